What follows belongs to an exercise in optimizing a design on an open flow for small area; a production flow would make more cautious choices.
Only simulation tests tie the RTL to the original design; equivalence was not proved.
Runs are listed by start time; runs that overlapped did not see each other's results, and the first one shown may already differ from the original design.
Not every run is shown, and edits may drop behaviour that the tests do not exercise.

==> flow/config.mk <==
export PLATFORM = sky130hd
export DESIGN_NAME = vga_char_86x32
export DESIGN_NICKNAME = vga_char_86x32
export VERILOG_FILES = /design/flow/design.v
export SDC_FILE = /design/flow/constraint.sdc
export NUM_CORES = 4
export LEC_CHECK = 0
export CAP_MARGIN = 20
export CORE_MARGIN = 2
export CORE_UTILIZATION = 40
export SLEW_MARGIN = 20
export SYNTH_MEMORY_MAX_BITS = 32768
==> flow/constraint.sdc <==
create_clock -name core_clock -period 20.0 [get_ports {clk}]
set_input_delay 4.0000 -clock core_clock [delete_from_list [all_inputs] [get_ports {clk}]]
set_output_delay 4.0000 -clock core_clock [all_outputs]
set_load 0.01 [all_outputs]
==> flow/design.v <==
module vga_char_86x32 #(
    parameter VGA_CLK_DIV = 1
)(
	input  logic         clk, rst_n,
	output logic         hsync, vsync,
	output logic         red, green, blue,
    output logic         req,
    output logic [ 6:0]  reqx,
    output logic [ 4:0]  reqy,
    input  logic [ 6:0]  ascii
);
localparam  H_END           =                 10'd688,
            H_BRSTART       = H_END         + 10'd4  ,
            H_BREND         = H_BRSTART     + 10'd30 ,
            H_SYNCSTART     = H_BREND       + 10'd25 ,
            H_SYNCEND       = H_SYNCSTART   + 10'd128,
            H_BLSTART       = H_SYNCEND     + 10'd89 ,
            H_BLEND         = H_BLSTART     + 10'd30 ,
            H_PERIOD        = H_BLEND       + 10'd4  ,
            V_END           =                 10'd512,
            V_BRSTART       = V_END         + 10'd4  ,
            V_BREND         = V_BRSTART     + 10'd30 ,
            V_SYNCSTART     = V_BREND       + 10'd38 ,
            V_SYNCEND       = V_SYNCSTART   + 10'd4  ,
            V_BLSTART       = V_SYNCEND     + 10'd66 ,
            V_BLEND         = V_BLSTART     + 10'd30 ,
            V_PERIOD        = V_BLEND       + 10'd4  ;
logic [3:0] rlp, clp, hsp, vsp;
logic vlbr, vgbl, vlbl, vgbr, hlbr, hgbl, hlbl, hgbr;
logic vir, hir, vbr, hbr, vbl, hbl, hb, vb, border;
logic [9:0] cnt, hcnt, vcnt;
logic req1, req2;
logic [6:0] ascii_bufferout, ascii_latch, ascii_to_rom;
logic [7:0] rom_data;
logic [6:0] x_h, x_h1, x_h2;
logic [5:0] y_h;
logic [2:0] x_l, x_l1, x_l2, x_l3, x_l4;
logic [3:0] y_l, y_l1, y_l2, y_l3;
assign {x_h, x_l} = hcnt;
assign {y_h, y_l} = vcnt;
always @ (posedge clk)
    if(~rst_n) begin
        vlbr<= 1'b0;
        vgbl<= 1'b0;
        vlbl<= 1'b0;
        vgbr<= 1'b0;
        hlbr<= 1'b0;
        hgbl<= 1'b0;
        hlbl<= 1'b0;
        hgbr<= 1'b0;
        vir <= 1'b0;
        hir <= 1'b0;
        vbr <= 1'b0;
        hbr <= 1'b0;
        vbl <= 1'b0;
        hbl <= 1'b0;
        hb  <= 1'b0;
        vb  <= 1'b0;
        border <= 1'b0;
    end else begin
        vlbr<= vcnt <  V_BREND  ;
        vgbl<= vcnt >= V_BLSTART;
        vlbl<= vcnt <  V_BLEND  ;
        vgbr<= vcnt >= V_BRSTART;
        hlbr<= hcnt <  H_BREND  ;
        hgbl<= hcnt >= H_BLSTART;
        hlbl<= hcnt <  H_BLEND;
        hgbr<= hcnt >= H_BRSTART;
        vir <= vlbr | vgbl;
        hir <= hlbr | hgbl;
        vbr <= vgbr & vlbr;
        hbr <= hgbr & hlbr;
        vbl <= vgbl & vlbl;
        hbl <= hgbl & hlbl;
        hb  <= (hbr | hbl) & vir;
        vb  <= (vbr | vbl) & hir;
        border <= hb | vb;
    end
always @ (posedge clk or negedge rst_n)
    if(~rst_n) begin
        cnt  <= 10'h0;
        hcnt <= 10'h0;
        vcnt <= 10'h0;
    end else begin
        cnt <= (cnt<(VGA_CLK_DIV-1)) ? cnt + 10'h1 : 10'h0;
        if(cnt==10'h0) begin
            if(hcnt < H_PERIOD) begin
                hcnt <= hcnt + 10'h1;
            end else begin
                hcnt <= 10'h0;
                vcnt <= (vcnt<V_PERIOD) ? vcnt + 10'h1 : 10'h0;
            end
        end
    end
always @ (posedge clk or negedge rst_n)
    if(~rst_n) begin
        req <= 1'b0;
        req1<= 1'b0;
        req2<= 1'b0;
    end else begin
        req <= cnt==10'h0 && hcnt<H_END && vcnt<V_END && x_l==3'h0 && y_l==4'h0;
        req1<= req;
        req2<= req1;
    end
always @ (posedge clk or negedge rst_n)
    if(~rst_n) begin
        clp <= 4'h0;
        rlp <= 4'h0;
        hsp <= 4'h0;
        vsp <= 4'h0;
    end else begin
        clp <= {clp[2:0], ( cnt==10'h0 ) };
        rlp <= {rlp[2:0], ( hcnt<H_END && vcnt<V_END ) };
        hsp <= {hsp[2:0], ( hcnt>=H_SYNCSTART && hcnt<H_SYNCEND ) };
        vsp <= {vsp[2:0], ( vcnt>=V_SYNCSTART && vcnt<V_SYNCEND ) };
    end
always @ (posedge clk or negedge rst_n)
    if(~rst_n) begin
        {reqy, reqx} <= '0;
    end else begin
        if( cnt==10'h0 && hcnt<H_END && vcnt<V_END ) begin
            {reqy, reqx} <= {y_h[4:0],x_h};
        end else begin
            {reqy, reqx} <= '0;
        end
    end
always @ (posedge clk or negedge rst_n)
    if(~rst_n)
        {x_l1, y_l1, x_l2, y_l2, x_l3, y_l3, x_l4, x_h1, x_h2} <= 38'h0;
    else
        {x_l1, y_l1, x_l2, y_l2, x_l3, y_l3, x_l4, x_h1, x_h2} <= {x_l, y_l, x_l1, y_l1, x_l2, y_l2, x_l3, x_h, x_h1};
always @ (posedge clk or negedge rst_n)
    if(~rst_n) begin
        hsync <= 1'b0;
        vsync <= 1'b0;
        {red,green,blue} <= 3'h0;
    end else begin
        if(clp[3]) begin
            hsync <= ~hsp[3];
            vsync <= ~vsp[3];
            if(rlp[3])
                {red,green,blue} <= {3{rom_data[x_l4]}};
            else if(border)
                {red,green,blue} <= 3'b100;
            else
                {red,green,blue} <= 3'b000;
        end
    end
always @ (posedge clk or negedge rst_n)
    if(~rst_n)
        ascii_latch <= 6'h0;
    else begin
        ascii_latch <= req1 ? ascii : 6'h0;
    end
assign ascii_to_rom = req2 ? ascii_latch : ascii_bufferout;
ram128B vga_line_buffer_i(             
    .clk        (  clk                 ),
    .i_we       (  req1                ),
    .i_addr     (  x_h2                ),
    .i_wdata    (  ascii               ),
    .o_rdata    (  ascii_bufferout     )
);
char8x16_rom char_8x16_rom_i(
    .clk        ( clk                  ),
    .addr       ( {ascii_to_rom, y_l3} ),
    .data       ( rom_data             )
);
endmodule
module ram128B(             
    input  logic        clk,
    input  logic        i_we,
    input  logic [ 6:0] i_addr,
    input  logic [ 6:0] i_wdata,
    output logic [ 6:0] o_rdata
);
logic [6:0] data_ram_cell [0:127];
always @ (posedge clk)
    o_rdata <= data_ram_cell[i_addr];
always @ (posedge clk)
    if(i_we) 
        data_ram_cell[i_addr] <= i_wdata;
endmodule
module char8x16_rom(
    input  logic        clk,
    input  logic [10:0] addr,
    output logic [ 7:0] data
);
logic [7:0] rom_cell [0:2047];
initial $readmemh("font8x16.hex", rom_cell);
always @ (posedge clk)
    data <= rom_cell[addr];
endmodule
==> flow/font8x16.hex <==
00
00
00
00
00
00
00
00
00
00
00
00
00
00
00
00
00
00
00
00
00
00
00
00
00
00
00
00
00
00
00
00
00
00
00
00
00
00
00
00
00
00
00
00
00
00
00
00
00
00
00
00
00
00
00
00
00
00
00
00
00
00
00
00
00
00
00
00
00
00
00
00
00
00
00
00
00
00
00
00
00
00
00
00
00
00
00
00
00
00
00
00
00
00
00
00
00
00
00
00
00
00
00
00
00
00
00
00
00
00
00
00
00
00
00
00
00
00
00
00
00
00
00
00
00
00
00
00
00
00
00
00
00
00
00
00
00
00
00
00
00
00
00
00
00
00
00
00
00
00
00
00
00
00
00
00
00
00
00
00
00
00
00
00
00
00
00
00
00
00
00
00
00
00
00
00
00
00
00
00
00
00
00
00
00
00
00
00
00
00
00
00
00
00
00
00
00
00
00
00
00
00
00
00
00
00
00
00
00
00
00
00
00
00
00
00
00
00
00
00
00
00
00
00
00
00
00
00
00
00
00
00
00
00
00
00
00
00
00
00
00
00
00
00
00
00
00
00
00
00
00
00
00
00
00
00
00
00
00
00
00
00
00
00
00
00
00
00
00
00
00
00
00
00
00
00
00
00
00
00
00
00
00
00
00
00
00
00
00
00
00
00
00
00
00
00
00
00
00
00
00
00
00
00
00
00
00
00
00
00
00
00
00
00
00
00
00
00
00
00
00
00
00
00
00
00
00
00
00
00
00
00
00
00
00
00
00
00
00
00
00
00
00
00
00
00
00
00
00
00
00
00
00
00
00
00
00
00
00
00
00
00
00
00
00
00
00
00
00
00
00
00
00
00
00
00
00
00
00
00
00
00
00
00
00
00
00
00
00
00
00
00
00
00
00
00
00
00
00
00
00
00
00
00
00
00
00
00
00
00
00
00
00
00
00
00
00
00
00
00
00
00
00
00
00
00
00
00
00
00
00
00
00
00
00
00
00
00
00
00
00
00
00
00
00
00
00
00
00
00
00
00
00
00
00
00
00
00
00
00
00
00
00
00
00
00
00
00
00
00
00
00
00
00
00
00
00
00
00
00
00
00
00
00
00
00
00
00
00
00
00
00
00
00
00
00
00
00
00
00
00
00
00
00
00
00
00
00
00
00
00
00
00
00
00
00
00
00
00
00
00
00
00
00
00
00
00
00
00
00
00
18
18
18
18
18
18
10
00
10
18
00
00
00
00
00
00
2c
24
24
24
00
00
00
00
00
00
00
00
00
00
00
00
00
68
24
fe
24
24
24
7e
24
24
00
00
00
00
00
00
10
7c
16
12
16
38
68
48
48
3e
08
08
00
00
00
00
86
4b
69
2e
10
08
68
94
92
63
00
00
00
00
00
00
00
3c
26
26
1c
4e
52
73
62
fe
00
00
00
00
00
00
18
18
18
18
00
00
00
00
00
00
00
00
00
00
00
00
20
10
18
08
0c
0c
0c
0c
08
08
18
30
20
00
00
00
04
08
10
10
30
20
20
20
30
10
18
08
04
00
00
00
10
50
2c
38
56
10
00
00
00
00
00
00
00
00
00
00
00
00
00
18
18
18
fe
18
18
18
00
00
00
00
00
00
00
00
00
00
00
00
00
00
18
18
10
0c
00
00
00
00
00
00
00
00
00
00
3c
00
00
00
00
00
00
00
00
00
00
00
00
00
00
00
00
00
18
18
00
00
00
00
00
00
40
60
20
30
10
10
08
08
04
04
02
00
00
00
00
00
00
3c
66
42
e2
da
ce
42
66
3c
00
00
00
00
00
00
00
18
1e
12
10
10
10
10
10
7e
00
00
00
00
00
00
00
3c
62
60
60
20
10
08
04
7e
00
00
00
00
00
00
00
3e
60
60
20
3c
40
40
60
3e
00
00
00
00
00
00
00
30
38
28
24
26
22
ff
20
20
00
00
00
00
00
00
00
7e
06
06
06
7e
40
40
60
3e
00
00
00
00
00
00
00
78
0c
06
12
6e
42
42
46
3c
00
00
00
00
00
00
00
7e
40
60
20
30
10
18
08
0c
00
00
00
00
00
00
00
3c
46
42
6c
38
66
42
42
3c
00
00
00
00
00
00
00
3c
66
42
42
66
58
40
20
1e
00
00
00
00
00
00
00
00
00
18
18
00
00
00
18
18
00
00
00
00
00
00
00
00
00
18
18
00
00
00
18
18
10
0c
00
00
00
00
00
00
00
20
18
0c
06
08
30
60
00
00
00
00
00
00
00
00
00
00
00
7e
00
7e
00
00
00
00
00
00
00
00
00
00
00
0c
18
20
60
30
08
04
00
00
00
00
00
00
0c
38
60
60
60
18
08
00
08
08
00
00
00
00
00
00
38
44
82
82
bb
ad
a5
a5
f5
29
03
02
3c
00
00
00
00
18
38
2c
24
64
46
7e
c2
83
00
00
00
00
00
00
00
3e
62
42
62
3e
42
42
42
3e
00
00
00
00
00
00
00
78
04
02
02
02
02
02
06
7c
00
00
00
00
00
00
00
3e
62
42
c2
c2
c2
42
62
1e
00
00
00
00
00
00
00
7e
06
06
06
7e
06
06
06
7e
00
00
00
00
00
00
00
7e
06
06
06
7e
06
06
06
06
00
00
00
00
00
00
00
78
06
02
02
73
42
42
46
7c
00
00
00
00
00
00
00
42
42
42
42
7e
42
42
42
42
00
00
00
00
00
00
00
7e
18
18
18
18
18
18
18
7e
00
00
00
00
00
00
00
3e
20
20
20
20
20
20
22
1e
00
00
00
00
00
00
00
42
22
12
0a
0e
1a
32
22
42
00
00
00
00
00
00
00
04
04
04
04
04
04
04
04
7c
00
00
00
00
00
00
00
46
66
e6
fa
da
da
83
83
83
00
00
00
00
00
00
00
46
46
4e
4a
5a
52
72
62
62
00
00
00
00
00
00
00
3c
46
c2
c3
c3
c3
c2
46
3c
00
00
00
00
00
00
00
3e
62
42
42
62
1e
02
02
02
00
00
00
00
00
00
00
3c
46
c2
c3
c3
c3
c2
46
3c
18
f0
00
00
00
00
00
3e
66
46
66
3e
36
26
66
46
00
00
00
00
00
00
00
7c
06
02
06
38
60
40
40
3e
00
00
00
00
00
00
00
fe
18
18
18
18
18
18
18
18
00
00
00
00
00
00
00
42
42
42
42
42
42
42
46
3c
00
00
00
00
00
00
00
83
c2
42
46
64
24
2c
38
18
00
00
00
00
00
00
00
83
83
82
92
da
da
6e
66
66
00
00
00
00
00
00
00
c2
66
2c
18
18
38
24
66
c3
00
00
00
00
00
00
00
83
42
66
2c
38
18
18
18
18
00
00
00
00
00
00
00
7e
40
20
30
18
08
04
06
7e
00
00
00
00
00
00
38
08
08
08
08
08
08
08
08
08
08
08
38
00
00
00
02
04
04
08
08
10
10
30
20
60
40
00
00
00
00
00
3c
30
30
30
30
30
30
30
30
30
30
30
3c
00
00
00
00
18
38
24
46
00
00
00
00
00
00
00
00
00
00
00
00
00
00
00
00
00
00
00
00
00
00
00
ff
00
00
00
04
08
00
00
00
00
00
00
00
00
00
00
00
00
00
00
00
00
00
3c
60
40
7c
42
62
5e
00
00
00
00
00
00
02
02
02
3a
46
42
42
42
42
3e
00
00
00
00
00
00
00
00
00
78
04
06
02
06
04
7c
00
00
00
00
00
00
40
40
40
7c
46
42
42
42
66
5c
00
00
00
00
00
00
00
00
00
3c
46
42
7e
02
06
7c
00
00
00
00
00
00
f0
18
08
08
7e
08
08
08
08
08
00
00
00
00
00
00
00
00
00
fc
66
42
66
1a
02
7c
c2
42
3c
00
00
00
02
02
02
3a
46
42
42
42
42
42
00
00
00
00
00
00
18
18
00
1e
10
10
10
10
10
7e
00
00
00
00
00
00
20
30
00
3e
20
20
20
20
20
20
20
30
1e
00
00
00
06
06
06
46
36
1e
0e
16
26
46
00
00
00
00
00
00
1e
10
10
10
10
10
10
10
10
7e
00
00
00
00
00
00
00
00
00
6e
d2
d2
d2
d2
d2
d2
00
00
00
00
00
00
00
00
00
3a
46
42
42
42
42
42
00
00
00
00
00
00
00
00
00
3c
46
42
c2
42
46
3c
00
00
00
00
00
00
00
00
00
3a
46
42
42
42
42
3e
02
02
02
00
00
00
00
00
00
7c
46
42
42
42
66
5c
40
40
40
00
00
00
00
00
00
76
4e
c6
06
06
06
06
00
00
00
00
00
00
00
00
00
7c
04
04
3c
60
40
3e
00
00
00
00
00
00
00
08
08
7f
08
08
08
08
08
78
00
00
00
00
00
00
00
00
00
42
42
42
42
42
66
5c
00
00
00
00
00
00
00
00
00
c2
42
66
24
2c
18
18
00
00
00
00
00
00
00
00
00
83
83
da
5a
7a
66
66
00
00
00
00
00
00
00
00
00
46
64
38
18
38
64
46
00
00
00
00
00
00
00
00
00
c2
42
66
24
2c
38
18
18
0c
07
00
00
00
00
00
00
7e
60
30
18
08
04
7e
00
00
00
00
00
00
70
18
08
08
08
0c
0e
08
08
08
08
18
70
00
00
10
10
10
10
10
10
10
10
10
10
10
10
10
10
00
00
00
0c
18
10
10
10
30
70
10
10
10
10
18
0c
00
00
00
00
00
00
00
00
8e
d2
60
00
00
00
00
00
00
00
00
00
00
00
00
00
00
00
00
00
00
00
00
00
==> flow/run.sh <==
#!/bin/bash
# synth_recipe.tcl (not shown) runs the flow's synth.tcl, then flattens the netlist and writes it again
# the make line also repeats each setting of config.mk as NAME=value (left out here)
make -C /OpenROAD-flow-scripts/flow DESIGN_CONFIG=/design/flow/config.mk WORK_HOME=/design/flow/orfs CLKGATE_MAP_FILE= SYNTH_SCRIPT=/design/flow/synth_recipe.tcl finish
==> results.ini, run 1 <==
[layout]
drive_gt1_frac = 0.0989
final_area_um2 = 48700
nets = 3223
area_growth_pct = 10.6
n_fill_cell = 9734

[drt]
drc = 0
detail-route-antenna-nets = 0
wl_per_cell_um = 32.9
drtIter0Drc = 5394
dr_total_vias = 31487
drt-vias-per-instance = 6.71
wl_um = 155000
first_pass_iters = 6

[floorplan]
die_h_um = 336
die_area_um2 = 113000
pin_count = 27
coreArea_um2 = 109000
die_w_um = 336
rows = 121
start_util = 0.404

[critical_path]
end_kind = output pin
crit_family = buffers and inverters
rrSetupSlack_ns = 15.28
path_max_fanout = 3
path_class = reg2out
rr_endpoint = vga_line_buffer_i.o_rdata[3]
slowest_stage = clkdlybuf4s50_1
critPathLaunchType = flop
reg2reg_depth = 10
worstPathRequired_ns = 16.00
r2r-start = x_h2[1]
path_cells = clkdlybuf4s50_1
cp_slowest_stage_delay_ns = 0.55
arrival_ns = 1.58
path_buf_inv = 1

[hold_path]
hold_end = x_l3[2]
min-delay-start = x_l2[2]
min_path_cells = 0
hold_path_class = reg2reg

[synth]
synth_mux_area_frac = 0.0224
synth.ff_latch_count = 1028
synth_top_family_by_area = compound AO/OA/AOI/OAI gates
synth_edf_count = 896
synth_compound_area_frac = 0.175
synth_area_um2 = 44100
synth_flop_cell = edfxtp_1
synth_cells = 3271
async_reset_ff_frac = 0.0973
synth_xor_area_frac = 0.00258
ys_top_cells_by_area = edfxtp_1 (61%), dfrtp_1 (5.7%), a22oi_1 (3.9%), nor2_1 (2.2%), a221oi_1 (2.0%)
yosysSeqAreaShare = 0.682
synth-adder-area-share = 0.00397
synth_fp_nets = 3294
yosys.area.top_type = edfxtp_1
synthDominantCellAreaShare = 0.611
ys_warn_count = 3
synthSimpleGateAreaFrac = 0.0806
yosysUniqueCellTypes = 87
avgSynthCellArea_um2 = 13.5

[timing]
tightest_slew_ns = 1.18
period_minus_slack_ns = 5.58
rsz0062_at_grt = false
relSlewSlack = 0.196
tns_ns = 0
slew_viol_final = 0
whs_ns = 0.343
fin_skew_ns = 0.0427
setup_viol = 0
finalCritPeriodShare = 0.279
max_freq_mhz = 179
hold_viol = 0

[flow_run]
maxCapViolations = 0

[clock_tree]
numClockSinks = 1028
clkLatencyLatePin_ns = 0.68
ctsResizeCount = 0
root_buffer = clkbuf_16
holdBufCountCts = 0
clockBufferDepth = 3
cts_tree = done
clk_pin_slew_ns = 0.06
h-tree-depth = 3
cts_setup_buffers = 0
numCtsBuffers = 100

[grt]
grt_max_degree = 130
grt_pass1_wl_um = 222000
grtUsageTotal = 0.270
overflow = 0
antenna_found_initial = 6
grt_pass1_vias = 29562

[place]
placed_area_um2 = 45600
io_buffers = 26
hpwl_um = 93900
gp_congestion = 1.06

[outcome]
status = timing/DRC/antenna clean

## kinds of logic after synthesis
kind of cell             after synthesis
multiplexers                          78
other                                  1
AND/OR/NAND/NOR                      736
adder cells (fa/ha/maj)               14
AO/OA/AOI/OAI                       1081
buffers and inverters                320
flip-flops                          1028
XOR/XNOR                              13
## worst reg2reg max path, stage by stage (launching register included)
cell	delay [ns]
dfrtp_4	0.73
buf_4	0.66
and3_4	0.59
buf_4	0.58
buf_4	0.62
a22o_1	0.33
a221oi_1	0.04
and3_1	0.23
mux4_2	0.47
a211o_1	0.31
nand4_1	0.09
## cells in the mapped netlist (11+ instances only)
library cell / n
nor3_1: 42
o31ai_1: 14
o211ai_1: 51
nand2_1: 155
dfrtp_1: 100
inv_1: 22
nand2b_1: 19
nand4_1: 42
ha_1: 14
a22oi_1: 231
a311oi_1: 14
a22o_1: 90
nor4_1: 24
a31oi_1: 90
a21oi_1: 139
edfxtp_1: 896
clkbuf_1: 125
a211oi_1: 32
mux2_2: 33
a221oi_1: 103
o311ai_0: 11
nor2b_1: 22
mux2i_1: 31
and2_1: 25
nor2_1: 254
dfxtp_1: 32
o21ai_0: 143
o2111ai_1: 18
nand3_1: 75
mux4_2: 13
o221ai_1: 12
buf_4: 11
a2111oi_0: 14
buf_2: 124
buf_1: 28
o22ai_1: 26
and3_1: 16
## through the flow
step                      utilization  cells  setup slack [ns]
after global routing            0.447   4691             14.38
after detailed placement        0.418   4512             14.41
final                           0.447   4693             14.42
after CTS                       0.447   4691             14.38
after global placement          0.418   4512             14.42
after floorplan                     -   3271             15.45
## layout by cell type, fill, tap and decap left out, types with 20 or more instances in the layout
cell type,instances
a22oi_1,231
clkinv_1,20
o21ai_0,143
nor3_1,42
a211oi_1,32
a21oi_1,139
nor2_1,252
nand3_1,75
a22o_1,90
inv_1,22
clkbuf_1,23
mux2_2,32
dfrtp_1,95
nand4_1,42
buf_4,101
a31oi_1,90
nor4_1,24
clkbuf_16,104
edfxtp_1,896
o22ai_1,26
o211ai_1,51
dfxtp_1,32
and2_1,25
mux2i_1,27
a221oi_1,103
nand2_1,155
## layer usage
layer  GRT usage  share of wire  up-vias
met5           0        0.00015        -
met3      0.0616           0.11      504
li1            -              -    12973
met1       0.372           0.39    15760
met2       0.405           0.44     2246
met4       0.128          0.057        4
## registers in the layout, summed over array words and instances (netlist names), 4 cells and up
register / flops
vga_line_buffer_i.data_ram_cell: 896
hcnt: 10
vcnt: 10
char_8x16_rom_i.data: 8
ascii_latch: 7
reqx: 7
vga_line_buffer_i.o_rdata: 7
x_h1: 7
x_h2: 7
reqy: 5
clp: 4
hsp: 4
rlp: 4
vsp: 4
y_l1: 4
y_l2: 4
y_l3: 4
## worst max-delay path by stage
stage | startpoint | endpoint | slack, ns | cells past startpoint
floorplan | green | green | 15.45 | 1
global placement | rst_n | border | 14.42 | 3
detailed placement | ascii[2] | vga_line_buffer_i.data_ram_cell[12][2] | 14.41 | 2
CTS | green | blue | 14.38 | 1
global route | green | green | 14.38 | 1
finish | green | blue | 14.42 | 1
## final cells by class
class,instances,area (µm²),area share
clock inverters,51,423,0.00868
inverters,24,90.1,0.00185
well taps,1414,1770,0.0363
multi-input cells,1923,12700,0.260
flip-flops and latches,1028,30100,0.617
repair buffers,123,1020,0.0209
diodes,2,5.00,0.000103
clock buffers,128,2700,0.0555
Power of run 1 is not shown: the default activity estimate is doubtful for this run.
==> run 2: changes to the inputs <==
==> flow/design.v (replaced) <==
module vga_char_86x32 #(
    parameter VGA_CLK_DIV = 1
)(
    input  logic         clk, rst_n,
    output logic         hsync, vsync,
    output logic         red, green, blue,
    output logic         req,
    output logic [ 6:0]  reqx,
    output logic [ 4:0]  reqy,
    input  logic [ 6:0]  ascii
);
logic [9:0] h, v;
logic       hold;
always @ (posedge clk or negedge rst_n)
    if (~rst_n) begin
        h    <= 10'd998;
        v    <= 10'd688;
        hold <= 1'b1;
    end else begin
        if (h == 10'd998) begin
            h <= 10'd0;
            v <= (v == 10'd688) ? 10'd0 : v + 10'd1;
        end else
            h <= h + 10'd1;
        if (h == 10'd3) hold <= 1'b0;
    end
wire [6:0] x  = h[9:3];
wire       act = (h < 10'd688) && (v < 10'd512);
assign req  = act && h[2:0] == 3'd0 && v[3:0] == 4'd0;
assign reqx = act ? x      : 7'd0;
assign reqy = act ? v[8:4] : 5'd0;
wire wr = act && h[2:0] == 3'd1 && v[3:0] == 4'd0;
wire ga = x < 7'd37;
wire gb = ~ga && x < 7'd74;
wire gc = ~ga && ~gb && x < 7'd83;
wire gd = ~ga && ~gb && ~gc;
logic [37*7-1:0] ra, rb;
logic [ 9*7-1:0] rc;
logic [ 3*7-1:0] rd;
always @ (posedge clk) begin
    ra <= {ra[36*7-1:0], (wr && ga) ? ascii : ra[37*7-1 -: 7]};
    rb <= {rb[36*7-1:0], (wr && gb) ? ascii : rb[37*7-1 -: 7]};
    rc <= {rc[ 8*7-1:0], (wr && gc) ? ascii : rc[ 9*7-1 -: 7]};
    rd <= {rd[ 2*7-1:0], (wr && gd) ? ascii : rd[ 3*7-1 -: 7]};
end
logic [6:0] ch;
always @ (posedge clk)
    if (h[2:0] == 3'd3)
        ch <= ga ? ra[13:7] : gb ? rb[13:7] : gc ? rc[13:7] : rd[13:7];
logic [7:0] font [0:2047];
initial $readmemh("font8x16.hex", font);
wire [7:0] row = font[{ch, v[3:0]}];
wire pix = row[h[2:0] ^ 3'd4];
wire txt = (h >= 10'd4) && (h < 10'd692) && (v < 10'd512);
wire hs = (h >= 10'd751) && (h < 10'd879);
wire vs = (h >= 10'd4) ? (v >= 10'd584 && v < 10'd588) : (v >= 10'd585 && v < 10'd589);
wire hr = (h >= 10'd696 && h < 10'd726) || (h >= 10'd968 && h < 10'd998);
wire hi = (h < 10'd726) || (h >= 10'd968);
wire vr = (v >= 10'd516 && v < 10'd546) || (v >= 10'd654 && v < 10'd684);
wire vi = (v < 10'd546) || (v >= 10'd654);
wire vr1 = (v >= 10'd517 && v < 10'd547) || (v >= 10'd655 && v < 10'd685);
wire border = (h < 10'd4) ? vr1 : ((hr && vi) || (vr && hi));
assign hsync = ~hold & ~hs;
assign vsync = ~hold & ~vs;
assign green = txt & pix;
assign blue  = txt & pix;
assign red   = (txt & pix) | border;
endmodule
==> run 2 against run 1 <==
- flip-flop and latch count fell by 398
- critical path type unchanged
- worst setup slack got worse by 4.7 ns
- final cell count fell by 42%
- via count fell by 46%
- maximum frequency fell by 46%
- critical path depth rose by 11
- die area fell by 51%
- area after synthesis fell by 51%
- count of clock-buffer cells in the layout fell by 57
- non-clock buffer count fell by 38
- design area fell by 50%
==> results.ini, run 2 <==
[outcome]
status = timing/DRC/antenna clean

[synth]
synth_top_family_by_area = compound AO/OA/AOI/OAI gates
async_reset_ff_frac = 0.0333  ; -0.0639
synth_common_cells = dfxtp_1 (602), nand2_1 (118), o21ai_0 (103)
ys_top_cells_by_area = dfxtp_1 (56%), o21ai_0 (2.4%), a21oi_1 (2.4%), nand2_1 (2.1%), mux2_2 (1.8%)
synth.ff_latch_count = 630  ; -39%
synth_cells = 2005  ; -39%
synth_fp_nets = 2035  ; -38%
yosys.area.top_type = dfxtp_1
synth_area_um2 = 21500  ; -51%
synth_edf_count = 7  ; -99%
avgSynthCellArea_um2 = 10.7  ; -21%
yosysUniqueCellTypes = 95  ; +9.2%
synthSimpleGateAreaFrac = 0.135  ; +0.0540
synth_xor_area_frac = 0.00489  ; +0.00231
synth_mux_area_frac = 0.0232  ; +0.000760
synth_compound_area_frac = 0.183  ; +0.00778
synth-adder-area-share = 0.0122  ; +0.00826
yosys.cell_count.top_type = dfxtp_1
ys_warn_count = 1  ; -2
synthDominantCellAreaShare = 0.561  ; -0.0493
yosysSeqAreaShare = 0.596  ; -0.0857
synth_flop_cell = dfxtp_1

[floorplan]
coreArea_um2 = 52900  ; -52%
die_area_um2 = 55600  ; -51%
die_w_um = 236  ; -30%
rows = 84  ; -31%
pin_count = 27  ; unchanged
die_h_um = 236  ; -30%
start_util = 0.406  ; +0.00191

[drt]
wl_per_cell_um = 33.3  ; +1.0%
wl_um = 90000  ; -42%
drc = 0  ; unchanged
drtIter0Drc = 2222  ; -59%
first_pass_iters = 8  ; +2
dr_total_vias = 17029  ; -46%
detail-route-antenna-nets = 0  ; unchanged
drt-vias-per-instance = 6.30  ; -6.2%

[layout]
final_common_cell = dfxtp_1
n_fill_cell = 4940  ; -49%
nets = 1999  ; -38%
layout_common_cells = dfxtp_1 (602), nand2_1 (118), a21oi_1 (102), o21ai_0 (102), nor2_1 (91)
final_area_um2 = 24200  ; -50%
multi_input_area_um2 = 7730  ; -39%
seq_area_um2 = 12800  ; -57%
biggestRegsByFlops = ra x259, rb x259, rc x63
area_growth_pct = 12.5
drive_gt1_frac = 0.126  ; +0.0273

[timing]
setup_viol = 0  ; unchanged
hold_viol = 0  ; unchanged
tightest_slew_ns = 1.23  ; +0.0585 ns
max_freq_mhz = 97.1  ; -46%
period_minus_slack_ns = 10.30  ; +4.72 ns
tns_ns = 0  ; unchanged
relSlewSlack = 0.175  ; -0.0212
rsz0062_at_grt = false
fin_skew_ns = 0.0260  ; -0.0167 ns
slew_viol_final = 0  ; unchanged
finalCritPeriodShare = 0.515  ; +0.236

[clock_tree]
clockBufferDepth = 3  ; unchanged
cts_setup_buffers = 0  ; unchanged
numClockSinks = 630  ; -39%
h-tree-depth = 2  ; -1
clkLatencyLatePin_ns = 0.60  ; -0.08 ns
root_buffer = clkbuf_16
cts_tree = done
clk_pin_slew_ns = 0.07  ; about the same
numCtsBuffers = 54  ; -46%
ctsResizeCount = 0  ; unchanged
holdBufCountCts = 0  ; unchanged

[grt]
antenna_found_initial = 2  ; -4
grt_max_degree = 102  ; -22%
grtUsageTotal = 0.317  ; +0.0473
overflow = 0  ; unchanged
grt_pass1_vias = 16401  ; -45%
grt_pass1_wl_um = 126000  ; -43%

[place]
gp_congestion = 1.05  ; -0.85%
hpwl_um = 60600  ; -35%
placed_area_um2 = 22200  ; -51%
io_buffers = 26  ; unchanged

[critical_path]
end_kind = output pin
arrival_ns = 6.30  ; +4.72 ns
worstPathRequired_ns = 16.00  ; about the same
path_class = reg2out
critPathLaunchType = flop
path_max_fanout = 64  ; +61

[hold_path]
hold_path_class = reg2reg

[flow_run]
maxCapViolations = 0  ; unchanged

[run 2: cell type report]
cell class / count / area share
Timing Repair Buffer: 85 / 0.0299
Sequential cell: 630 / 0.530
Clock inverter: 29 / 0.0181
Antenna cell: 4 / 0.000414
Inverter: 23 / 0.00357
Tap cell: 688 / 0.0356
Clock buffer: 71 / 0.0619
Multi-Input combinational cell: 1175 / 0.320
[run 2: final timing paths]
check                       from      to  slack, ns  depth (start not counted)
setup / recovery            v[3]     red       9.70                         12
hold / removal             rb[3]  rb[10]       0.31                          0
setup reg to reg            v[3]   ra[3]      15.98                          8
hold reg to reg            rb[3]  rb[10]       0.31                          0
max in group asynchronous  rst_n    v[2]      16.18                          1
min in group asynchronous  rst_n    v[1]       3.39                          1
[run 2: logic make-up (layout without fill, tap and decap cells)]
| group | count (synthesis) | count (layout) |
|---|---|---|
| AND/OR/NAND/NOR | 539 | 539 |
| buffers and inverters | 200 | 208 |
| AO/OA/AOI/OAI | 560 | 560 |
| multiplexers | 43 | 43 |
| adder cells (fa/ha/maj) | 21 | 21 |
| XOR/XNOR | 12 | 12 |
| other | 0 | 4 |
| flip-flops | 630 | 630 |
[run 2: worst max-delay path: stages, from the launching register on]
cell and delay [ns]:
dfrtp_4 0.80, buf_4 0.54, buf_4 0.74, and2_0 0.68, a2111oi_0 0.37, buf_4 0.24
a211oi_1 0.30, o311ai_0 0.17, nor4bb_1 0.48, a31oi_1 0.08, o21a_1 0.27, a32oi_1 0.31
clkdlybuf4s50_1 0.61
[run 2: per-stage QoR]
step / hold WS (ns) / setup WS [ns] / util / instances
6_report: 0.315 / 9.70 / 0.457 / 2705
5_1_grt: 0.325 / 9.69 / 0.457 / 2701
4_1_cts: 0.318 / 9.95 / 0.457 / 2701
3_5_place_dp: 0.312 / 10.62 / 0.420 / 2601
3_3_place_gp: 0.310 / 10.52 / 0.420 / 2601
2_1_floorplan: 0.310 / 12.51 / - / 2005
[run 2: per-layer routing]
metal  wire (µm)  vias to the layer above  part of all wire  global-route usage
met2       35700                     1143              0.40               0.440
met5          13                        -           0.00014                   0
met4        5810                        2             0.065               0.177
li1            -                     7229                 -                   -
met3       10400                      347              0.12               0.107
met1       38000                     8308              0.42               0.430
Power of run 2 is not shown: the default activity estimate is doubtful for this run.
==> run 3: changes to the inputs <==
--- a/flow/design.v
+++ b/flow/design.v
@@ -47,10 +47,8 @@
 always @ (posedge clk)
     if (h[2:0] == 3'd3)
         ch <= ga ? ra[13:7] : gb ? rb[13:7] : gc ? rc[13:7] : rd[13:7];
-logic [7:0] font [0:2047];
-initial $readmemh("font8x16.hex", font);
-wire [7:0] row = font[{ch, v[3:0]}];
-wire pix = row[h[2:0] ^ 3'd4];
+wire pix;
+glyph_rom u_rom(.c(ch), .y(v[3:0]), .xc(h[2:0]), .p(pix));
 wire txt = (h >= 10'd4) && (h < 10'd692) && (v < 10'd512);
 wire hs = (h >= 10'd751) && (h < 10'd879);
 wire vs = (h >= 10'd4) ? (v >= 10'd584 && v < 10'd588) : (v >= 10'd585 && v < 10'd589);
@@ -66,3 +64,683 @@
 assign blue  = txt & pix;
 assign red   = (txt & pix) | border;
 endmodule
+module glyph_rom(input logic [6:0] c, input logic [3:0] y, input logic [2:0] xc, output logic p);
+wire [2:0] xx = xc ^ 3'd4;
+wire r_new_n16, r_new_n17, r_new_n18, r_new_n19, r_new_n20, r_new_n21, r_new_n22, r_new_n23, r_new_n24, r_new_n25, r_new_n26, r_new_n27, r_new_n28, r_new_n29, r_new_n30, r_new_n31, r_new_n32, r_new_n33, r_new_n34, r_new_n35, r_new_n36, r_new_n37, r_new_n38, r_new_n39, r_new_n40, r_new_n41, r_new_n42, r_new_n43, r_new_n44, r_new_n45, r_new_n46, r_new_n47, r_new_n48, r_new_n49, r_new_n50, r_new_n51, r_new_n52, r_new_n53, r_new_n54, r_new_n55, r_new_n56, r_new_n57, r_new_n58, r_new_n59, r_new_n60, r_new_n61, r_new_n62, r_new_n63, r_new_n64, r_new_n65, r_new_n66, r_new_n67, r_new_n68, r_new_n69, r_new_n70, r_new_n71, r_new_n72, r_new_n73, r_new_n74, r_new_n75, r_new_n76, r_new_n77, r_new_n78, r_new_n79, r_new_n80, r_new_n81, r_new_n82, r_new_n83, r_new_n84, r_new_n85, r_new_n86, r_new_n87, r_new_n88, r_new_n89, r_new_n90, r_new_n91, r_new_n92, r_new_n93, r_new_n94, r_new_n95, r_new_n96, r_new_n97, r_new_n98, r_new_n99, r_new_n100, r_new_n101, r_new_n102, r_new_n103, r_new_n104, r_new_n105, r_new_n106, r_new_n107, r_new_n108, r_new_n109, r_new_n110, r_new_n111, r_new_n112, r_new_n113, r_new_n114, r_new_n115, r_new_n116, r_new_n117, r_new_n118, r_new_n119, r_new_n120, r_new_n121, r_new_n122, r_new_n123, r_new_n124, r_new_n125, r_new_n126, r_new_n127, r_new_n128, r_new_n129, r_new_n130, r_new_n131, r_new_n132, r_new_n133, r_new_n134, r_new_n135, r_new_n136, r_new_n137, r_new_n138, r_new_n139, r_new_n140, r_new_n141, r_new_n142, r_new_n143, r_new_n144, r_new_n145, r_new_n146, r_new_n147, r_new_n148, r_new_n149, r_new_n150, r_new_n151, r_new_n152, r_new_n153, r_new_n154, r_new_n155, r_new_n156, r_new_n157, r_new_n158, r_new_n159, r_new_n160, r_new_n161, r_new_n162, r_new_n163, r_new_n164, r_new_n165, r_new_n166, r_new_n167, r_new_n168, r_new_n169, r_new_n170, r_new_n171, r_new_n172, r_new_n173, r_new_n174, r_new_n175, r_new_n176, r_new_n177, r_new_n178, r_new_n179, r_new_n180, r_new_n181, r_new_n182, r_new_n183, r_new_n184, r_new_n185, r_new_n186, r_new_n187, r_new_n188, r_new_n189, r_new_n190, r_new_n191, r_new_n192, r_new_n193, r_new_n194, r_new_n195, r_new_n196, r_new_n197, r_new_n198, r_new_n199, r_new_n200, r_new_n201, r_new_n202, r_new_n203, r_new_n204, r_new_n205, r_new_n206, r_new_n207, r_new_n208, r_new_n209, r_new_n210, r_new_n211, r_new_n212, r_new_n213, r_new_n214, r_new_n215, r_new_n216, r_new_n217, r_new_n218, r_new_n219, r_new_n220, r_new_n221, r_new_n222, r_new_n223, r_new_n224, r_new_n225, r_new_n226, r_new_n227, r_new_n228, r_new_n229, r_new_n230, r_new_n231, r_new_n232, r_new_n233, r_new_n234, r_new_n235, r_new_n236, r_new_n237, r_new_n238, r_new_n239, r_new_n240, r_new_n241, r_new_n242, r_new_n243, r_new_n244, r_new_n245, r_new_n246, r_new_n247, r_new_n248, r_new_n249, r_new_n250, r_new_n251, r_new_n252, r_new_n253, r_new_n254, r_new_n255, r_new_n256, r_new_n257, r_new_n258, r_new_n259, r_new_n260, r_new_n261, r_new_n262, r_new_n263, r_new_n264, r_new_n265, r_new_n266, r_new_n267, r_new_n268, r_new_n269, r_new_n270, r_new_n271, r_new_n272, r_new_n273, r_new_n274, r_new_n275, r_new_n276, r_new_n277, r_new_n278, r_new_n279, r_new_n280, r_new_n281, r_new_n282, r_new_n283, r_new_n284, r_new_n285, r_new_n286, r_new_n287, r_new_n288, r_new_n289, r_new_n290, r_new_n291, r_new_n292, r_new_n293, r_new_n294, r_new_n295, r_new_n296, r_new_n297, r_new_n298, r_new_n299, r_new_n300, r_new_n301, r_new_n302, r_new_n303, r_new_n304, r_new_n305, r_new_n306, r_new_n307, r_new_n308, r_new_n309, r_new_n310, r_new_n311, r_new_n312, r_new_n313, r_new_n314, r_new_n315, r_new_n316, r_new_n317, r_new_n318, r_new_n319, r_new_n320, r_new_n321, r_new_n322, r_new_n323, r_new_n324, r_new_n325, r_new_n326, r_new_n327, r_new_n328, r_new_n329, r_new_n330, r_new_n331, r_new_n332, r_new_n333, r_new_n334, r_new_n335, r_new_n336, r_new_n337, r_new_n338, r_new_n339, r_new_n340, r_new_n341, r_new_n342, r_new_n343, r_new_n344, r_new_n345, r_new_n346, r_new_n347, r_new_n348, r_new_n349, r_new_n350, r_new_n351, r_new_n352, r_new_n353, r_new_n354, r_new_n355, r_new_n356, r_new_n357, r_new_n358, r_new_n359, r_new_n360, r_new_n361, r_new_n362, r_new_n363, r_new_n364, r_new_n365, r_new_n366, r_new_n367, r_new_n368, r_new_n369, r_new_n370, r_new_n371, r_new_n372, r_new_n373, r_new_n374, r_new_n375, r_new_n376, r_new_n377, r_new_n378, r_new_n379, r_new_n380, r_new_n381, r_new_n382, r_new_n383, r_new_n384, r_new_n385, r_new_n386, r_new_n387, r_new_n388, r_new_n389, r_new_n390, r_new_n391, r_new_n392, r_new_n393, r_new_n394, r_new_n395, r_new_n396, r_new_n397, r_new_n398, r_new_n399, r_new_n400, r_new_n401, r_new_n402, r_new_n403, r_new_n404, r_new_n405, r_new_n406, r_new_n407, r_new_n408, r_new_n409, r_new_n410, r_new_n411, r_new_n412, r_new_n413, r_new_n414, r_new_n415, r_new_n416, r_new_n417, r_new_n418, r_new_n419, r_new_n420, r_new_n421, r_new_n422, r_new_n423, r_new_n424, r_new_n425, r_new_n426, r_new_n427, r_new_n428, r_new_n429, r_new_n430, r_new_n431, r_new_n432, r_new_n433, r_new_n434, r_new_n435, r_new_n436, r_new_n437, r_new_n438, r_new_n439, r_new_n440, r_new_n441, r_new_n442, r_new_n443, r_new_n444, r_new_n445, r_new_n446, r_new_n447, r_new_n448, r_new_n449, r_new_n450, r_new_n451, r_new_n452, r_new_n453, r_new_n454, r_new_n455, r_new_n456, r_new_n457, r_new_n458, r_new_n459, r_new_n460, r_new_n461, r_new_n462, r_new_n463, r_new_n464, r_new_n465, r_new_n466, r_new_n467, r_new_n468, r_new_n469, r_new_n470, r_new_n471, r_new_n472, r_new_n473, r_new_n474, r_new_n475, r_new_n476, r_new_n477, r_new_n478, r_new_n479, r_new_n480, r_new_n481, r_new_n482, r_new_n483, r_new_n484, r_new_n485, r_new_n486, r_new_n487, r_new_n488, r_new_n489, r_new_n490, r_new_n491, r_new_n492, r_new_n493, r_new_n494, r_new_n495, r_new_n496, r_new_n497, r_new_n498, r_new_n499, r_new_n500, r_new_n501, r_new_n502, r_new_n503, r_new_n504, r_new_n505, r_new_n506, r_new_n507, r_new_n508, r_new_n509, r_new_n510, r_new_n511, r_new_n512, r_new_n513, r_new_n514, r_new_n515, r_new_n516, r_new_n517, r_new_n518, r_new_n519, r_new_n520, r_new_n521, r_new_n522, r_new_n523, r_new_n524, r_new_n525, r_new_n526, r_new_n527, r_new_n528, r_new_n529, r_new_n530, r_new_n531, r_new_n532, r_new_n533, r_new_n534, r_new_n535, r_new_n536, r_new_n537, r_new_n538, r_new_n539, r_new_n540, r_new_n541, r_new_n542, r_new_n543, r_new_n544, r_new_n545, r_new_n546, r_new_n547, r_new_n548, r_new_n549, r_new_n550, r_new_n551, r_new_n552, r_new_n553, r_new_n554, r_new_n555, r_new_n556, r_new_n557, r_new_n558, r_new_n559, r_new_n560, r_new_n561, r_new_n562, r_new_n563, r_new_n564, r_new_n565, r_new_n566, r_new_n567, r_new_n568, r_new_n569, r_new_n570, r_new_n571, r_new_n572, r_new_n573, r_new_n574, r_new_n575, r_new_n576, r_new_n577, r_new_n578, r_new_n579, r_new_n580, r_new_n581, r_new_n582, r_new_n583, r_new_n584, r_new_n585, r_new_n586, r_new_n587, r_new_n588, r_new_n589, r_new_n590, r_new_n591, r_new_n592, r_new_n593, r_new_n594, r_new_n595, r_new_n596, r_new_n597, r_new_n598, r_new_n599, r_new_n600, r_new_n601, r_new_n602, r_new_n603, r_new_n604, r_new_n605, r_new_n606, r_new_n607, r_new_n608, r_new_n609, r_new_n610, r_new_n611, r_new_n612, r_new_n613, r_new_n614, r_new_n615, r_new_n616, r_new_n617, r_new_n618, r_new_n619, r_new_n620, r_new_n621, r_new_n622, r_new_n623, r_new_n624, r_new_n625, r_new_n626, r_new_n627, r_new_n628, r_new_n629, r_new_n630, r_new_n631, r_new_n632, r_new_n633, r_new_n634, r_new_n635, r_new_n636, r_new_n637, r_new_n638, r_new_n639, r_new_n640, r_new_n641, r_new_n642, r_new_n643, r_new_n644, r_new_n645, r_new_n646, r_new_n647, r_new_n648, r_new_n649, r_new_n650, r_new_n651, r_new_n652, r_new_n653, r_new_n654, r_new_n655, r_new_n656, r_new_n657, r_new_n658, r_new_n659, r_new_n660, r_new_n661, r_new_n662, r_new_n663, r_new_n664, r_new_n665, r_new_n666, r_new_n667, r_new_n668, r_new_n669, r_new_n670, r_new_n671, r_new_n672, r_new_n673, r_new_n674, r_new_n675, r_new_n676, r_new_n677, r_new_n678, r_new_n679, r_new_n680, r_new_n681, r_new_n682, r_new_n683, r_new_n684, r_new_n685, r_new_n686, r_new_n687, r_new_n688, r_new_n689, r_p;
+assign r_new_n16 = (~y[2]);
+assign r_new_n17 = (~y[3]&~r_new_n16);
+assign r_new_n18 = (~y[3]);
+assign r_new_n19 = (~y[2]&~r_new_n18);
+assign r_new_n20 = (~r_new_n17&~r_new_n19);
+assign r_new_n21 = (~r_new_n20);
+assign r_new_n22 = (~y[0]&~y[1]);
+assign r_new_n23 = (~r_new_n22);
+assign r_new_n24 = (~r_new_n16&~r_new_n23);
+assign r_new_n25 = (~r_new_n24&~r_new_n21);
+assign r_new_n26 = (~c[0]&~r_new_n25);
+assign r_new_n27 = (~r_new_n26);
+assign r_new_n28 = (~xx[0]&~xx[1]);
+assign r_new_n29 = (~r_new_n28);
+assign r_new_n30 = (~y[3]&~r_new_n29);
+assign r_new_n31 = (~y[1]);
+assign r_new_n32 = (~y[0]&~r_new_n31);
+assign r_new_n33 = (~r_new_n32);
+assign r_new_n34 = (~xx[1]&~r_new_n30&~r_new_n33&~r_new_n27);
+assign r_new_n35 = (~y[0]);
+assign r_new_n36 = (~r_new_n35&~r_new_n31);
+assign r_new_n37 = (~r_new_n36);
+assign r_new_n38 = (~c[0]&~y[3]);
+assign r_new_n39 = (~r_new_n38);
+assign r_new_n40 = (~r_new_n16&~r_new_n39);
+assign r_new_n41 = (~r_new_n40);
+assign r_new_n42 = (~r_new_n31&~r_new_n41);
+assign r_new_n43 = (~c[0]);
+assign r_new_n44 = (~y[3]&~r_new_n43);
+assign r_new_n45 = (~y[1]&~y[2]);
+assign r_new_n46 = (~r_new_n44&~r_new_n45) | (~r_new_n20);
+assign r_new_n47 = (~r_new_n43&~r_new_n18);
+assign r_new_n48 = (~r_new_n47);
+assign r_new_n49 = (~r_new_n16&~r_new_n48);
+assign r_new_n50 = (~r_new_n49) | (~r_new_n36);
+assign r_new_n51 = (~r_new_n50) | (~r_new_n46);
+assign r_new_n52 = (~r_new_n51&~r_new_n42) | (~r_new_n36&~r_new_n42);
+assign r_new_n53 = (~y[3]&~r_new_n37);
+assign r_new_n54 = (~r_new_n53);
+assign r_new_n55 = (~r_new_n54&~r_new_n52);
+assign r_new_n56 = (~r_new_n17);
+assign r_new_n57 = (~r_new_n43&~r_new_n56);
+assign r_new_n58 = (~r_new_n37&~r_new_n55) | (~r_new_n57&~r_new_n55);
+assign r_new_n59 = (~xx[2]);
+assign r_new_n60 = (~xx[1]&~r_new_n59);
+assign r_new_n61 = (~r_new_n60);
+assign r_new_n62 = (~xx[0]&~r_new_n61);
+assign r_new_n63 = (~xx[0]);
+assign r_new_n64 = (~xx[1]);
+assign r_new_n65 = (~xx[2]&~r_new_n64);
+assign r_new_n66 = (~r_new_n65);
+assign r_new_n67 = (~r_new_n63&~r_new_n66);
+assign r_new_n68 = (~r_new_n62&~r_new_n67);
+assign r_new_n69 = (~r_new_n68&~r_new_n58);
+assign r_new_n70 = (~c[1]);
+assign r_new_n71 = (~c[3]&~r_new_n70);
+assign r_new_n72 = (~r_new_n71);
+assign r_new_n73 = (~xx[1]&~r_new_n63);
+assign r_new_n74 = (~r_new_n35&~r_new_n16);
+assign r_new_n75 = (~r_new_n74);
+assign r_new_n76 = (~r_new_n39&~r_new_n75);
+assign r_new_n77 = (~r_new_n76) | (~r_new_n73);
+assign r_new_n78 = (~r_new_n77);
+assign r_new_n79 = (~r_new_n58&~r_new_n72) | (~r_new_n78&~r_new_n72);
+assign r_new_n80 = (~y[0]&~r_new_n61);
+assign r_new_n81 = (~xx[0]&~xx[2]);
+assign r_new_n82 = (~r_new_n81);
+assign r_new_n83 = (~c[0]&~r_new_n18);
+assign r_new_n84 = (~r_new_n24);
+assign r_new_n85 = (~r_new_n62);
+assign r_new_n86 = (~y[0]&~r_new_n85);
+assign r_new_n87 = (~r_new_n63&~r_new_n59);
+assign r_new_n88 = (~r_new_n87);
+assign r_new_n89 = (~r_new_n64&~r_new_n88) | (~y[3]&~r_new_n88);
+assign r_new_n90 = (~r_new_n84&~r_new_n89&~r_new_n65&~r_new_n86);
+assign r_new_n91 = (~r_new_n90) | (~r_new_n83);
+assign r_new_n92 = (~xx[0]&~r_new_n59);
+assign r_new_n93 = (~xx[2]&~r_new_n63);
+assign r_new_n94 = (~r_new_n92&~r_new_n93);
+assign r_new_n95 = (~r_new_n94);
+assign r_new_n96 = (~r_new_n83);
+assign r_new_n97 = (~y[1]&~r_new_n96);
+assign r_new_n98 = (~r_new_n97);
+assign r_new_n99 = (~r_new_n95&~r_new_n98);
+assign r_new_n100 = (~r_new_n63&~r_new_n64);
+assign r_new_n101 = (~r_new_n28&~r_new_n100);
+assign r_new_n102 = (~r_new_n29&~r_new_n36);
+assign r_new_n103 = (~r_new_n19);
+assign r_new_n104 = (~c[0]&~r_new_n103);
+assign r_new_n105 = (~r_new_n22&~r_new_n101&~r_new_n102) | (~r_new_n104);
+assign r_new_n106 = (~r_new_n99&~r_new_n105) | (~r_new_n91);
+assign r_new_n107 = (~r_new_n106) | (~r_new_n82);
+assign r_new_n108 = (~xx[0]&~r_new_n66);
+assign r_new_n109 = (~r_new_n108);
+assign r_new_n110 = (~r_new_n60&~r_new_n65);
+assign r_new_n111 = (~r_new_n23&~r_new_n110);
+assign r_new_n112 = (~r_new_n111);
+assign r_new_n113 = (~r_new_n112&~r_new_n41) | (~r_new_n109&~r_new_n41);
+assign r_new_n114 = (~r_new_n23&~r_new_n96);
+assign r_new_n115 = (~xx[1]&~xx[2]);
+assign r_new_n116 = (~r_new_n104&~r_new_n115) | (~xx[2]&~r_new_n115);
+assign r_new_n117 = (~r_new_n114&~r_new_n113) | (~r_new_n116&~r_new_n113);
+assign r_new_n118 = (~r_new_n80&~r_new_n107) | (~r_new_n79) | (~r_new_n117);
+assign r_new_n119 = (~c[1]&~c[3]);
+assign r_new_n120 = (~xx[0]&~r_new_n64);
+assign r_new_n121 = (~r_new_n110);
+assign r_new_n122 = (~r_new_n95&~r_new_n121);
+assign r_new_n123 = (~y[0]&~r_new_n120);
+assign r_new_n124 = (~r_new_n123);
+assign r_new_n125 = (~r_new_n124&~r_new_n122);
+assign r_new_n126 = (~y[0]&~r_new_n125) | (~r_new_n120&~r_new_n125);
+assign r_new_n127 = (~r_new_n59&~r_new_n33);
+assign r_new_n128 = (~r_new_n31&~r_new_n127);
+assign r_new_n129 = (~r_new_n101);
+assign r_new_n130 = (~r_new_n60&~r_new_n129);
+assign r_new_n131 = (~r_new_n126) | (~r_new_n128) | (~r_new_n130);
+assign r_new_n132 = (~y[1]&~r_new_n61);
+assign r_new_n133 = (~r_new_n132);
+assign r_new_n134 = (~r_new_n35&~r_new_n63);
+assign r_new_n135 = (~r_new_n134);
+assign r_new_n136 = (~r_new_n135&~r_new_n133);
+assign r_new_n137 = (~r_new_n31&~r_new_n136) | (~r_new_n67&~r_new_n136);
+assign r_new_n138 = (~r_new_n31&~r_new_n59);
+assign r_new_n139 = (~y[1]&~r_new_n35);
+assign r_new_n140 = (~r_new_n92) | (~r_new_n139);
+assign r_new_n141 = (~r_new_n64&~r_new_n140);
+assign r_new_n142 = (~r_new_n129&~r_new_n141) | (~r_new_n138&~r_new_n141);
+assign r_new_n143 = (~r_new_n131&~r_new_n103) | (~r_new_n137&~r_new_n103) | (~r_new_n142&~r_new_n103);
+assign r_new_n144 = (~r_new_n138);
+assign r_new_n145 = (~r_new_n28) | (~y[0]);
+assign r_new_n146 = (~r_new_n145&~r_new_n144);
+assign r_new_n147 = (~y[1]&~xx[0]);
+assign r_new_n148 = (~r_new_n147);
+assign r_new_n149 = (~r_new_n121&~r_new_n148) | (~r_new_n137);
+assign r_new_n150 = (~r_new_n146&~r_new_n149) | (~r_new_n17);
+assign r_new_n151 = (~r_new_n73);
+assign r_new_n152 = (~r_new_n56&~r_new_n33);
+assign r_new_n153 = (~r_new_n152);
+assign r_new_n154 = (~r_new_n151&~r_new_n153) | (~r_new_n66&~r_new_n153);
+assign r_new_n155 = (~r_new_n43&~r_new_n154);
+assign r_new_n156 = (~r_new_n110) | (~xx[0]);
+assign r_new_n157 = (~r_new_n109) | (~r_new_n156);
+assign r_new_n158 = (~r_new_n157) | (~r_new_n16) | (~r_new_n53);
+assign r_new_n159 = (~r_new_n150) | (~r_new_n155) | (~r_new_n158);
+assign r_new_n160 = (~r_new_n90&~r_new_n143&~r_new_n159);
+assign r_new_n161 = (~r_new_n115);
+assign r_new_n162 = (~r_new_n63&~r_new_n161);
+assign r_new_n163 = (~r_new_n108&~r_new_n22&~r_new_n162) | (~y[0]&~r_new_n22&~r_new_n162);
+assign r_new_n164 = (~r_new_n120);
+assign r_new_n165 = (~r_new_n164) | (~r_new_n22);
+assign r_new_n166 = (~r_new_n165&~r_new_n121);
+assign r_new_n167 = (~r_new_n16&~r_new_n166&~r_new_n163);
+assign r_new_n168 = (~r_new_n167);
+assign r_new_n169 = (~y[2]&~r_new_n36);
+assign r_new_n170 = (~r_new_n39&~r_new_n169);
+assign r_new_n171 = (~r_new_n170);
+assign r_new_n172 = (~r_new_n85&~r_new_n171);
+assign r_new_n173 = (~r_new_n39&~r_new_n172);
+assign r_new_n174 = (~r_new_n168) | (~r_new_n173);
+assign r_new_n175 = (~r_new_n16&~r_new_n37);
+assign r_new_n176 = (~r_new_n67);
+assign r_new_n177 = (~r_new_n175&~r_new_n176);
+assign r_new_n178 = (~r_new_n96&~r_new_n177);
+assign r_new_n179 = (~r_new_n29) | (~r_new_n59);
+assign r_new_n180 = (~r_new_n179);
+assign r_new_n181 = (~y[1]&~r_new_n63);
+assign r_new_n182 = (~r_new_n181);
+assign r_new_n183 = (~r_new_n61&~r_new_n182);
+assign r_new_n184 = (~r_new_n183);
+assign r_new_n185 = (~r_new_n59&~r_new_n22);
+assign r_new_n186 = (~r_new_n185);
+assign r_new_n187 = (~r_new_n164&~r_new_n186);
+assign r_new_n188 = (~r_new_n187);
+assign r_new_n189 = (~r_new_n188) | (~r_new_n184);
+assign r_new_n190 = (~r_new_n110&~r_new_n165);
+assign r_new_n191 = (~r_new_n24&~r_new_n189&~r_new_n190) | (~r_new_n24&~r_new_n16&~r_new_n190) | (~r_new_n180&~r_new_n189&~r_new_n190) | (~r_new_n180&~r_new_n16&~r_new_n190);
+assign r_new_n192 = (~r_new_n191) | (~r_new_n178);
+assign r_new_n193 = (~r_new_n192) | (~r_new_n174);
+assign r_new_n194 = (~r_new_n193&~r_new_n160) | (~r_new_n119);
+assign r_new_n195 = (~r_new_n16&~r_new_n22);
+assign r_new_n196 = (~r_new_n102);
+assign r_new_n197 = (~r_new_n148&~r_new_n61);
+assign r_new_n198 = (~r_new_n197);
+assign r_new_n199 = (~r_new_n66&~r_new_n33);
+assign r_new_n200 = (~r_new_n199);
+assign r_new_n201 = (~r_new_n200&~r_new_n16) | (~r_new_n198&~r_new_n16);
+assign r_new_n202 = (~r_new_n74&~r_new_n169&~r_new_n68);
+assign r_new_n203 = (~r_new_n202&~r_new_n201) | (~r_new_n196&~r_new_n201);
+assign r_new_n204 = (~r_new_n96&~r_new_n195&~r_new_n203);
+assign r_new_n205 = (~r_new_n43&~r_new_n103);
+assign r_new_n206 = (~r_new_n205);
+assign r_new_n207 = (~c[3]);
+assign r_new_n208 = (~r_new_n70&~r_new_n207);
+assign r_new_n209 = (~r_new_n208);
+assign r_new_n210 = (~r_new_n197&~r_new_n209) | (~r_new_n205&~r_new_n209) | (~r_new_n35&~r_new_n209);
+assign r_new_n211 = (~r_new_n22&~r_new_n36);
+assign r_new_n212 = (~r_new_n67) | (~r_new_n211);
+assign r_new_n213 = (~r_new_n206&~r_new_n212) | (~r_new_n210);
+assign r_new_n214 = (~r_new_n161&~r_new_n135);
+assign r_new_n215 = (~r_new_n214);
+assign r_new_n216 = (~r_new_n215) | (~r_new_n66);
+assign r_new_n217 = (~xx[2]&~r_new_n216) | (~xx[2]&~r_new_n47) | (~r_new_n44&~r_new_n216) | (~r_new_n44&~r_new_n47);
+assign r_new_n218 = (~r_new_n36) | (~r_new_n120);
+assign r_new_n219 = (~r_new_n31&~r_new_n29);
+assign r_new_n220 = (~r_new_n219);
+assign r_new_n221 = (~r_new_n164&~r_new_n195) | (~r_new_n220);
+assign r_new_n222 = (~r_new_n73&~r_new_n221) | (~r_new_n37&~r_new_n221);
+assign r_new_n223 = (~r_new_n16&~r_new_n222&~r_new_n217) | (~r_new_n218&~r_new_n222&~r_new_n217);
+assign r_new_n224 = (~r_new_n213&~r_new_n223&~r_new_n204);
+assign r_new_n225 = (~c[4]);
+assign r_new_n226 = (~r_new_n225) | (~c[2]);
+assign r_new_n227 = (~c[1]&~r_new_n207);
+assign r_new_n228 = (~r_new_n227);
+assign r_new_n229 = (~r_new_n139);
+assign r_new_n230 = (~r_new_n229&~r_new_n110);
+assign r_new_n231 = (~r_new_n230);
+assign r_new_n232 = (~r_new_n206&~r_new_n231);
+assign r_new_n233 = (~r_new_n232);
+assign r_new_n234 = (~r_new_n96&~r_new_n203) | (~r_new_n233);
+assign r_new_n235 = (~r_new_n228&~r_new_n234);
+assign r_new_n236 = (~r_new_n226&~r_new_n235&~r_new_n224);
+assign r_new_n237 = (~r_new_n34&~r_new_n69&~r_new_n118) | (~r_new_n194) | (~r_new_n236);
+assign r_new_n238 = (~r_new_n119);
+assign r_new_n239 = (~r_new_n110&~r_new_n153);
+assign r_new_n240 = (~r_new_n37&~r_new_n129);
+assign r_new_n241 = (~r_new_n240);
+assign r_new_n242 = (~r_new_n56&~r_new_n241);
+assign r_new_n243 = (~r_new_n242&~r_new_n239) | (~r_new_n61&~r_new_n239);
+assign r_new_n244 = (~r_new_n64&~r_new_n59);
+assign r_new_n245 = (~r_new_n244);
+assign r_new_n246 = (~r_new_n39&~r_new_n245);
+assign r_new_n247 = (~r_new_n47&~r_new_n53&~r_new_n246) | (~r_new_n174);
+assign r_new_n248 = (~r_new_n230) | (~r_new_n17) | (~r_new_n29);
+assign r_new_n249 = (~r_new_n21&~r_new_n209) | (~r_new_n197&~r_new_n209) | (~r_new_n35&~r_new_n209);
+assign r_new_n250 = (~r_new_n81&~r_new_n243) | (~r_new_n248) | (~r_new_n249) | (~r_new_n247);
+assign r_new_n251 = (~r_new_n31&~r_new_n56);
+assign r_new_n252 = (~r_new_n68);
+assign r_new_n253 = (~r_new_n252&~r_new_n209) | (~r_new_n251&~r_new_n209);
+assign r_new_n254 = (~r_new_n195&~r_new_n48);
+assign r_new_n255 = (~r_new_n252&~r_new_n43) | (~r_new_n254&~r_new_n43);
+assign r_new_n256 = (~y[2]&~r_new_n28&~r_new_n229) | (~r_new_n253) | (~r_new_n255);
+assign r_new_n257 = (~c[2]&~c[4]);
+assign r_new_n258 = (~r_new_n169);
+assign r_new_n259 = (~y[3]&~r_new_n258) | (~c[0]);
+assign r_new_n260 = (~y[2]&~xx[0]&~r_new_n35);
+assign r_new_n261 = (~r_new_n18&~r_new_n22&~r_new_n260);
+assign r_new_n262 = (~r_new_n261&~r_new_n68&~r_new_n259);
+assign r_new_n263 = (~r_new_n238&~r_new_n262) | (~r_new_n256) | (~r_new_n257) | (~r_new_n250);
+assign r_new_n264 = (~y[2]&~r_new_n61);
+assign r_new_n265 = (~y[3]) | (~xx[0]);
+assign r_new_n266 = (~r_new_n37) | (~r_new_n265);
+assign r_new_n267 = (~r_new_n264&~r_new_n55) | (~r_new_n264&~r_new_n65) | (~r_new_n266&~r_new_n55) | (~r_new_n266&~r_new_n65);
+assign r_new_n268 = (~r_new_n172&~r_new_n267);
+assign r_new_n269 = (~r_new_n57);
+assign r_new_n270 = (~r_new_n198) | (~r_new_n212);
+assign r_new_n271 = (~r_new_n36&~r_new_n270) | (~r_new_n108&~r_new_n270);
+assign r_new_n272 = (~r_new_n16&~r_new_n271) | (~r_new_n269);
+assign r_new_n273 = (~r_new_n36&~r_new_n102) | (~r_new_n81&~r_new_n102);
+assign r_new_n274 = (~r_new_n273) | (~r_new_n65);
+assign r_new_n275 = (~r_new_n274) | (~r_new_n104);
+assign r_new_n276 = (~r_new_n62) | (~r_new_n211);
+assign r_new_n277 = (~r_new_n36) | (~r_new_n60);
+assign r_new_n278 = (~r_new_n277&~r_new_n269);
+assign r_new_n279 = (~r_new_n100);
+assign r_new_n280 = (~r_new_n22&~r_new_n279);
+assign r_new_n281 = (~r_new_n280);
+assign r_new_n282 = (~r_new_n63) | (~y[2]);
+assign r_new_n283 = (~r_new_n281) | (~r_new_n65) | (~r_new_n282);
+assign r_new_n284 = (~r_new_n283) | (~r_new_n44);
+assign r_new_n285 = (~r_new_n278&~r_new_n284);
+assign r_new_n286 = (~r_new_n151&~r_new_n144);
+assign r_new_n287 = (~r_new_n65&~r_new_n286) | (~r_new_n181&~r_new_n286);
+assign r_new_n288 = (~r_new_n287);
+assign r_new_n289 = (~r_new_n16&~r_new_n96&~r_new_n288);
+assign r_new_n290 = (~r_new_n289&~r_new_n285) | (~r_new_n276);
+assign r_new_n291 = (~r_new_n83&~r_new_n272&~r_new_n268) | (~r_new_n275) | (~r_new_n290);
+assign r_new_n292 = (~r_new_n59&~r_new_n151);
+assign r_new_n293 = (~r_new_n292);
+assign r_new_n294 = (~r_new_n37&~r_new_n293);
+assign r_new_n295 = (~r_new_n294);
+assign r_new_n296 = (~r_new_n295&~r_new_n41) | (~r_new_n295&~r_new_n206) | (~r_new_n112&~r_new_n41) | (~r_new_n188&~r_new_n41) | (~r_new_n112&~r_new_n206) | (~r_new_n188&~r_new_n206);
+assign r_new_n297 = (~r_new_n162&~r_new_n187&~r_new_n111&~r_new_n78);
+assign r_new_n298 = (~r_new_n43&~r_new_n84&~r_new_n297);
+assign r_new_n299 = (~r_new_n296&~r_new_n298);
+assign r_new_n300 = (~r_new_n18&~r_new_n299) | (~r_new_n175&~r_new_n171);
+assign r_new_n301 = (~r_new_n66&~r_new_n37);
+assign r_new_n302 = (~r_new_n108&~r_new_n292&~r_new_n301) | (~r_new_n300);
+assign r_new_n303 = (~r_new_n120&~r_new_n301) | (~r_new_n32&~r_new_n301);
+assign r_new_n304 = (~r_new_n64&~r_new_n140) | (~r_new_n303);
+assign r_new_n305 = (~r_new_n37&~r_new_n166&~r_new_n286&~r_new_n304) | (~r_new_n162&~r_new_n166&~r_new_n286&~r_new_n304);
+assign r_new_n306 = (~r_new_n255);
+assign r_new_n307 = (~r_new_n244) | (~xx[0]);
+assign r_new_n308 = (~r_new_n307) | (~r_new_n161);
+assign r_new_n309 = (~c[0]&~r_new_n23&~r_new_n20&~r_new_n308) | (~xx[1]&~r_new_n23&~r_new_n20&~r_new_n308);
+assign r_new_n310 = (~r_new_n309&~r_new_n306) | (~r_new_n56&~r_new_n306);
+assign r_new_n311 = (~r_new_n56&~r_new_n305) | (~r_new_n310);
+assign r_new_n312 = (~y[0]&~r_new_n82);
+assign r_new_n313 = (~r_new_n60&~r_new_n92);
+assign r_new_n314 = (~r_new_n281&~r_new_n43) | (~r_new_n180&~r_new_n43);
+assign r_new_n315 = (~r_new_n23&~r_new_n313) | (~r_new_n314);
+assign r_new_n316 = (~r_new_n315) | (~r_new_n17);
+assign r_new_n317 = (~r_new_n312&~r_new_n316&~r_new_n311);
+assign r_new_n318 = (~r_new_n317) | (~xx[1]);
+assign r_new_n319 = (~y[2]) | (~xx[1]);
+assign r_new_n320 = (~r_new_n122) | (~r_new_n319);
+assign r_new_n321 = (~r_new_n35&~r_new_n82) | (~r_new_n33) | (~r_new_n293);
+assign r_new_n322 = (~r_new_n43&~r_new_n20);
+assign r_new_n323 = (~r_new_n320&~r_new_n72) | (~r_new_n321&~r_new_n72) | (~r_new_n322&~r_new_n72);
+assign r_new_n324 = (r_new_n318&r_new_n302&r_new_n323) | (r_new_n291&r_new_n227);
+assign r_new_n325 = (~r_new_n114);
+assign r_new_n326 = (~r_new_n325&~r_new_n168);
+assign r_new_n327 = (~r_new_n195&~r_new_n96);
+assign r_new_n328 = (~r_new_n327&~r_new_n42);
+assign r_new_n329 = (~r_new_n328);
+assign r_new_n330 = (~y[3]&~r_new_n126);
+assign r_new_n331 = (~r_new_n162);
+assign r_new_n332 = (~r_new_n59&~r_new_n164);
+assign r_new_n333 = (~r_new_n162&~r_new_n332);
+assign r_new_n334 = (~r_new_n18&~r_new_n333) | (~r_new_n331&~r_new_n333);
+assign r_new_n335 = (~r_new_n334&~r_new_n330) | (~r_new_n329);
+assign r_new_n336 = (~r_new_n326&~r_new_n335) | (r_new_n326&r_new_n335);
+assign r_new_n337 = (~r_new_n17&~r_new_n336);
+assign r_new_n338 = (~r_new_n23&~r_new_n313&~r_new_n337);
+assign r_new_n339 = (~y[0]&~r_new_n16);
+assign r_new_n340 = (~r_new_n339);
+assign r_new_n341 = (~r_new_n340&~r_new_n328);
+assign r_new_n342 = (~c[0]&~r_new_n341) | (~c[0]&~r_new_n63) | (~r_new_n24&~r_new_n341) | (~r_new_n24&~r_new_n63);
+assign r_new_n343 = (~r_new_n342&~r_new_n66) | (~r_new_n325&~r_new_n66);
+assign r_new_n344 = (~r_new_n23&~r_new_n129);
+assign r_new_n345 = (~r_new_n344);
+assign r_new_n346 = (~r_new_n186&~r_new_n306) | (~r_new_n345&~r_new_n306);
+assign r_new_n347 = (~y[1]&~r_new_n66);
+assign r_new_n348 = (~r_new_n347);
+assign r_new_n349 = (~r_new_n348) | (~r_new_n277);
+assign r_new_n350 = (~y[0]&~r_new_n82) | (~r_new_n19);
+assign r_new_n351 = (~r_new_n63&~r_new_n186) | (~c[0]&~r_new_n101);
+assign r_new_n352 = (~r_new_n350&~r_new_n351&~r_new_n349);
+assign r_new_n353 = (~r_new_n346&~r_new_n352) | (~r_new_n311);
+assign r_new_n354 = (~r_new_n42) | (~r_new_n162);
+assign r_new_n355 = (~r_new_n64&~r_new_n312) | (~r_new_n29);
+assign r_new_n356 = (~r_new_n349) | (~r_new_n40) | (~r_new_n355);
+assign r_new_n357 = (~r_new_n353) | (~r_new_n71) | (~r_new_n354) | (~r_new_n356);
+assign r_new_n358 = (~c[2]) | (~c[4]);
+assign r_new_n359 = (~c[0]&~r_new_n169&~r_new_n292);
+assign r_new_n360 = (~r_new_n83&~r_new_n271) | (~r_new_n83&~r_new_n359) | (~r_new_n33&~r_new_n271) | (~r_new_n355&~r_new_n271) | (~r_new_n33&~r_new_n359) | (~r_new_n355&~r_new_n359);
+assign r_new_n361 = (~r_new_n206&~r_new_n345);
+assign r_new_n362 = (~r_new_n299) | (~r_new_n316);
+assign r_new_n363 = (~r_new_n327&~r_new_n361&~r_new_n362) | (~r_new_n360);
+assign r_new_n364 = (~r_new_n363&~r_new_n358) | (~r_new_n119&~r_new_n358);
+assign r_new_n365 = (~r_new_n104);
+assign r_new_n366 = (~r_new_n187&~r_new_n292&~r_new_n190) | (~r_new_n57);
+assign r_new_n367 = (~r_new_n60&~r_new_n141) | (~r_new_n32&~r_new_n141);
+assign r_new_n368 = (~r_new_n97&~r_new_n32&~r_new_n265) | (~r_new_n52);
+assign r_new_n369 = (~y[2]&~r_new_n331);
+assign r_new_n370 = (~r_new_n369);
+assign r_new_n371 = (~r_new_n370&~r_new_n20) | (~r_new_n293&~r_new_n20);
+assign r_new_n372 = (~xx[2]&~r_new_n129);
+assign r_new_n373 = (~r_new_n347&~r_new_n372&~r_new_n86);
+assign r_new_n374 = (~r_new_n373);
+assign r_new_n375 = (~r_new_n374&~r_new_n371) | (~r_new_n24&~r_new_n371);
+assign r_new_n376 = (~r_new_n375);
+assign r_new_n377 = (~r_new_n75&~r_new_n376) | (~r_new_n75&~r_new_n99) | (~r_new_n65&~r_new_n376) | (~r_new_n368&~r_new_n376) | (~r_new_n65&~r_new_n99) | (~r_new_n368&~r_new_n99);
+assign r_new_n378 = (~r_new_n365&~r_new_n367) | (~r_new_n210) | (~r_new_n366) | (~r_new_n377);
+assign r_new_n379 = (~r_new_n122);
+assign r_new_n380 = (~r_new_n349);
+assign r_new_n381 = (~xx[2]&~r_new_n229) | (~r_new_n380) | (~r_new_n178);
+assign r_new_n382 = (~r_new_n35&~r_new_n178) | (~r_new_n19) | (~r_new_n379) | (~r_new_n381);
+assign r_new_n383 = (~r_new_n245&~r_new_n148) | (~r_new_n293);
+assign r_new_n384 = (~r_new_n341&~r_new_n228) | (~r_new_n383&~r_new_n228);
+assign r_new_n385 = (~r_new_n382) | (~r_new_n384);
+assign r_new_n386 = (r_new_n76&r_new_n251&r_new_n252) | (r_new_n378&r_new_n385);
+assign r_new_n387 = (~r_new_n343&~r_new_n357&~r_new_n338) | (~r_new_n364) | (~r_new_n386);
+assign r_new_n388 = (~r_new_n299);
+assign r_new_n389 = (~r_new_n388&~r_new_n76) | (~r_new_n35&~r_new_n76) | (~y[3]&~r_new_n76);
+assign r_new_n390 = (~r_new_n148&~r_new_n66);
+assign r_new_n391 = (~r_new_n33&~r_new_n331);
+assign r_new_n392 = (~r_new_n111&~r_new_n390&~r_new_n391);
+assign r_new_n393 = (~r_new_n392);
+assign r_new_n394 = (~r_new_n215&~r_new_n40) | (~r_new_n184&~r_new_n40);
+assign r_new_n395 = (~r_new_n187&~r_new_n394&~r_new_n393);
+assign r_new_n396 = (~r_new_n327);
+assign r_new_n397 = (~r_new_n312&~r_new_n396);
+assign r_new_n398 = (~r_new_n17&~r_new_n397);
+assign r_new_n399 = (~r_new_n229&~r_new_n206);
+assign r_new_n400 = (~r_new_n110&~r_new_n84);
+assign r_new_n401 = (~r_new_n399&~r_new_n400) | (~r_new_n95&~r_new_n400);
+assign r_new_n402 = (~r_new_n228&~r_new_n361);
+assign r_new_n403 = (r_new_n73&r_new_n206&r_new_n402) | (r_new_n401&r_new_n206&r_new_n402) | (r_new_n73&r_new_n295&r_new_n402) | (r_new_n401&r_new_n295&r_new_n402);
+assign r_new_n404 = (~r_new_n305&~r_new_n389) | (~r_new_n395&~r_new_n398) | (~r_new_n403);
+assign r_new_n405 = (~r_new_n316&~r_new_n395);
+assign r_new_n406 = (~r_new_n405) | (~r_new_n211);
+assign r_new_n407 = (~r_new_n22&~r_new_n181&~r_new_n101);
+assign r_new_n408 = (~r_new_n36&~r_new_n293);
+assign r_new_n409 = (~r_new_n350&~r_new_n407&~r_new_n408);
+assign r_new_n410 = (~r_new_n400&~r_new_n409) | (~r_new_n43);
+assign r_new_n411 = (~r_new_n251) | (~r_new_n67);
+assign r_new_n412 = (~r_new_n16&~r_new_n122) | (~r_new_n29&~r_new_n122);
+assign r_new_n413 = (~r_new_n412) | (~r_new_n254);
+assign r_new_n414 = (~r_new_n246&~r_new_n238) | (~r_new_n175&~r_new_n238);
+assign r_new_n415 = (~r_new_n413) | (~r_new_n77) | (~r_new_n414);
+assign r_new_n416 = (~r_new_n57&~r_new_n415) | (~r_new_n252&~r_new_n415) | (~r_new_n411&~r_new_n415);
+assign r_new_n417 = (~r_new_n253);
+assign r_new_n418 = (~c[2]&~r_new_n225);
+assign r_new_n419 = (~r_new_n43&~r_new_n18&~r_new_n203) | (~r_new_n211&~r_new_n18&~r_new_n203);
+assign r_new_n420 = (~r_new_n417&~r_new_n419) | (~r_new_n418);
+assign r_new_n421 = (~r_new_n406&~r_new_n420) | (~r_new_n410&~r_new_n420) | (~r_new_n416&~r_new_n420);
+assign r_new_n422 = (~r_new_n353&~r_new_n56) | (~r_new_n293&~r_new_n56);
+assign r_new_n423 = (~r_new_n412) | (~r_new_n114);
+assign r_new_n424 = (~r_new_n176&~r_new_n259) | (~r_new_n423);
+assign r_new_n425 = (~r_new_n80);
+assign r_new_n426 = (~y[1]&~r_new_n425) | (~r_new_n271);
+assign r_new_n427 = (~r_new_n426&~r_new_n424) | (~r_new_n327);
+assign r_new_n428 = (~y[2]&~xx[0]) | (~r_new_n35);
+assign r_new_n429 = (~r_new_n260&r_new_n428);
+assign r_new_n430 = (~r_new_n427&~r_new_n429) | (~r_new_n299) | (~r_new_n79);
+assign r_new_n431 = (~r_new_n422&~r_new_n430) | (~r_new_n421) | (~r_new_n404);
+assign r_new_n432 = (~r_new_n263&~r_new_n324) | (~r_new_n237) | (~r_new_n431) | (~r_new_n387);
+assign r_new_n433 = (~r_new_n432&~c[6]) | (~c[5]&~c[6]);
+assign r_new_n434 = (~r_new_n45&~r_new_n175);
+assign r_new_n435 = (~r_new_n434) | (~r_new_n67);
+assign r_new_n436 = (~r_new_n108&~r_new_n199) | (~r_new_n169&~r_new_n199);
+assign r_new_n437 = (~r_new_n291&~r_new_n48) | (~r_new_n435&~r_new_n48) | (~r_new_n436&~r_new_n48);
+assign r_new_n438 = (~r_new_n130);
+assign r_new_n439 = (~r_new_n438&~r_new_n328) | (~r_new_n339&~r_new_n328);
+assign r_new_n440 = (~r_new_n439);
+assign r_new_n441 = (~r_new_n31&~r_new_n269);
+assign r_new_n442 = (~r_new_n441);
+assign r_new_n443 = (~r_new_n245&~r_new_n442) | (~r_new_n440);
+assign r_new_n444 = (~r_new_n270&~r_new_n288);
+assign r_new_n445 = (~r_new_n444) | (~r_new_n425) | (~r_new_n218);
+assign r_new_n446 = (~r_new_n339&~r_new_n445) | (~r_new_n443);
+assign r_new_n447 = (~r_new_n63&~r_new_n442) | (~r_new_n50);
+assign r_new_n448 = (~r_new_n447) | (~r_new_n115);
+assign r_new_n449 = (~r_new_n446) | (~r_new_n402) | (~r_new_n448);
+assign r_new_n450 = (r_new_n264&~r_new_n299) | (~r_new_n264&r_new_n299);
+assign r_new_n451 = (~r_new_n65&~r_new_n120) | (~r_new_n251);
+assign r_new_n452 = (~r_new_n58&~r_new_n451) | (~r_new_n109&~r_new_n451);
+assign r_new_n453 = (~r_new_n245&~r_new_n258);
+assign r_new_n454 = (~r_new_n114&~r_new_n329&~r_new_n232) | (~r_new_n114&~r_new_n372&~r_new_n232) | (~r_new_n453&~r_new_n329&~r_new_n232) | (~r_new_n453&~r_new_n372&~r_new_n232);
+assign r_new_n455 = (~r_new_n313&~r_new_n153) | (~r_new_n454);
+assign r_new_n456 = (~r_new_n72&~r_new_n455&~r_new_n452);
+assign r_new_n457 = (~r_new_n48&~r_new_n143&~r_new_n450) | (~r_new_n456);
+assign r_new_n458 = (~r_new_n336);
+assign r_new_n459 = (~r_new_n332);
+assign r_new_n460 = (~r_new_n16&~r_new_n115&~r_new_n87);
+assign r_new_n461 = (~r_new_n460);
+assign r_new_n462 = (~r_new_n241) | (~r_new_n370) | (~r_new_n459) | (~r_new_n461);
+assign r_new_n463 = (~r_new_n462&~r_new_n238) | (~r_new_n254&~r_new_n238);
+assign r_new_n464 = (~r_new_n243);
+assign r_new_n465 = (~c[0]&~r_new_n162);
+assign r_new_n466 = (~r_new_n459&~r_new_n465) | (~c[0]&~r_new_n465);
+assign r_new_n467 = (~r_new_n466&~r_new_n464) | (~y[3]&~r_new_n441);
+assign r_new_n468 = (~r_new_n458) | (~r_new_n463) | (~r_new_n467);
+assign r_new_n469 = (~r_new_n33) | (~r_new_n59);
+assign r_new_n470 = (~r_new_n122&~r_new_n52);
+assign r_new_n471 = (~r_new_n150) | (~r_new_n469) | (~r_new_n470);
+assign r_new_n472 = (~r_new_n220&~r_new_n461);
+assign r_new_n473 = (~r_new_n472);
+assign r_new_n474 = (~r_new_n216&~r_new_n177) | (~r_new_n45&~r_new_n177);
+assign r_new_n475 = (~r_new_n474) | (~r_new_n473);
+assign r_new_n476 = (~r_new_n252) | (~r_new_n57);
+assign r_new_n477 = (~r_new_n185&~r_new_n476) | (~r_new_n208);
+assign r_new_n478 = (~r_new_n475&~r_new_n477) | (~r_new_n47&~r_new_n477);
+assign r_new_n479 = (~r_new_n471&~c[2]&~r_new_n225) | (~r_new_n478&~c[2]&~r_new_n225) | (~r_new_n427&~c[2]&~r_new_n225);
+assign r_new_n480 = (~r_new_n449&~r_new_n437) | (~r_new_n457) | (~r_new_n468) | (~r_new_n479);
+assign r_new_n481 = (~r_new_n472&~r_new_n202) | (~r_new_n44);
+assign r_new_n482 = (~r_new_n57&~r_new_n228) | (~r_new_n180&~r_new_n228) | (~r_new_n32&~r_new_n228);
+assign r_new_n483 = (~r_new_n335) | (~r_new_n413) | (~r_new_n481) | (~r_new_n482);
+assign r_new_n484 = (~r_new_n332&~r_new_n230) | (~r_new_n19);
+assign r_new_n485 = (~r_new_n110&~r_new_n153) | (~r_new_n484);
+assign r_new_n486 = (~r_new_n242&~r_new_n371&~r_new_n485) | (~r_new_n242&~r_new_n128&~r_new_n485) | (~r_new_n332&~r_new_n371&~r_new_n485) | (~r_new_n332&~r_new_n128&~r_new_n485);
+assign r_new_n487 = (~r_new_n254&~r_new_n441);
+assign r_new_n488 = (~r_new_n487);
+assign r_new_n489 = (~r_new_n120&~r_new_n369&~r_new_n400) | (~r_new_n488) | (~r_new_n486);
+assign r_new_n490 = (~r_new_n124&~r_new_n486) | (~r_new_n71) | (~r_new_n489) | (~r_new_n458);
+assign r_new_n491 = (~r_new_n490) | (~r_new_n483);
+assign r_new_n492 = (~r_new_n331&~r_new_n171) | (~r_new_n491);
+assign r_new_n493 = (~r_new_n257);
+assign r_new_n494 = (~r_new_n333);
+assign r_new_n495 = (~r_new_n341&~r_new_n494) | (~r_new_n341&~r_new_n441) | (~r_new_n279&~r_new_n494) | (~r_new_n469&~r_new_n494) | (~r_new_n279&~r_new_n441) | (~r_new_n469&~r_new_n441);
+assign r_new_n496 = (~c[0]&~r_new_n292) | (~r_new_n37);
+assign r_new_n497 = (~r_new_n175&~r_new_n472) | (~r_new_n180&~r_new_n472);
+assign r_new_n498 = (~r_new_n496&~r_new_n495) | (~r_new_n496&~r_new_n96) | (~r_new_n497&~r_new_n495) | (~r_new_n497&~r_new_n96);
+assign r_new_n499 = (~r_new_n60&~r_new_n294&~r_new_n154) | (~r_new_n339&~r_new_n294&~r_new_n154);
+assign r_new_n500 = (~r_new_n259&~r_new_n373) | (~r_new_n499);
+assign r_new_n501 = (~y[3]&~r_new_n314) | (~r_new_n103);
+assign r_new_n502 = (r_new_n500&r_new_n476&r_new_n501) | (r_new_n209) | (r_new_n278);
+assign r_new_n503 = (~r_new_n460) | (~r_new_n47) | (~r_new_n22);
+assign r_new_n504 = (~r_new_n43&~r_new_n486) | (~r_new_n171&~r_new_n283) | (~r_new_n503);
+assign r_new_n505 = (~r_new_n238&~r_new_n504) | (~r_new_n498&~r_new_n502);
+assign r_new_n506 = (~r_new_n48&~r_new_n84&~r_new_n129);
+assign r_new_n507 = (~r_new_n506) | (~r_new_n61);
+assign r_new_n508 = (~r_new_n505&~r_new_n493) | (~r_new_n507&~r_new_n493);
+assign r_new_n509 = (~r_new_n92);
+assign r_new_n510 = (~r_new_n58) | (~r_new_n509) | (~r_new_n156);
+assign r_new_n511 = (~r_new_n65&~r_new_n101&~r_new_n58) | (~r_new_n488) | (~r_new_n510);
+assign r_new_n512 = (~y[2]&~r_new_n37);
+assign r_new_n513 = (~r_new_n512) | (~r_new_n38) | (~r_new_n180);
+assign r_new_n514 = (~r_new_n412&~r_new_n172) | (~r_new_n327&~r_new_n172);
+assign r_new_n515 = (~r_new_n511) | (~r_new_n227) | (~r_new_n513) | (~r_new_n514);
+assign r_new_n516 = (~r_new_n37&~r_new_n279);
+assign r_new_n517 = (~r_new_n110&~r_new_n301);
+assign r_new_n518 = (~y[2]&~r_new_n517);
+assign r_new_n519 = (~r_new_n400&~r_new_n518) | (~r_new_n47);
+assign r_new_n520 = (~r_new_n516&~r_new_n519);
+assign r_new_n521 = (~r_new_n379&~r_new_n134) | (~r_new_n520);
+assign r_new_n522 = (~r_new_n43&~r_new_n243) | (~r_new_n208) | (~r_new_n521) | (~r_new_n335);
+assign r_new_n523 = (~r_new_n520);
+assign r_new_n524 = (~r_new_n151&~r_new_n523) | (~r_new_n66&~r_new_n523);
+assign r_new_n525 = (~r_new_n238&~r_new_n524);
+assign r_new_n526 = (~r_new_n245&~r_new_n171);
+assign r_new_n527 = (~r_new_n18&~r_new_n23) | (~r_new_n365);
+assign r_new_n528 = (~r_new_n399&~r_new_n527&~r_new_n526) | (~r_new_n462);
+assign r_new_n529 = (~r_new_n525) | (~r_new_n233) | (~r_new_n243) | (~r_new_n528);
+assign r_new_n530 = (~r_new_n252) | (~r_new_n32);
+assign r_new_n531 = (~r_new_n101) | (~r_new_n139);
+assign r_new_n532 = (~r_new_n530&~y[2]) | (~r_new_n531&~y[2]);
+assign r_new_n533 = (~r_new_n340&~r_new_n75&~r_new_n245) | (~r_new_n340&~xx[0]&~r_new_n245) | (~y[1]&~r_new_n75&~r_new_n245) | (~y[1]&~xx[0]&~r_new_n245);
+assign r_new_n534 = (~r_new_n24&~r_new_n175);
+assign r_new_n535 = (~r_new_n534) | (~r_new_n162);
+assign r_new_n536 = (~r_new_n110&~r_new_n534) | (~r_new_n535);
+assign r_new_n537 = (~r_new_n533&~r_new_n536&~r_new_n532) | (~r_new_n47&~r_new_n172);
+assign r_new_n538 = (~r_new_n26) | (~r_new_n67);
+assign r_new_n539 = (~r_new_n512) | (~xx[2]) | (~r_new_n38);
+assign r_new_n540 = (~r_new_n35&~r_new_n72&~r_new_n242) | (~r_new_n161&~r_new_n72&~r_new_n242) | (~r_new_n441&~r_new_n72&~r_new_n242);
+assign r_new_n541 = (~r_new_n537&~r_new_n226) | (~r_new_n538&~r_new_n226) | (~r_new_n539&~r_new_n226) | (~r_new_n540&~r_new_n226);
+assign r_new_n542 = (~r_new_n529) | (~r_new_n515) | (~r_new_n522) | (~r_new_n541);
+assign r_new_n543 = (~r_new_n317) | (~r_new_n100);
+assign r_new_n544 = (~r_new_n133&~r_new_n103) | (~r_new_n140&~r_new_n103);
+assign r_new_n545 = (~r_new_n380&~r_new_n544) | (~r_new_n20&~r_new_n544) | (~r_new_n65&~r_new_n544) | (~r_new_n266&~r_new_n544);
+assign r_new_n546 = (~r_new_n50) | (~r_new_n46) | (~r_new_n62);
+assign r_new_n547 = (~r_new_n43&~r_new_n545) | (~r_new_n227) | (~r_new_n546) | (~r_new_n543);
+assign r_new_n548 = (~r_new_n72&~r_new_n506&~r_new_n204);
+assign r_new_n549 = (~c[0]&~r_new_n390);
+assign r_new_n550 = (~r_new_n200) | (~r_new_n549);
+assign r_new_n551 = (~r_new_n183&~r_new_n103) | (~c[0]&~r_new_n103);
+assign r_new_n552 = (~r_new_n36&~r_new_n185);
+assign r_new_n553 = (~r_new_n552);
+assign r_new_n554 = (~r_new_n104&~r_new_n553);
+assign r_new_n555 = (~r_new_n129&~r_new_n554) | (~r_new_n129&~r_new_n81) | (~r_new_n196&~r_new_n554) | (~r_new_n553&~r_new_n554) | (~r_new_n196&~r_new_n81) | (~r_new_n553&~r_new_n81);
+assign r_new_n556 = (~r_new_n344&~r_new_n408&~r_new_n550) | (~r_new_n551) | (~r_new_n555);
+assign r_new_n557 = (~r_new_n308);
+assign r_new_n558 = (~r_new_n134&~r_new_n245&~r_new_n466) | (~r_new_n557&~r_new_n465);
+assign r_new_n559 = (~r_new_n558) | (~r_new_n251);
+assign r_new_n560 = (~r_new_n548) | (~r_new_n556) | (~r_new_n559);
+assign r_new_n561 = (~r_new_n292&~r_new_n187) | (~r_new_n32);
+assign r_new_n562 = (~r_new_n110) | (~r_new_n181);
+assign r_new_n563 = (~r_new_n65) | (~r_new_n22);
+assign r_new_n564 = (r_new_n140&r_new_n561&r_new_n562&r_new_n563) | (r_new_n365);
+assign r_new_n565 = (~r_new_n564&~r_new_n358) | (~r_new_n208&~r_new_n358);
+assign r_new_n566 = (~r_new_n495) | (~r_new_n463) | (~r_new_n538);
+assign r_new_n567 = (~r_new_n547) | (~r_new_n560) | (~r_new_n565) | (~r_new_n566);
+assign r_new_n568 = (~r_new_n567) | (~c[5]) | (~c[6]) | (~r_new_n542);
+assign r_new_n569 = (~r_new_n492&~r_new_n568) | (~r_new_n508&~r_new_n568);
+assign r_new_n570 = (~r_new_n162&~r_new_n187&~r_new_n111&~r_new_n136);
+assign r_new_n571 = (~r_new_n129&~r_new_n453&~r_new_n440);
+assign r_new_n572 = (~r_new_n133&~r_new_n365) | (~r_new_n563&~r_new_n365);
+assign r_new_n573 = (~r_new_n44&~r_new_n72&~r_new_n572&~r_new_n571) | (~r_new_n167&~r_new_n72&~r_new_n572&~r_new_n571);
+assign r_new_n574 = (~r_new_n48&~r_new_n191) | (~r_new_n573);
+assign r_new_n575 = (~r_new_n37&~r_new_n121) | (~r_new_n144&~r_new_n121);
+assign r_new_n576 = (~r_new_n35&~r_new_n333) | (~r_new_n392);
+assign r_new_n577 = (~r_new_n575&~r_new_n576) | (~r_new_n57);
+assign r_new_n578 = (~r_new_n219&~r_new_n523) | (~r_new_n577);
+assign r_new_n579 = (~y[1]&~r_new_n68);
+assign r_new_n580 = (~r_new_n127&~r_new_n579) | (~r_new_n49);
+assign r_new_n581 = (~r_new_n73&~r_new_n231) | (~r_new_n331);
+assign r_new_n582 = (~xx[2]&~r_new_n581) | (~xx[2]&~r_new_n327) | (~r_new_n104&~r_new_n581) | (~r_new_n344&~r_new_n581) | (~r_new_n104&~r_new_n327) | (~r_new_n344&~r_new_n327);
+assign r_new_n583 = (~r_new_n582) | (~r_new_n119) | (~r_new_n580);
+assign r_new_n584 = (~r_new_n405&~r_new_n574) | (~r_new_n578&~r_new_n583);
+assign r_new_n585 = (~r_new_n41&~r_new_n570) | (~r_new_n584);
+assign r_new_n586 = (~r_new_n146);
+assign r_new_n587 = (~r_new_n586&~r_new_n56) | (~r_new_n200&~r_new_n56) | (~r_new_n531&~r_new_n56);
+assign r_new_n588 = (~r_new_n251&~r_new_n587) | (~r_new_n67&~r_new_n587);
+assign r_new_n589 = (~r_new_n84&~r_new_n121&~r_new_n30) | (~r_new_n43) | (~r_new_n588);
+assign r_new_n590 = (~r_new_n297);
+assign r_new_n591 = (~r_new_n241&~r_new_n349) | (~r_new_n231&~r_new_n349);
+assign r_new_n592 = (~r_new_n33&~r_new_n293) | (~r_new_n31&~r_new_n109);
+assign r_new_n593 = (~r_new_n592&~r_new_n579&~r_new_n591);
+assign r_new_n594 = (~r_new_n590&~r_new_n375) | (~r_new_n103&~r_new_n593);
+assign r_new_n595 = (~r_new_n589&~r_new_n594) | (~r_new_n311);
+assign r_new_n596 = (~r_new_n595) | (~r_new_n227);
+assign r_new_n597 = (~r_new_n244&~r_new_n376) | (~r_new_n244&~r_new_n35) | (~r_new_n147&~r_new_n376) | (~r_new_n147&~r_new_n35);
+assign r_new_n598 = (~xx[2]&~r_new_n365&~r_new_n593);
+assign r_new_n599 = (~r_new_n209&~r_new_n424&~r_new_n598);
+assign r_new_n600 = (~r_new_n41&~r_new_n597) | (~r_new_n52&~r_new_n277) | (~r_new_n599);
+assign r_new_n601 = (~r_new_n585) | (~r_new_n418) | (~r_new_n596) | (~r_new_n600);
+assign r_new_n602 = (~r_new_n136);
+assign r_new_n603 = (~r_new_n444&~r_new_n269) | (~r_new_n602&~r_new_n269);
+assign r_new_n604 = (~r_new_n80) | (~r_new_n148);
+assign r_new_n605 = (~r_new_n93) | (~y[1]);
+assign r_new_n606 = (~r_new_n605);
+assign r_new_n607 = (~r_new_n120&~r_new_n606&~r_new_n214&~r_new_n516);
+assign r_new_n608 = (~r_new_n607&~r_new_n206) | (~r_new_n604&~r_new_n206);
+assign r_new_n609 = (~xx[1]&~r_new_n37);
+assign r_new_n610 = (~r_new_n609);
+assign r_new_n611 = (~r_new_n156) | (~r_new_n23);
+assign r_new_n612 = (~r_new_n611) | (~r_new_n165);
+assign r_new_n613 = (~r_new_n612&~r_new_n41) | (~r_new_n610&~r_new_n41);
+assign r_new_n614 = (~r_new_n608&~r_new_n613&~r_new_n603);
+assign r_new_n615 = (~y[1]&~r_new_n82);
+assign r_new_n616 = (~r_new_n615&~r_new_n349) | (~r_new_n64);
+assign r_new_n617 = (~r_new_n111) | (~xx[0]);
+assign r_new_n618 = (~r_new_n139) | (~y[2]) | (~r_new_n115);
+assign r_new_n619 = (~r_new_n93&~r_new_n37) | (~r_new_n16);
+assign r_new_n620 = (~r_new_n16&~r_new_n301&~r_new_n391) | (~r_new_n94&~r_new_n619);
+assign r_new_n621 = (~r_new_n620&~r_new_n96) | (~r_new_n616&~r_new_n96) | (~r_new_n617&~r_new_n96) | (~r_new_n618&~r_new_n96);
+assign r_new_n622 = (~r_new_n109&~r_new_n442) | (~r_new_n119);
+assign r_new_n623 = (~c[0]&~r_new_n81&~r_new_n110&~r_new_n54);
+assign r_new_n624 = (~r_new_n48&~r_new_n84&~r_new_n557);
+assign r_new_n625 = (~r_new_n622&~r_new_n623&~r_new_n624&~r_new_n621);
+assign r_new_n626 = (~r_new_n301&~r_new_n614) | (~r_new_n625);
+assign r_new_n627 = (~r_new_n503) | (~r_new_n71);
+assign r_new_n628 = (~r_new_n524&~r_new_n627&~r_new_n317);
+assign r_new_n629 = (~r_new_n154&~r_new_n26) | (~r_new_n590);
+assign r_new_n630 = (~r_new_n628) | (~r_new_n629);
+assign r_new_n631 = (~r_new_n27&~r_new_n333) | (~r_new_n84&~r_new_n333);
+assign r_new_n632 = (~r_new_n631);
+assign r_new_n633 = (~r_new_n400);
+assign r_new_n634 = (~r_new_n25);
+assign r_new_n635 = (~r_new_n634) | (~r_new_n252);
+assign r_new_n636 = (~r_new_n635&~r_new_n43) | (~r_new_n633&~r_new_n43);
+assign r_new_n637 = (~r_new_n104&~r_new_n636) | (~r_new_n111&~r_new_n636);
+assign r_new_n638 = (r_new_n135) | (r_new_n588);
+assign r_new_n639 = (~r_new_n287&~r_new_n103) | (~r_new_n563&~r_new_n103);
+assign r_new_n640 = (~r_new_n331&~r_new_n487) | (~r_new_n276&~r_new_n487);
+assign r_new_n641 = (~r_new_n639&~r_new_n640);
+assign r_new_n642 = (~r_new_n638) | (~r_new_n632) | (~r_new_n641);
+assign r_new_n643 = (~c[0]&~r_new_n59) | (~r_new_n360);
+assign r_new_n644 = (~r_new_n376&~r_new_n642) | (~r_new_n376&~c[0]) | (~r_new_n643&~r_new_n642) | (~r_new_n643&~c[0]);
+assign r_new_n645 = (~r_new_n227&~r_new_n644) | (~r_new_n227&~r_new_n208) | (~r_new_n632&~r_new_n644) | (~r_new_n637&~r_new_n644) | (~r_new_n632&~r_new_n208) | (~r_new_n637&~r_new_n208);
+assign r_new_n646 = (~r_new_n630) | (~r_new_n257) | (~r_new_n626) | (~r_new_n645);
+assign r_new_n647 = (~r_new_n219&~r_new_n557) | (~r_new_n586);
+assign r_new_n648 = (~r_new_n407&~r_new_n56) | (~r_new_n43&~r_new_n56);
+assign r_new_n649 = (~r_new_n647) | (~r_new_n648);
+assign r_new_n650 = (~y[1]&~r_new_n81&~r_new_n206) | (~r_new_n151&~r_new_n81&~r_new_n206);
+assign r_new_n651 = (~r_new_n199&~r_new_n292&~r_new_n650) | (~r_new_n551);
+assign r_new_n652 = (~r_new_n40&~r_new_n552&~r_new_n205) | (~r_new_n120);
+assign r_new_n653 = (~r_new_n554&~r_new_n652) | (~r_new_n649) | (~r_new_n651) | (~r_new_n548);
+assign r_new_n654 = (~r_new_n301&~r_new_n60) | (~r_new_n20&~r_new_n60);
+assign r_new_n655 = (~r_new_n259);
+assign r_new_n656 = (~r_new_n655&~r_new_n106);
+assign r_new_n657 = (~r_new_n615&~r_new_n606) | (~r_new_n38);
+assign r_new_n658 = (~r_new_n509&~r_new_n98) | (~r_new_n657);
+assign r_new_n659 = (~y[2]&~r_new_n610) | (~r_new_n319);
+assign r_new_n660 = (~r_new_n659&~r_new_n228) | (~r_new_n658&~r_new_n228);
+assign r_new_n661 = (~r_new_n654&~r_new_n656) | (~r_new_n660);
+assign r_new_n662 = (~r_new_n494) | (~r_new_n322);
+assign r_new_n663 = (~r_new_n40) | (~r_new_n22) | (~r_new_n29);
+assign r_new_n664 = (~r_new_n322&~r_new_n635) | (~r_new_n662) | (~r_new_n663) | (~r_new_n525);
+assign r_new_n665 = (~r_new_n41&~r_new_n593);
+assign r_new_n666 = (~r_new_n209&~r_new_n665);
+assign r_new_n667 = (~r_new_n666&~r_new_n358) | (~r_new_n50&~r_new_n358);
+assign r_new_n668 = (~r_new_n664) | (~r_new_n653) | (~r_new_n661) | (~r_new_n667);
+assign r_new_n669 = (~r_new_n646) | (~r_new_n668);
+assign r_new_n670 = (~r_new_n326);
+assign r_new_n671 = (~r_new_n63&~r_new_n138&~r_new_n642) | (~r_new_n57) | (~r_new_n273);
+assign r_new_n672 = (~r_new_n95) | (~r_new_n45);
+assign r_new_n673 = (~r_new_n45&~r_new_n161) | (~r_new_n307) | (~r_new_n672);
+assign r_new_n674 = (~r_new_n673&~r_new_n228) | (~r_new_n254&~r_new_n228);
+assign r_new_n675 = (~r_new_n109&~r_new_n27) | (~r_new_n670) | (~r_new_n674) | (~r_new_n671);
+assign r_new_n676 = (~r_new_n26&~r_new_n309) | (~r_new_n372&~r_new_n309);
+assign r_new_n677 = (~r_new_n578) | (~r_new_n279) | (~r_new_n145) | (~r_new_n282);
+assign r_new_n678 = (~r_new_n628) | (~r_new_n676) | (~r_new_n677);
+assign r_new_n679 = (~r_new_n578);
+assign r_new_n680 = (~r_new_n438) | (~r_new_n605);
+assign r_new_n681 = (~r_new_n680&~r_new_n209) | (~r_new_n40&~r_new_n209) | (~r_new_n273&~r_new_n209);
+assign r_new_n682 = (~r_new_n679&~r_new_n226) | (~r_new_n107&~r_new_n226) | (~r_new_n681&~r_new_n226);
+assign r_new_n683 = (~c[0]&~r_new_n162&~r_new_n187);
+assign r_new_n684 = (~r_new_n245&~r_new_n434) | (~r_new_n265&~r_new_n610) | (~r_new_n683);
+assign r_new_n685 = (~r_new_n376&~r_new_n684) | (~r_new_n31&~r_new_n684) | (~y[2]&~r_new_n684);
+assign r_new_n686 = (~r_new_n315) | (~r_new_n634);
+assign r_new_n687 = (~r_new_n686&~r_new_n685) | (~r_new_n119);
+assign r_new_n688 = (~r_new_n675) | (~r_new_n678) | (~r_new_n682) | (~r_new_n687);
+assign r_new_n689 = (~c[5]&~r_new_n669&r_new_n688);
+assign r_p = (~r_new_n480&~r_new_n601&~r_new_n433) | (~r_new_n480&~r_new_n689&~r_new_n433) | (~r_new_n569&~r_new_n601&~r_new_n433) | (~r_new_n569&~r_new_n689&~r_new_n433);
+assign p = r_p;
+endmodule
==> flow/flow/run.sh (new file) <==
#!/bin/bash
# Layout flow: the standard ORFS flow, except that synthesis maps the
# combinational logic with an area-oriented ABC script (flow/abc_area_map.script)
# instead of ORFS's delay-oriented one.  Everything else -- the Yosys front end,
# flip-flop mapping, register names, floorplan, placement, CTS, routing -- is
# standard.sh unchanged, but for the port buffers, which are the
# smallest buffer cell.  Each tool's output goes to a log of its own.
set -euo pipefail
W=$PWD
F=$W/flow

# synth_recipe.tcl with one addition: Yosys's abc command gets our script.
{
  head -n 1 synth_recipe.tcl
  cat <<TCL
proc abc {args} {
  set i [lsearch -exact \$args -script]
  if {\$i >= 0} { lset args [expr {\$i + 1}] $F/abc_area_map.script }
  yosys abc {*}\$args
}
TCL
  tail -n +2 synth_recipe.tcl
} > $W/area_synth.tcl

bash standard.sh SYNTH_SCRIPT=$W/area_synth.tcl synth > $W/synth.log 2>&1
bash standard.sh BUFFER_PORTS_ARGS="-buffer_cell sky130_fd_sc_hd__buf_1" finish > $W/layout.log 2>&1
test -s $W/out/final.def
==> flow/flow/abc_area_map.script (new file) <==
strash
dch
map -a
strash
dch
map -a
topo
==> flow/standard.sh (new file) <==
#!/bin/bash
# synth_recipe.tcl (not shown) runs the flow's synth.tcl, then flattens the netlist and writes it again
# the make line also repeats each setting of config.mk as NAME=value (left out here)
make -C /OpenROAD-flow-scripts/flow DESIGN_CONFIG=/design/flow/config.mk WORK_HOME=/design/flow/orfs CLKGATE_MAP_FILE= SYNTH_SCRIPT=/design/flow/synth_recipe.tcl "${@:-finish}"
==> flow/config.mk (replaced) <==
export PLATFORM = sky130hd
export DESIGN_NAME = vga_char_86x32
export DESIGN_NICKNAME = vga_char_86x32
export VERILOG_FILES = /design/flow/design.v
export SDC_FILE = /design/flow/constraint.sdc
export NUM_CORES = 4
export LEC_CHECK = 0
export CAP_MARGIN = 10
export CORE_MARGIN = 2
export CORE_UTILIZATION = 55
export CTS_BUF_LIST = sky130_fd_sc_hd__clkbuf_16
export CTS_CLUSTER_DIAMETER = 100
export CTS_CLUSTER_SIZE = 25
export GPL_TIMING_DRIVEN = 0
export SLEW_MARGIN = 10
export SYNTH_MEMORY_MAX_BITS = 32768
removed: flow/font8x16.hex
removed: flow/run.sh
==> run 3 against run 2 <==
- still clean
- sequential share of layout area up 14 points
- die area down 40%
- non-clock buffer count down 54
- critical endpoint unchanged
- highest routed layer is now met4
==> results.ini, run 3 <==
[hold_path]
hold_path_class = reg2reg

[drt]
wl_um = 64700  ; -28%
first_pass_iters = 7  ; -1
dr_total_vias = 13010  ; -24%
drtIter0Drc = 1891  ; -15%
detail-route-antenna-nets = 0  ; unchanged
drc = 0  ; unchanged
wl_per_cell_um = 32.0  ; -3.7%
drt-vias-per-instance = 6.45  ; +2.4%

[timing]
setup_viol = 0  ; unchanged
fin_skew_ns = 0.0326  ; +0.00659 ns
max_freq_mhz = 78.7  ; -19%
period_minus_slack_ns = 12.70  ; +2.40 ns
tns_ns = 0  ; unchanged
hold_viol = 0  ; unchanged
relSlewSlack = 0.114  ; -0.0607
tightest_slew_ns = 1.31  ; +0.0781 ns
finalCritPeriodShare = 0.635  ; +0.120
rsz0062_at_grt = false
slew_viol_final = 0  ; unchanged
whs_ns = 0.320  ; +0.00489 ns

[synth]
synthDominantCellAreaShare = 0.681  ; +0.120
synth.ff_latch_count = 630  ; unchanged
ys_top_cells_by_area = dfxtp_1 (68%), nor2_1 (4.4%), clkinv_1 (3.3%), a21oi_1 (2.4%), o21ai_0 (2.2%)
ys_warn_count = 1  ; unchanged
avgSynthCellArea_um2 = 11.4  ; +6.5%
synth_flop_cell = dfxtp_1
yosys.cell_count.top_type = dfxtp_1
synth_cells = 1550  ; -23%
async_reset_ff_frac = 0.0333  ; unchanged
synth_edf_count = 7  ; unchanged
synth_area_um2 = 17700  ; -18%
yosysUniqueCellTypes = 38  ; -60%
synth_common_cells = dfxtp_1 (602), nor2_1 (208), clkinv_1 (157)
yosys.area.top_type = dfxtp_1
yosysSeqAreaShare = 0.724  ; +0.128
synth_fp_nets = 1587  ; -22%

[critical_path]
worstPathRequired_ns = 16.00  ; about the same
arrival_ns = 8.70  ; +2.40 ns
end_kind = output pin
critPathLaunchType = flop
path_class = reg2out
path_max_fanout = 20  ; -69%

[floorplan]
die_area_um2 = 33600  ; -40%
die_w_um = 183  ; -22%
start_util = 0.559  ; +0.153
die_h_um = 183  ; -22%
coreArea_um2 = 31600  ; -40%
rows = 65  ; -23%
pin_count = 27  ; unchanged

[outcome]
status = timing/DRC/antenna clean

[clock_tree]
clockBufferDepth = 3  ; unchanged
clk_pin_slew_ns = 0.11  ; +0.04 ns
numCtsBuffers = 29  ; -46%
ctsResizeCount = 0  ; unchanged
cts_setup_buffers = 0  ; unchanged
numClockSinks = 630  ; unchanged
holdBufCountCts = 0  ; unchanged
clkLatencyLatePin_ns = 0.59  ; about the same
root_buffer = clkbuf_16
h-tree-depth = 1  ; -1
cts_tree = done

[layout]
diodes = 0  ; -4
final_common_cell = dfxtp_1
area_growth_pct = 8.06
drive_gt1_frac = 0.0495  ; -0.0767
nets = 1648  ; -18%
layout_common_cells = dfxtp_1 (602), nor2_1 (206), clkinv_1 (157), a21oi_1 (86), o21ai_0 (76)
biggestRegsByFlops = ra x259, rb x259, rc x63

[place]
gp_congestion = 1.16  ; +10%
hpwl_um = 44100  ; -27%
io_buffers = 26  ; unchanged

[grt]
overflow = 0  ; unchanged
grt_pass1_wl_um = 92300  ; -27%
grtUsageTotal = 0.388  ; +0.0709
grt_max_degree = 27  ; -74%
antenna_found_initial = 2  ; unchanged
grt_pass1_vias = 12868  ; -22%

[flow_run]
maxCapViolations = 0  ; unchanged

-- run 3: cell count changes after synthesis, sizes merged, moves of 19 or more --
cell,change
a21o,-21
o21ai,-31
buf,-95
and2,-28
clkbuf,-81
nand3,-20
nor2b,-33
nand2b,-39
nand2,-47
nor2,+114
inv,-21
nand3b,-19
clkinv,+155
a211oi,-21
-- run 3: final cells by class --
class	instances	area, µm²
Tap cell	402	503
Timing Repair Buffer	30	131
Clock buffer	29	726
Buffer	1	7.51
Multi-Input combinational cell	762	4300
Fill cell	2379	12500
Sequential cell	630	12800
Clock inverter	7	58.8
Inverter	157	589
-- run 3: through the flow --
stage	worst slack [ns]	utilization	area (µm²)	cells
after detailed placement	8.90	0.579	18300	1981
after global routing	7.57	0.604	19100	2018
after global placement	7.71	0.578	18300	1978
after floorplan	12.18	-	17700	1550
final	7.30	0.604	19100	2018
after CTS	8.26	0.604	19100	2017
-- run 3: logic make-up (layout without fill, tap and decap cells) --
| kind of cell | Yosys count | count (layout) | share of synthesized area |
|---|---|---|---|
| AO/OA/AOI/OAI | 310 | 310 | 0.110 |
| XOR/XNOR | 4 | 4 | 0.00198 |
| adder cells (fa/ha/maj) | 28 | 28 | 0.0198 |
| buffers and inverters | 158 | 224 | 0.0337 |
| flip-flops | 630 | 630 | 0.724 |
| multiplexers | 28 | 28 | 0.0178 |
| AND/OR/NAND/NOR | 392 | 392 | 0.0933 |
-- run 3: critical path, stage by stage (launching register included) --
cell,delay [ns]
dfrtp_1,0.74
clkinv_1,0.67
ha_1,0.84
clkinv_1,0.95
nor2_1,0.65
clkinv_1,0.48
o21ai_0,0.99
clkinv_1,0.32
nor2_1,0.15
o21ai_0,0.09
nand4_1,0.16
nand4_1,0.23
nand4_1,0.24
nand4_1,0.32
a221oi_1,0.81
o21bai_1,0.24
buf_1,0.19
-- run 3: final timing paths --
path / start / endpoint / slack, ns / depth (start not counted)
min in group asynchronous: rst_n / v[8] / 3.37 / 1
worst max-delay path: v[1] / red / 7.30 / 16
worst min register to register: rb[27] / rb[34] / 0.32 / 0
max in group asynchronous: rst_n / v[7] / 16.22 / 1
worst max register to register: h[2] / v[9] / 14.52 / 11
worst min-delay path: rb[27] / rb[34] / 0.32 / 0
-- run 3: metal layers --
layer  GRT usage  share of wire  vias to the layer above
met5           0              0                        -
met4       0.241          0.079                        0
met3      0.0967           0.10                      324
met2       0.606           0.44                     1004
met1       0.486           0.38                     6314
li1            -              -                     5368
Power of run 3 is not shown: the default activity estimate is doubtful for this run.
==> run 4: changes to the inputs <==
==> flow/flow/abc_area_map.script (replaced) <==
strash
&get -n
&dch
&nf -R 1000 -p -F 8 -A 4 -C 32
&put
strash
&get -n
&dch
&nf -R 1000 -p -F 8 -A 4 -C 32
&put
topo
--- a/flow/config.mk
+++ b/flow/config.mk
@@ -10,7 +10,7 @@
 export CORE_UTILIZATION = 55
 export CTS_BUF_LIST = sky130_fd_sc_hd__clkbuf_16
 export CTS_CLUSTER_DIAMETER = 100
-export CTS_CLUSTER_SIZE = 25
+export CTS_CLUSTER_SIZE = 27
 export GPL_TIMING_DRIVEN = 0
 export SLEW_MARGIN = 10
 export SYNTH_MEMORY_MAX_BITS = 32768
==> run 4 against run 3 <==
- synthesized cell count decreased by 7.1%
- first-iteration DRC count increased by 15%
- worst setup slack improved by 0.55 ns
- sequential share of layout area increased by 0.42 points
- highest routed layer unchanged
==> results.ini, run 4 <==
[outcome]
status = timing/DRC/antenna clean

[grt]
grt_pass1_wl_um = 81600  ; -12%
overflow = 0  ; unchanged
antenna_found_initial = 0  ; -2
grtUsageTotal = 0.336  ; -0.0526
grt_pass1_vias = 12162  ; -5.5%
grt_max_degree = 35  ; +30%

[flow_run]
maxCapViolations = 0  ; unchanged

[drt]
drtIter0Drc = 2175  ; +15%
first_pass_iters = 7  ; unchanged
wl_per_cell_um = 29.1  ; -9.0%
wl_um = 55700  ; -14%
detail-route-antenna-nets = 0  ; unchanged
dr_total_vias = 12126  ; -6.8%
drc = 0  ; unchanged
drt-vias-per-instance = 6.35  ; -1.5%

[clock_tree]
clockBufferDepth = 3  ; unchanged
clk_pin_slew_ns = 0.10  ; about the same
clkLatencyLatePin_ns = 0.59  ; about the same
holdBufCountCts = 0  ; unchanged
h-tree-depth = 1  ; unchanged
root_buffer = clkbuf_16
numClockSinks = 630  ; unchanged
ctsResizeCount = 0  ; unchanged
cts_tree = done
numCtsBuffers = 27  ; -6.9%
cts_setup_buffers = 0  ; unchanged

[layout]
biggestRegsByFlops = ra x259, rb x259, rc x63
area_growth_pct = 8.33
diodes = 0  ; unchanged
layout_common_cells = dfxtp_1 (602), nand2_1 (131), nor2_1 (101), a21oi_1 (98), o21ai_0 (76)
nets = 1538  ; -6.7%
final_common_cell = dfxtp_1
fin_cells = 1910  ; -5.4%
fin_util = 0.604  ; about the same
drive_gt1_frac = 0.0398  ; -0.00972

[critical_path]
path_class = reg2out
r2r-start = h[2]
path_buf_inv = 3  ; -2
crit_family = compound AO/OA/AOI/OAI gates
rr_endpoint = v[6]
path_cells = clkinv_1, ha_1, nor2b_1, nor2_1, o21ai_0, a211o_1, nor3b_1, a21oi_1, o311ai_0, a221o_1, a31oi_1, a2111oi_0, buf_4, buf_1
path_max_fanout = 24  ; +20%
slowest_stage = dfstp_2
worstPathRequired_ns = 16.00  ; about the same
rrSetupSlack_ns = 14.95  ; +0.43 ns
critPathLaunchType = flop
arrival_ns = 8.15  ; -0.55 ns
end_kind = output pin
cp_slowest_stage_delay_ns = 1.03  ; +0.04 ns
reg2reg_depth = 6  ; -5

[synth]
ys_top_cells_by_area = dfxtp_1 (69%), nand2_1 (2.8%), a21oi_1 (2.8%), nor2_1 (2.2%), o21ai_0 (2.2%)
synth.ff_latch_count = 630  ; unchanged
yosysSeqAreaShare = 0.730  ; +0.00615
synthDominantCellAreaShare = 0.687  ; +0.00578
ys_warn_count = 1  ; unchanged
async_reset_ff_frac = 0.0333  ; unchanged
yosys.cell_count.top_type = dfxtp_1
synth_cells = 1440  ; -7.1%
yosys.area.top_type = dfxtp_1
avgSynthCellArea_um2 = 12.2  ; +6.7%
synth_fp_nets = 1477  ; -6.9%
synth_common_cells = dfxtp_1 (602), nand2_1 (131), nor2_1 (102)
synth_area_um2 = 17500  ; -0.84%
synth_edf_count = 7  ; unchanged
yosysUniqueCellTypes = 55  ; +45%
synth_flop_cell = dfxtp_1

[timing]
slew_viol_final = 0  ; unchanged
hold_viol = 0  ; unchanged
rsz0062_at_grt = false
tightest_slew_ns = 1.30  ; -0.0123 ns
fin_skew_ns = 0.0208  ; -0.0118 ns
max_freq_mhz = 82.3  ; +4.5%
setup_viol = 0  ; unchanged
tns_ns = 0  ; unchanged
finalCritPeriodShare = 0.607  ; -0.0276
relSlewSlack = 0.111  ; -0.00314
period_minus_slack_ns = 12.15  ; -0.551 ns

[hold_path]
hold_path_class = reg2reg
min-delay-start = ra[108]
min_path_cells = 0  ; unchanged
hold_end = ra[115]

[floorplan]
pin_count = 27  ; unchanged
die_h_um = 183  ; -0.41%
rows = 65  ; unchanged
coreArea_um2 = 31500  ; -0.51%
die_area_um2 = 33300  ; -0.82%
die_w_um = 183  ; -0.41%
start_util = 0.557  ; -0.00184

[place]
hpwl_um = 36200  ; -18%
dp.cells = 1874  ; -5.4%
gp_congestion = 1.06  ; -8.4%
io_buffers = 26  ; unchanged

run 4: cell types whose count changed after synthesis, sizes merged, moves of 15 or more:
| cell | previous run | this run |
|---|---|---|
| nand2 | 72 | 131 |
| clkinv | 157 | 21 |
| nor2 | 208 | 102 |
| and2 | 0 | 17 |
| nor3 | 48 | 33 |
| a22oi | 22 | 5 |
| nor2b | 0 | 18 |
run 4: logic make-up (layout without fill, tap and decap cells):
family,Yosys count,in the layout,share of synthesized area
muxes,28,28,0.0180
DFF,630,630,0.730
xor gates and xnor gates,11,11,0.00549
AOI/OAI and AO/OA,323,323,0.117
and+or+nand+nor,398,398,0.105
buffers and inverters,22,90,0.00492
adders and majority gates,28,28,0.0200
run 4: area by class of cell:
cell class	instances	area, µm²
clock inverter	9	63.8
sequential	630	12800
tap	402	503
inverter	21	78.8
clock buffer	27	676
buffer	1	7.51
multi-input combinational	788	4680
timing repair buffer	32	181
fill	2372	12500
run 4: through the flow:
| stage | hold WS (ns) | worst slack (ns) | cell area [µm²] |
|---|---|---|---|
| global route | 0.334 | 7.79 | 19000 |
| detailed placement | 0.312 | 9.08 | 18200 |
| global placement | 0.310 | 7.55 | 18100 |
| finish | 0.328 | 7.85 | 19000 |
| floorplan | 0.310 | 10.99 | 17500 |
| CTS | 0.328 | 8.43 | 19000 |
run 4: how the worst max path moves through the flow:
stage | from | endpoint | slack (ns) | depth (start not counted)
2_1_floorplan | v[2] | green | 10.99 | 15
3_3_place_gp | v[2] | green | 7.55 | 16
3_5_place_dp | h[2] | green | 9.08 | 14
4_1_cts | h[2] | green | 8.43 | 14
5_1_grt | h[2] | green | 7.79 | 14
6_report | h[2] | green | 7.85 | 14
run 4: layer usage:
metal  part of all wire  vias up  track usage  wire [µm]
li1                   -     5200            -          -
met1               0.39     5753        0.440      21800
met2               0.43      906        0.512      24100
met3               0.11      267       0.0858       6110
met4              0.066        0        0.182       3690
met5                  0        -            0          0
run 4: worst register-to-register path: stages, from the launching register on:
cell and delay [ns]:
dfstp_2 1.03, ha_1 1.13, clkinv_1 0.56, nor2_1 1.10, nand4_1 0.53, nor2_1 0.45, nor3_1 0.14
Power of run 4 is not shown: the default activity estimate is doubtful for this run.
==> run 5: changes to the inputs <==
--- a/flow/design.v
+++ b/flow/design.v
@@ -10,6 +10,17 @@
     input  logic [ 6:0]  ascii
 );
 logic [9:0] h, v;
+function automatic logic lt(input logic [9:0] a, input logic [9:0] c);
+    logic r;
+    integer i;
+    r = 1'b0;
+    for (i = 0; i < 10; i = i + 1)
+        r = c[i] ? (~a[i] | r) : (~a[i] & r);
+    lt = r;
+endfunction
+function automatic logic ge(input logic [9:0] a, input logic [9:0] c);
+    ge = ~lt(a, c);
+endfunction
 logic       hold;
 always @ (posedge clk or negedge rst_n)
     if (~rst_n) begin
@@ -25,14 +36,14 @@
         if (h == 10'd3) hold <= 1'b0;
     end
 wire [6:0] x  = h[9:3];
-wire       act = (h < 10'd688) && (v < 10'd512);
+wire       act = lt(h, 10'd688) && lt(v, 10'd512);
 assign req  = act && h[2:0] == 3'd0 && v[3:0] == 4'd0;
 assign reqx = act ? x      : 7'd0;
 assign reqy = act ? v[8:4] : 5'd0;
 wire wr = act && h[2:0] == 3'd1 && v[3:0] == 4'd0;
-wire ga = x < 7'd37;
-wire gb = ~ga && x < 7'd74;
-wire gc = ~ga && ~gb && x < 7'd83;
+wire ga = lt({3'd0, x}, 10'd37);
+wire gb = ~ga && lt({3'd0, x}, 10'd74);
+wire gc = ~ga && ~gb && lt({3'd0, x}, 10'd83);
 wire gd = ~ga && ~gb && ~gc;
 logic [37*7-1:0] ra, rb;
 logic [ 9*7-1:0] rc;
@@ -49,15 +60,15 @@
         ch <= ga ? ra[13:7] : gb ? rb[13:7] : gc ? rc[13:7] : rd[13:7];
 wire pix;
 glyph_rom u_rom(.c(ch), .y(v[3:0]), .xc(h[2:0]), .p(pix));
-wire txt = (h >= 10'd4) && (h < 10'd692) && (v < 10'd512);
-wire hs = (h >= 10'd751) && (h < 10'd879);
-wire vs = (h >= 10'd4) ? (v >= 10'd584 && v < 10'd588) : (v >= 10'd585 && v < 10'd589);
-wire hr = (h >= 10'd696 && h < 10'd726) || (h >= 10'd968 && h < 10'd998);
-wire hi = (h < 10'd726) || (h >= 10'd968);
-wire vr = (v >= 10'd516 && v < 10'd546) || (v >= 10'd654 && v < 10'd684);
-wire vi = (v < 10'd546) || (v >= 10'd654);
-wire vr1 = (v >= 10'd517 && v < 10'd547) || (v >= 10'd655 && v < 10'd685);
-wire border = (h < 10'd4) ? vr1 : ((hr && vi) || (vr && hi));
+wire txt = ge(h, 10'd4) && lt(h, 10'd692) && lt(v, 10'd512);
+wire hs = ge(h, 10'd751) && lt(h, 10'd879);
+wire vs = ge(h, 10'd4) ? (ge(v, 10'd584) && lt(v, 10'd588)) : (ge(v, 10'd585) && lt(v, 10'd589));
+wire hr = (ge(h, 10'd696) && lt(h, 10'd726)) || (ge(h, 10'd968) && lt(h, 10'd998));
+wire hi = lt(h, 10'd726) || ge(h, 10'd968);
+wire vr = (ge(v, 10'd516) && lt(v, 10'd546)) || (ge(v, 10'd654) && lt(v, 10'd684));
+wire vi = lt(v, 10'd546) || ge(v, 10'd654);
+wire vr1 = (ge(v, 10'd517) && lt(v, 10'd547)) || (ge(v, 10'd655) && lt(v, 10'd685));
+wire border = lt(h, 10'd4) ? vr1 : ((hr && vi) || (vr && hi));
 assign hsync = ~hold & ~hs;
 assign vsync = ~hold & ~vs;
 assign green = txt & pix;
--- a/flow/flow/run.sh
+++ b/flow/flow/run.sh
@@ -1,7 +1,8 @@
 #!/bin/bash
 # Layout flow: the standard ORFS flow, except that synthesis maps the
 # combinational logic with an area-oriented ABC script (flow/abc_area_map.script)
-# instead of ORFS's delay-oriented one.  Everything else -- the Yosys front end,
+# instead of ORFS's delay-oriented one, and leaves adders to ABC rather than
+# mapping them onto half/full-adder cells first (ADDER_MAP_FILE empty).  Everything else -- the Yosys front end,
 # flip-flop mapping, register names, floorplan, placement, CTS, routing -- is
 # standard.sh unchanged, but for the port buffers, which are the
 # smallest buffer cell.  Each tool's output goes to a log of its own.
@@ -22,6 +23,6 @@
   tail -n +2 synth_recipe.tcl
 } > $W/area_synth.tcl
 
-bash standard.sh SYNTH_SCRIPT=$W/area_synth.tcl synth > $W/synth.log 2>&1
+bash standard.sh SYNTH_SCRIPT=$W/area_synth.tcl ADDER_MAP_FILE= synth > $W/synth.log 2>&1
 bash standard.sh BUFFER_PORTS_ARGS="-buffer_cell sky130_fd_sc_hd__buf_1" finish > $W/layout.log 2>&1
 test -s $W/out/final.def
--- a/flow/config.mk
+++ b/flow/config.mk
@@ -10,7 +10,7 @@
 export CORE_UTILIZATION = 55
 export CTS_BUF_LIST = sky130_fd_sc_hd__clkbuf_16
 export CTS_CLUSTER_DIAMETER = 100
-export CTS_CLUSTER_SIZE = 27
+export CTS_CLUSTER_SIZE = 30
 export GPL_TIMING_DRIVEN = 0
 export SLEW_MARGIN = 10
 export SYNTH_MEMORY_MAX_BITS = 32768
==> run 5 against run 4 <==
- via count decreased by 0.78%
- hold slack got worse by 0.0029 ns
- design area decreased by 1.9%
- area after synthesis down 2.1%
- routed wire length up 0.41%
- flip-flop and latch count did not move
- clock skew up 0.028 ns
- die area shrank 2.0%
- core utilization up 0.40 points
- worst setup slack improved by 0.99 ns
- maximum frequency grew 8.9%
==> results.ini, run 5 <==
[place]
hpwl_um = 36300  ; +0.35%
dp.cells = 1828  ; -2.5%
place_ws_ns = 10.12  ; +1.04 ns
gp_congestion = 1.03  ; -2.6%
io_buffers = 26  ; unchanged

[timing]
slew_viol_final = 0  ; unchanged
hold_viol = 0  ; unchanged
period_minus_slack_ns = 11.16  ; -0.992 ns
max_freq_mhz = 89.6  ; +8.9%
fin_skew_ns = 0.0492  ; +0.0284 ns
tns_ns = 0  ; unchanged
rsz0062_at_grt = false
worst_slack_ns = 8.84  ; +0.992 ns
finalCritPeriodShare = 0.558  ; -0.0496
relSlewSlack = 0.0840  ; -0.0269
setup_viol = 0  ; unchanged
tightest_slew_ns = 1.37  ; +0.0689 ns

[critical_path]
rrSetupSlack_ns = 14.62  ; -0.33 ns
end_kind = output pin
critPathLaunchType = flop
path_buf_inv = 1  ; -2
cp_slowest_stage_delay_ns = 1.18  ; +0.15 ns
crit_family = simple AND/OR/NAND/NOR gates
crit_top_cell = nand2_1
reg2reg_depth = 9  ; +3
r2r-start = h[2]
worstPathRequired_ns = 16.00  ; about the same
slowest_stage = dfstp_2
path_cells = nand2_1, nand2_1, nor3_1, o21ai_0, a31oi_1, a311oi_1, and3b_1, nand2_1, a311oi_1, o21ai_0, nand4_1, a211o_1, and4_1, nand3b_1, buf_1
path_class = reg2out
rr_endpoint = v[9]
path_max_fanout = 36  ; +50%
arrival_ns = 7.16  ; -0.99 ns

[floorplan]
coreArea_um2 = 30700  ; -2.6%
rows = 64  ; -1.5%
die_h_um = 181  ; -1.0%
pin_count = 27  ; unchanged
start_util = 0.560  ; +0.00283
die_area_um2 = 32700  ; -2.0%
die_w_um = 181  ; -1.0%

[grt]
grt_max_degree = 39  ; +11%
grt_pass1_vias = 11727  ; -3.6%
overflow = 0  ; unchanged
grtUsageTotal = 0.339  ; +0.00312
grt_pass1_wl_um = 81500  ; about the same
antenna_found_initial = 2  ; +2

[hold_path]
min-delay-start = rb[5]
min_path_cells = 0  ; unchanged
hold_end = rb[12]
hold_path_class = reg2reg

[clock_tree]
clockBufferDepth = 3  ; unchanged
cts_tree = done
clkLatencyLatePin_ns = 0.59  ; about the same
holdBufCountCts = 0  ; unchanged
cts_setup_buffers = 0  ; unchanged
ctsResizeCount = 0  ; unchanged
root_buffer = clkbuf_16
numCtsBuffers = 24  ; -11%
numClockSinks = 630  ; unchanged
h-tree-depth = 1  ; unchanged
clk_pin_slew_ns = 0.12  ; +0.02 ns

[layout]
drive_gt1_frac = 0.0418  ; +0.00196
diodes = 0  ; unchanged
layout_common_cells = dfxtp_1 (602), nor2_1 (109), nand2_1 (102), a21oi_1 (102), o21ai_0 (75)
fin_cells = 1857  ; -2.8%
nets = 1467  ; -4.6%
n_fill_cell = 2245  ; -5.4%
area_growth_pct = 8.51
biggestRegsByFlops = ra x259, rb x259, rc x63
final_common_cell = dfxtp_1

[drt]
drtIter0Drc = 1766  ; -19%
wl_per_cell_um = 30.1  ; +3.3%
drt-vias-per-instance = 6.48  ; +2.1%
first_pass_iters = 6  ; -1
detail-route-antenna-nets = 0  ; unchanged
dr_total_vias = 12032  ; -0.78%
drc = 0  ; unchanged
wl_um = 55900  ; +0.41%

[synth]
synth_area_um2 = 17200  ; -2.1%
synthDominantCellAreaShare = 0.702  ; +0.0145
yosys.cell_count.top_type = dfxtp_1
yosysUniqueCellTypes = 56  ; +1.8%
synth_fp_nets = 1405  ; -4.9%
synth_cells = 1396  ; -3.1%
yosysSeqAreaShare = 0.745  ; +0.0154
synth_flop_cell = dfxtp_1
synth.ff_latch_count = 630  ; unchanged
synth_edf_count = 7  ; unchanged
ys_warn_count = 1  ; unchanged
yosys.area.top_type = dfxtp_1
ys_top_cells_by_area = dfxtp_1 (70%), a21oi_1 (3.0%), nor2_1 (2.5%), nand2_1 (2.2%), o21ai_0 (2.2%)
avgSynthCellArea_um2 = 12.3  ; +1.0%
synth_common_cells = dfxtp_1 (602), nor2_1 (113), a21oi_1 (102), nand2_1 (102), o21ai_0 (75)
async_reset_ff_frac = 0.0333  ; unchanged

[flow_run]
maxCapViolations = 0  ; unchanged

[outcome]
status = timing/DRC/antenna clean

run 5: cell types whose count changed after synthesis, sizes merged, moves of 9 or more:
cell    delta
a22oi      +9
and2       -9
and3      +17
clkinv    -17
ha        -28
nand2     -29
nand3     -16
nor2      +11
nor3       +9
run 5: logic make-up after synthesis:
logic type,count (synthesis),share of synthesized area
AOI/OAI and AO/OA,330,0.121
and+or+nand+nor,393,0.108
buffers and inverters,5,0.00131
muxes,31,0.0201
DFF,630,0.745
xor gates and xnor gates,7,0.00357
run 5: cell type report:
cell class	instances	area, µm²	share of cell area
inverter	4	15.0	0.000806
tap	396	495	0.0266
clock inverter	5	45.0	0.00242
clock buffer	24	601	0.0322
buffer	1	7.51	0.000403
timing repair buffer	36	290	0.0156
multi-input combinational	761	4380	0.235
sequential	630	12800	0.687
run 5: how the worst max path moves through the flow:
stage          start  cells after the start  slack (ns)   to
3_5_place_dp    h[2]                     16       10.12  red
4_1_cts         h[2]                     16        9.46  red
3_3_place_gp    h[0]                     14        8.76  red
6_report        h[2]                     15        8.84  red
2_1_floorplan   h[0]                     14       11.92  red
5_1_grt         h[2]                     16        8.90  red
run 5: metrics by stage:
step | util | hold slack (ns) | instance area [µm²]
3_5_place_dp | 0.587 | 0.312 | 18000
6_report | 0.608 | 0.325 | 18600
3_3_place_gp | 0.579 | 0.310 | 17800
5_1_grt | 0.608 | 0.329 | 18600
4_1_cts | 0.608 | 0.325 | 18600
2_1_floorplan | - | 0.310 | 17200
run 5: metal layers:
| metal | global-route usage | vias up | share of wire |
|---|---|---|---|
| li1 | - | 5109 | - |
| met1 | 0.452 | 5805 | 0.40 |
| met2 | 0.522 | 859 | 0.44 |
| met3 | 0.0824 | 259 | 0.10 |
| met4 | 0.161 | 0 | 0.060 |
| met5 | 0 | - | 0 |
Power of run 5 is not shown: the default activity estimate is doubtful for this run.
==> run 6: changes to the inputs <==
==> flow/config.mk (replaced) <==
export PLATFORM = sky130hd
export DESIGN_NAME = vga_char_86x32
export DESIGN_NICKNAME = vga_char_86x32
export VERILOG_FILES = /design/flow/design.v
export SDC_FILE = /design/flow/constraint.sdc
export NUM_CORES = 4
export LEC_CHECK = 0
export CAP_MARGIN = 20
export CORE_MARGIN = 2
export CORE_UTILIZATION = 55
export CTS_BUF_LIST = sky130_fd_sc_hd__clkbuf_16
export CTS_CLUSTER_DIAMETER = 100
export CTS_CLUSTER_SIZE = 27
export GPL_TIMING_DRIVEN = 0
export SLEW_MARGIN = 20
export SYNTH_MEMORY_MAX_BITS = 32768
==> run 6 against run 5 <==
- highest routed layer is now met5
- via count grew 0.46%
- critical path depth grew 1
- flip-flop and latch count is the same
- first-iteration DRC count grew 7.1%
- synthesized cell count is the same
- worst setup slack gained 0.19 ns
- final cell count grew 0.32%
- die area is the same
- global-route usage is essentially flat
- non-clock buffer count is the same
- register-to-register slack gained 0.22 ns
==> results.ini, run 6 <==
[timing]
finalCritPeriodShare = 0.548  ; -0.00964
hold_viol = 0  ; unchanged
setup_viol = 0  ; unchanged
relSlewSlack = 0.163  ; +0.0794
fin_skew_ns = 0.0164  ; -0.0328 ns
period_minus_slack_ns = 10.96  ; -0.193 ns
slew_viol_final = 0  ; unchanged
max_freq_mhz = 91.2  ; +1.8%
tightest_slew_ns = 1.22  ; -0.146 ns
rsz0062_at_grt = false
tns_ns = 0  ; unchanged

[clock_tree]
numClockSinks = 630  ; unchanged
numCtsBuffers = 27  ; +13%
clk_pin_slew_ns = 0.10  ; -0.02 ns
ctsResizeCount = 0  ; unchanged
clockBufferDepth = 3  ; unchanged
holdBufCountCts = 0  ; unchanged
cts_tree = done
h-tree-depth = 1  ; unchanged
cts_setup_buffers = 0  ; unchanged
root_buffer = clkbuf_16
clkLatencyLatePin_ns = 0.58  ; about the same

[hold_path]
hold_end = ra[98]
min-delay-start = ra[91]
hold_path_class = reg2reg
min_path_cells = 0  ; unchanged

[drt]
top_layer_used = met5
first_pass_iters = 6  ; unchanged
drtIter0Drc = 1891  ; +7.1%
route.layer.met1.wl_um = 21900  ; -1.9%
dr_wl_met2_um = 24600  ; +0.33%
wl_um = 55500  ; -0.71%
drt-vias-per-instance = 6.49  ; +0.13%
detail-route-antenna-nets = 0  ; unchanged
routed-wl-met3_um = 5550  ; -1.8%
dr_total_vias = 12087  ; +0.46%
wl_per_cell_um = 29.8  ; -1.0%
drc = 0  ; unchanged

[critical_path]
path_class = reg2out
path_cells = and2_0, nand2_1, o21ai_0, nand3b_1, o21ai_0, and2_0, nand2_1, nand2_1, o311ai_0, a311oi_1, o21ai_0, nand4_1, a211o_1, and4_1, nand3b_1, buf_1
end_kind = output pin
crit_family = simple AND/OR/NAND/NOR gates
arrival_ns = 6.96  ; -0.20 ns
r2r-start = h[2]
critPathLaunchType = flop
rrSetupSlack_ns = 14.84  ; +0.22 ns
reg2reg_depth = 9  ; unchanged
slowest_stage = dfstp_2
cp_slowest_stage_delay_ns = 1.13  ; -0.05 ns
worstPathRequired_ns = 16.00  ; about the same
path_buf_inv = 1  ; unchanged
rr_endpoint = v[9]
path_max_fanout = 36  ; unchanged

[layout]
seq_area_um2 = 12800  ; unchanged
biggestRegsByFlops = ra x259, rb x259, rc x63
nets = 1470  ; +0.20%
area_growth_pct = 9.13
layout_common_cells = dfxtp_1 (602), nor2_1 (108), nand2_1 (102), a21oi_1 (102), o21ai_0 (75)
n_fill_cell = 2261  ; +0.71%
final_common_cell = dfxtp_1
drive_gt1_frac = 0.0457  ; +0.00398
multi_input_area_um2 = 4380  ; +0.17%

[synth]
synth_flop_cell = dfxtp_1
ys_warn_count = 1  ; unchanged
synth_edf_count = 7  ; unchanged
yosysUniqueCellTypes = 56  ; unchanged
yosys.area.top_type = dfxtp_1
yosysSeqAreaShare = 0.745  ; unchanged
ys_top_cells_by_area = dfxtp_1 (70%), a21oi_1 (3.0%), nor2_1 (2.5%), nand2_1 (2.2%), o21ai_0 (2.2%)
synthDominantCellAreaShare = 0.702  ; unchanged
async_reset_ff_frac = 0.0333  ; unchanged
synth.ff_latch_count = 630  ; unchanged
yosys.cell_count.top_type = dfxtp_1
synth_fp_nets = 1405  ; unchanged
avgSynthCellArea_um2 = 12.3  ; unchanged
synth_common_cells = dfxtp_1 (602), nor2_1 (113), a21oi_1 (102), nand2_1 (102), o21ai_0 (75)
synth_area_um2 = 17200  ; unchanged
synth_cells = 1396  ; unchanged

[floorplan]
start_util = 0.560  ; unchanged
die_w_um = 181  ; unchanged
coreArea_um2 = 30700  ; unchanged
die_area_um2 = 32700  ; unchanged
pin_count = 27  ; unchanged
die_h_um = 181  ; unchanged
rows = 64  ; unchanged

[flow_run]
maxCapViolations = 0  ; unchanged

[grt]
grt_pass1_wl_um = 82300  ; +0.89%
grt_pass1_vias = 12056  ; +2.8%
grtUsageTotal = 0.339  ; about the same
overflow = 0  ; unchanged
grt_max_degree = 37  ; -5.1%
antenna_found_initial = 5  ; +3

[place]
hpwl_um = 36400  ; +0.34%
io_buffers = 26  ; unchanged
gp_congestion = 1.03  ; unchanged

[outcome]
status = timing/DRC/antenna clean

==> run 6: stage by stage <==
step / cell area (µm²) / setup slack (ns) / hold slack, ns / std cells / util
floorplan: 17200 / 11.92 / 0.310 / 1396 / -
finish: 18700 / 9.04 / 0.324 / 1863 / 0.611
detailed placement: 18000 / 10.13 / 0.312 / 1828 / 0.587
global route: 18700 / 8.99 / 0.335 / 1861 / 0.611
CTS: 18700 / 9.49 / 0.329 / 1861 / 0.611
global placement: 17800 / 8.76 / 0.310 / 1818 / 0.579
==> run 6: cell families after synthesis <==
group | Yosys count | share of synthesized area
mux | 31 | 0.0201
flops | 630 | 0.745
xor+xnor | 7 | 0.00357
buf+inv | 5 | 0.00131
simple gates | 393 | 0.108
compound gates | 330 | 0.121
==> run 6: worst max path at each step <==
stage,start,endpoint,slack (ns),cells after the start
after floorplan,h[0],red,11.92,14
after global placement,h[0],red,8.76,14
after detailed placement,h[2],red,10.13,16
after CTS,h[2],red,9.49,16
after global routing,h[2],red,8.99,16
final,h[2],red,9.04,16
==> run 6: worst register-to-register path: stages, from the launching register on <==
cell and delay [ns]:
dfstp_2 1.13, nand2_1 0.93, nor2_1 0.89, and4_1 0.74, and3_1 0.36, and2_0 0.29, nand2_1 0.16, nor2_1 0.28
a21oi_1 0.12, nor3_1 0.19
==> run 6: area by class of cell <==
type,instances,area share
well taps,396,0.0264
flip-flops and latches,630,0.683
clock buffers,27,0.0360
clock inverters,6,0.00274
repair buffers,36,0.0162
plain buffers,1,0.000401
inverters,4,0.000801
diodes,2,0.000267
multi-input cells,761,0.234
==> run 6: layer usage <==
metal / GRT usage / vias up
met5: 0 / -
li1: - / 5113
met3: 0.0804 / 268
met2: 0.520 / 913
met4: 0.172 / 4
met1: 0.450 / 5789
Power of run 6 is not shown: the default activity estimate is doubtful for this run.

re-timing with driven ports:
The flow's constraints put no driver on any port. The routed layouts listed below were extracted and timed again, unchanged, in two steps.
Step 1, drivers: a clkbuf_16 drives clk and a buf_2 each remaining input, both assumed.
Step 2 adds t to the input delays and takes it off the output delays; t is the mean of the earliest and latest rising clock arrival at the registers after step 1. Input paths then give back, and output paths get back, about the clock's delay inside the block.
a / b / c = ideal / step 1 / step 2; a / b = the first two.
run	shift t [ns]	setup WS [ns]	hold slack, ns
run 1	0.725	14.424 / 14.353 / 14.382	0.343 / 0.343 / 0.343
run 2	0.642	9.700 / 9.643 / 10.285	0.315 / 0.315 / 0.315
run 3	0.629	7.300 / 7.246 / 7.875	0.320 / 0.320 / 0.320
run 4	0.635	7.852 / 7.793 / 8.429	0.328 / 0.328 / 0.328
run 5	0.619	8.844 / 8.788 / 9.407	0.325 / 0.325 / 0.325
run 6	0.629	9.037 / 8.978 / 9.607	0.324 / 0.324 / 0.324
After both steps every run listed still meets setup and hold. The setup slack of run 1, which loses most, moves by -0.071 ns with the drivers and by -0.042 ns with both steps.
